Background: an optimization exercise with open tools, aiming at small area. Do not read the settings as production practice. Only simulation tests tie the RTL to the original design; equivalence was not proved. The runs stand in the order in which they began. Some may have run side by side, so a run need not build on the results above it, and the first need not be the original design. The series may have gaps, and a smaller design here may also do less where the tests do not look.

--- design/flow/design.v ---
module PrimeCounter(Clock, Reset_n, En, Increment, TC, Count);
	parameter width = 32;
	parameter count_limit = 1000000;
	parameter rollover = 0;
	input Clock, En, Reset_n;
	input [9:0] Increment;
	output TC;
	output reg [width - 1 : 0 ] Count;
	reg tc_reg;
	assign TC = tc_reg;		 
	always @(posedge Clock)
	begin
		if (!Reset_n) begin
			Count <= 0;
			tc_reg <= 0;
		end
		else begin
			if(Count >= (count_limit - 1) ) begin		 
				tc_reg <= 1;
				if (rollover) begin
					Count <= 0;
				end
				else begin
					Count <= Count;
				end
			end
			else if(En && (Count < (count_limit - 1) ) ) begin
				Count <= Count + Increment;
				tc_reg <= 0;
			end
			else begin
				Count <= Count;
			end
		end
	end
endmodule
module PrimeStateMachine( clk, SW, KEYS, CountBlockDone, DispSelect, LoadVal, NextState);
	input clk;
	input [9:0] SW;
	input [3:0] KEYS;
	input CountBlockDone;
	output reg [1:0] DispSelect;
	output reg [19:0] LoadVal;
	output [1:0] NextState;
	reg [1:0] state;
	wire Reset;
	wire LSB_Entry;
	wire MSB_Entry;
	reg sync_LSB;
	reg sync_MSB;
	reg sync_Reset;
	assign Reset = KEYS[3];
	assign LSB_Entry = KEYS[0];
	assign MSB_Entry = KEYS[1];
	assign NextState = state;
	always@(posedge clk) begin : StateMachine
		parameter LSB_Load = 0, MSB_Load = 1, Calculate = 3, Display = 2;		 
		sync_LSB <= LSB_Entry;
		sync_MSB <= MSB_Entry;
		sync_Reset <= Reset;
		if(!sync_Reset) begin
			state <= LSB_Load;
			LoadVal <= 0;
			DispSelect <= 0;
		end
		else begin
			case (state)
				LSB_Load : begin
					LoadVal[9:0] <= SW;
					DispSelect <= 0;
					if( !sync_LSB ) begin		 
						state <= MSB_Load;
					end
				end
				MSB_Load : begin
					LoadVal[19:10] <= SW;
					DispSelect <= 0;
					if( !sync_MSB) begin		 
						state <= Calculate;
					end
				end
				Calculate : begin
					DispSelect <= 1;
					if(CountBlockDone) begin
						state <= Display;
					end
					else begin
						state <= Calculate;
					end
				end
				Display : begin
					DispSelect <= 2;
				end
			endcase
		end
	end
endmodule
module SevenSegment(value, disp0, disp1, disp2, disp3, disp4, disp5);
	input [19:0] value;
	output [6:0] disp0;
	output [6:0] disp1;
	output [6:0] disp2;
	output [6:0] disp3;
	output [6:0] disp4;
	output [6:0] disp5;
	wire [ 3:0 ] DispValues [  5 : 0 ];		 
	assign DispValues[0] = value % 10;					
	assign DispValues[1] = (value/10) % 10;
	assign DispValues[2] = (value/100) % 10;
	assign DispValues[3] = (value/1000) % 10;
	assign DispValues[4] = (value/10000) % 10;
	assign DispValues[5] = (value/100000) % 10;
	BCD Disp_0( .value(DispValues[0]) , .disp(disp0) );
	BCD Disp_1( .value(DispValues[1]) , .disp(disp1) );
	BCD Disp_2( .value(DispValues[2]) , .disp(disp2) );
	BCD Disp_3( .value(DispValues[3]) , .disp(disp3) );
	BCD Disp_4( .value(DispValues[4]) , .disp(disp4) );
	BCD Disp_5( .value(DispValues[5]) , .disp(disp5) );	
endmodule
module BCD(value, disp);
	input [3:0] value;
	output reg [6:0] disp;
	always @(*)
	begin
		case(value)
			4'b0000 : disp [6:0] <= 7'b1000000; 
			4'b0001 : disp [6:0] <= 7'b1111001; 
			4'b0010 : disp [6:0] <= 7'b0100100; 
			4'b0011 : disp [6:0] <= 7'b0110000; 
			4'b0100 : disp [6:0] <= 7'b0011001; 
			4'b0101 : disp [6:0] <= 7'b0010010; 
			4'b0110 : disp [6:0] <= 7'b0000010; 
			4'b0111 : disp [6:0] <= 7'b1111000; 
			4'b1000 : disp [6:0] <= 7'b0000000; 
			4'b1001 : disp [6:0] <= 7'b0011000; 
			default:	disp [6:0] <= 7'b0000001; 
		endcase
	end	
endmodule
module primeFinder(clk, SW, KEYS, LEDR, HEX0, HEX1, HEX2, HEX3, HEX4, HEX5);
	parameter DIGITS_OUT = 6;
	parameter WIDTH = 20;		 
	input clk;
	input [9:0] SW;
	input [3:0] KEYS;
	output [9:0] LEDR;
	output [6:0] HEX0;
	output [6:0] HEX1;
	output [6:0] HEX2;
	output [6:0] HEX3;
	output [6:0] HEX4;
	output [6:0] HEX5;
	wire Reset;
	assign Reset = KEYS[3];
	wire [ WIDTH - 1 : 0] InputValue;
	reg [ WIDTH - 1 : 0] TimeTaken;
	wire CounterBlockEnable;
	wire [ WIDTH - 1 : 0] LargestPrime_out;
	wire [ WIDTH - 1 : 0] LargestPrime = 20'd888888;
	reg [ WIDTH - 1 : 0] PrimeLimit;
	wire [1:0] state_out;
	wire [1:0] DisplaySelect;
	reg [WIDTH - 1 : 0 ] DisplayVal;
	wire PrimeDetermined;
	always@(posedge clk) begin
		if(~state_out[1]) begin
			DisplayVal <= InputValue;		 
		end
		else if (state_out[0]) begin
			DisplayVal <= TimeTaken;			 
		end
		else if (~state_out[0]) begin		 
			DisplayVal <= LargestPrime;
		end
		else begin
			DisplayVal <= 0;
		end
	end
	assign LEDR[0] = (~state_out[0] & ~state_out[1] );
	assign LEDR[1] = ( state_out[0] & ~state_out[1] );
	assign LEDR[2] = ( state_out[0] & state_out[1] );
	assign LEDR[3] = ( ~state_out[0] & state_out[1] );
	SevenSegment Display_0 (.value(DisplayVal[19:0]),
									.disp0(HEX0),
									.disp1(HEX1),
									.disp2(HEX2),
									.disp3(HEX3),
									.disp4(HEX4),
									.disp5(HEX5)
									);
	PrimeStateMachine SM_0(.clk(clk) ,
									.SW(SW[9:0]),
									.KEYS(KEYS[3:0]), 
									.CountBlockDone(PrimeDetermined),  
									.DispSelect(DisplaySelect),
									.LoadVal(InputValue[19:0]),
									.NextState(state_out[1:0]) 
									);
	always@(posedge clk) begin
		if(~state_out[1]) begin
			PrimeLimit <= InputValue;		 
		end
		else if (state_out[0]) begin
			PrimeLimit <= InputValue;			 
		end
		else if (~state_out[0]) begin		 
			PrimeLimit <= 0;
		end
		else begin
			PrimeLimit <= 0;
		end
	end
	wire RTC_Reset;
	wire RTC_Enable;
	wire RTC_TC;
	assign RTC_Enable = (state_out[1] & state_out[0] );
	assign RTC_Reset = KEYS[3];
	assign LEDR[9] = RTC_Enable;
	assign LEDR[8] = RTC_TC;
	assign LEDR[7:4] = 4'b0000;
	wire [25:0] RTC_Count;
	PrimeCounter CalculationTime( .Clock(clk),
											.Reset_n(RTC_Reset),
											.En(RTC_Enable),
											.Increment(1'b1),
											.TC(RTC_TC),
											.Count(RTC_Count)
											);
	defparam CalculationTime.width = 26;
	defparam CalculationTime.count_limit = 100;
	defparam CalculationTime.rollover = 1;
	assign PrimeDetermined = (TimeTaken >= 1000);
	wire RTC_TC_Rise = ~RTC_TC & (RTC_Count >= (100 - 1));
	always@(posedge clk) begin
		if(!RTC_Reset) begin
			TimeTaken <= 0;
		end
		else if(RTC_TC_Rise) begin
			TimeTaken <= TimeTaken + 1;
		end
	end
endmodule
--- design/flow/run.sh ---
#!/bin/bash
# synth_recipe.tcl (not shown) runs the flow's synth.tcl, then flattens the netlist and writes it again
# the make line also repeats each setting of config.mk as NAME=value (left out here)
make -C /OpenROAD-flow-scripts/flow DESIGN_CONFIG=/design/flow/config.mk WORK_HOME=/design/flow/orfs CLKGATE_MAP_FILE= SYNTH_SCRIPT=/design/flow/synth_recipe.tcl finish
--- design/flow/config.mk ---
export PLATFORM = sky130hd
export DESIGN_NAME = primeFinder
export DESIGN_NICKNAME = primeFinder
export VERILOG_FILES = /design/flow/design.v
export SDC_FILE = /design/flow/constraint.sdc
export NUM_CORES = 4
export LEC_CHECK = 0
export CAP_MARGIN = 20
export CORE_MARGIN = 2
export CORE_UTILIZATION = 40
export SLEW_MARGIN = 20
--- design/flow/constraint.sdc ---
create_clock -name core_clock -period 25.0 [get_ports {clk}]
set_input_delay 5.0000 -clock core_clock [delete_from_list [all_inputs] [get_ports {clk}]]
set_output_delay 5.0000 -clock core_clock [all_outputs]
set_load 0.01 [all_outputs]
==> results of run 1 <==
==> synthesized netlist by cell type (22+ instances only) <==
cell type  number
a211oi_1       42
a21boi_0       30
a21o_1         24
a21oi_1       145
a31oi_1        53
and2_1         47
and3_1         27
buf_2          42
buf_4          22
clkbuf_1       86
dfxtp_1        92
ha_1           50
inv_1          77
mux2i_1        44
nand2_1       257
nand2b_1       30
nand3_1        89
nand4_1        39
nor2_1        214
nor3_1        103
nor4_1         28
o211ai_1       40
o21a_1         33
o21ai_0       147
o22ai_1        29
o31ai_1        37
or2_2          26
or3_1          33
xnor2_1        96
xor2_1         24
==> metal layers <==
metal	track usage	share of wire
met5	0	0
met4	0.06273	0.020
met3	0.01220	0.049
met2	0.3984	0.48
met1	0.2950	0.45
==> area by class of cell <==
| class | instances | area (um2) | area share |
|---|---|---|---|
| flip-flops and latches | 92 | 1843 | 0.09815 |
| multi-input cells | 2207 | 14770 | 0.7863 |
| well taps | 592 | 740.7 | 0.03945 |
| repair buffers | 87 | 805.8 | 0.04291 |
| clock buffers | 9 | 225.2 | 0.01199 |
| inverters | 88 | 330.3 | 0.01759 |
| clock inverters | 7 | 67.56 | 0.003598 |
==> through the flow <==
step	cell area, um2	hold WS [ps]	util	std cells
floorplan	17780	440.5	-	2556
global placement	18460	458.8	0.4203	3066
detailed placement	18460	460.0	0.4203	3066
CTS	18760	470.0	0.4269	3082
global route	18780	495.5	0.4274	3082
finish	18780	465.6	0.4274	3082
==> worst paths after layout <==
check / depth (start not counted) / from / end
setup reg to reg: 10 / CalculationTime.Count[0] / TimeTaken[19]
hold / removal: 2 / SM_0.LoadVal[2] / SM_0.LoadVal[2]
hold reg to reg: 2 / SM_0.LoadVal[2] / SM_0.LoadVal[2]
setup / recovery: 39 / DisplayVal[17] / HEX2[0]
==> critical path, delay by kind of cell, from the launching register on <==
family / cells / cell delay (ps)
compound gates: 17 / 6300
simple gates: 13 / 4530
buf+inv: 5 / 1290
fa+ha+maj: 2 / 400
xor+xnor: 2 / 380
flops: 1 / 310
==> cell families after synthesis <==
logic type	count (synthesis)	synth area share
AOI/OAI and AO/OA	922	0.3861
xor gates and xnor gates	124	0.06370
adders and majority gates	61	0.04157
buffers and inverters	257	0.06787
DFF	92	0.1041
muxes	72	0.04631
other	1	0.0002119
and+or+nand+nor	1005	0.2902
==> impl_metrics.tcl, run 1 <==
set metrics [dict create \
    route.detailed.drc 0 \
    core_area_um2 43930 \
    die_y_um 214.3 \
    clk_latency_ps 340 \
    drt_iter0_markers 1587 \
    cts_resized 0 \
    routedWlPerCell_um 17.63 \
    synth-edff-count 0 \
    drive_gt1_frac 0.08554 \
    hold_path.class "flop to flop" \
    dp_slack_ps 6992 \
    rsz0062_at_grt "no" \
    drtPass1Iterations 6 \
    synthFlopType "dfxtp_1" \
    cts_root_buf "clkbuf_16" \
    path_max_fanout 59 \
    die_x_um 214.3 \
    path_class "flop to output port" \
    async_flop_share 0 \
    layout_commonest_cell "nand2_1" \
    diodes 0 \
    reg2reg_setup_slack_ps 21680 \
    skew_ps 6.236 \
    cts_buffers 9 \
    drv_slew 0 \
    clock.fmax_mhz 53.80 \
    cts_tree "built" \
    regMostFlops "CalculationTime.Count" \
    worstPathRequired_ps 20000 \
    cp_slowest_cell "nor2_1" \
    portBuffers 61 \
    worst_slack_ps 6412 \
    status "finished clean" \
    largest_reg_flops 26 \
    clk_pin_slew_worst_paths_ps 70 \
    core.rowCount 77 \
    yosys-top-cells-area "dfxtp_1 (10%), nand2_1 (5.5%), xnor2_1 (4.8%)" \
    grt_max_degree 62 \
    post-route-period-util 0.7435 \
    cp_data_arrival_time_ps 13590 \
    synth_area_per_cell_um2 6.984 \
    dp_hpwl_mm 40.22 \
    syn_inst 2534 \
    synth_top_area_cell "dfxtp_1" \
    synth_top_area_frac 0.1041 \
    grt_pass1_vias 18250 \
    final_hold_viol_count 0 \
    mostFrequentLayoutCells "nand2_1 (257), nor2_1 (214), o21ai_0 (147)" \
    ys_seq_elements 92 \
    grt_pass1_wl_mm 90.45 \
    start_util 0.4028 \
    vias 19540 \
    ios 67 \
    critical-path-max-stage-delay_ps 760 \
    ctsHoldBuffers 0 \
    nNetsFinal 2550 \
    htreeDepth 3 \
    relSlewSlack 0.2527 \
    netlist-cell-type-count 141 \
    viasPerCell 6.339 \
    track_usage 0.2248 \
    die_area_um2 45940 \
    finalSetupTns_ps 0 \
    clkSinkCount 92 \
    min_period_ps 18590 \
    cap_violations 0 \
    end_kind "output port" \
    clk_path_buf_depth 2 \
    postCtsSetupRepairBufs 0 \
    fillers 4627 \
    start_kind "flop" \
    detail-route-antenna-nets 0 \
    setup_violations 0 \
    worst_pin_slew_ps 1117 \
    wirelength_mm 54.33 \
    yosysWarningCount 5 \
    antenna_found_initial 0 \
    grt_overflow 0 \
    synth_area_um2 17700 \
    ys_seq_area_frac 0.1041 \
    gp_congestion 0.9029 \
    area_growth_pct 6.109 \
]
Power of run 1 is left out: the tool's default activity adds up to more than one toggle a clock period on the data nets, which glitch-free logic cannot reach.
==> run 2, diff against run 1 <==
==> design/flow/design.v (replaced) <==
module PrimeCounter(clk, Reset_n, En, TC, T);
	input clk, Reset_n, En;
	output reg TC;
	output reg [9:0] T;
	reg [6:0] P;
	wire wrap = P[6] & P[5] & P[1] & P[0];	 
	always @(posedge clk) begin
		if (!Reset_n) begin
			P <= 7'd0;
			TC <= 1'b0;
			T <= 10'd0;
		end else if (wrap) begin
			P <= 7'd0;
			TC <= 1'b1;
			T <= T + 10'd1;		 
		end else if (En) begin
			P <= P + 7'd1;
			TC <= 1'b0;
		end
	end
endmodule
module PrimeStateMachine(clk, SW, KEYS, Done, state, V);
	input clk;
	input [9:0] SW;
	input [3:0] KEYS;
	input Done;
	output reg [1:0] state;
	output reg [19:0] V;
	reg sLO, sHI, sRST;
	always @(posedge clk) begin
		sLO <= KEYS[0];
		sHI <= KEYS[1];
		sRST <= KEYS[3];
		if (!sRST) begin
			state <= 2'b00;
			V <= 20'd0;
		end else begin
			case (state)
				2'b00: begin
					V[9:0] <= SW;
					if (!sLO) state <= 2'b01;
				end
				2'b01: begin
					V[19:10] <= SW;
					if (!sHI) state <= 2'b11;
				end
				2'b11: if (Done) state <= 2'b10;
				default: ;
			endcase
		end
	end
endmodule
module SevenSegment(value, disp0, disp1, disp2, disp3, disp4, disp5);
	input [19:0] value;
	output [6:0] disp0, disp1, disp2, disp3, disp4, disp5;
	function [3:0] add3(input [3:0] d);
		begin
			add3[3] = d[3] | (d[2] & d[1]) | (d[2] & d[0]);
			add3[2] = (d[3] & d[0]) | (d[2] & ~d[1] & ~d[0]);
			add3[1] = (d[3] & ~d[0]) | (~d[2] & d[1]) | (d[1] & d[0]);
			add3[0] = (d[3] & ~d[0]) | (~d[3] & ~d[2] & d[0]) | (d[2] & d[1] & ~d[0]);
		end
	endfunction
	reg [27:0] bcd;
	integer i, j;
	always @(*) begin
		bcd = 28'd0;
		for (i = 19; i >= 0; i = i - 1) begin
			for (j = 0; j < 7; j = j + 1)
				bcd[4*j +: 4] = add3(bcd[4*j +: 4]);
			bcd = {bcd[26:0], value[i]};
		end
	end
	BCD Disp_0(.value(bcd[3:0]),   .disp(disp0));
	BCD Disp_1(.value(bcd[7:4]),   .disp(disp1));
	BCD Disp_2(.value(bcd[11:8]),  .disp(disp2));
	BCD Disp_3(.value(bcd[15:12]), .disp(disp3));
	BCD Disp_4(.value(bcd[19:16]), .disp(disp4));
	BCD Disp_5(.value(bcd[23:20]), .disp(disp5));
endmodule
module BCD(value, disp);
	input [3:0] value;
	output reg [6:0] disp;
	always @(*) begin
		case (value)
			4'd0: disp = 7'b1000000;
			4'd1: disp = 7'b1111001;
			4'd2: disp = 7'b0100100;
			4'd3: disp = 7'b0110000;
			4'd4: disp = 7'b0011001;
			4'd5: disp = 7'b0010010;
			4'd6: disp = 7'b0000010;
			4'd7: disp = 7'b1111000;
			4'd8: disp = 7'b0000000;
			4'd9: disp = 7'b0011000;
			default: disp = 7'bxxxxxxx;
		endcase
	end
endmodule
module primeFinder(clk, SW, KEYS, LEDR, HEX0, HEX1, HEX2, HEX3, HEX4, HEX5);
	input clk;
	input [9:0] SW;
	input [3:0] KEYS;
	output [9:0] LEDR;
	output [6:0] HEX0, HEX1, HEX2, HEX3, HEX4, HEX5;
	wire [1:0] state;
	wire [19:0] V;
	wire TC;
	wire [9:0] T;
	reg [19:0] D;
	wire calc = state[1] & state[0];
	wire done = T[9] & T[8] & T[7] & T[6] & T[5] & T[3];
	PrimeStateMachine SM_0(.clk(clk), .SW(SW), .KEYS(KEYS), .Done(done), .state(state), .V(V));
	PrimeCounter CalculationTime(.clk(clk), .Reset_n(KEYS[3]), .En(calc), .TC(TC), .T(T));
	always @(posedge clk) begin
		if (!state[1]) D <= V;
		else if (state[0]) D <= {10'd0, T};
		else D <= 20'd888888;
	end
	assign LEDR[0] = ~state[1] & ~state[0];
	assign LEDR[1] = ~state[1] & state[0];
	assign LEDR[2] = calc;
	assign LEDR[3] = state[1] & ~state[0];
	assign LEDR[7:4] = 4'b0000;
	assign LEDR[8] = TC;
	assign LEDR[9] = calc;
	SevenSegment Display_0(.value(D), .disp0(HEX0), .disp1(HEX1), .disp2(HEX2),
		.disp3(HEX3), .disp4(HEX4), .disp5(HEX5));
endmodule
--- a/design/flow/config.mk
+++ b/design/flow/config.mk
@@ -5,6 +5,8 @@
 export SDC_FILE = /design/flow/constraint.sdc
 export NUM_CORES = 4
 export LEC_CHECK = 0
+export ABC_AREA = 1
+export ABC_CLOCK_PERIOD_IN_PS = 25000
 export CAP_MARGIN = 20
 export CORE_MARGIN = 2
 export CORE_UTILIZATION = 40
==> run 2 against run 1 <==
  * Worst setup slack improved by 6900 ps
  * Maximum frequency increased by 58%
  * Global-route usage decreased by 6.5 points
  * Cell area decreased by 49%
  * Non-clock buffer count decreased by 26
  * Critical path type unchanged
  * Largest cell class unchanged
  * Highest routed layer unchanged
==> impl_metrics.tcl, run 2 <==
set metrics [dict create \
    netlist_top_cells_count "nand2_1 (560), nor2_1 (170), nand3_1 (165), inv_1 (137), nand2_2 (98)" \
    grt_overflow 0 \
    portBuffers 61 \
    min_period_ps 11730 \
    viasPerCell 4.735 \
    ys_seq_area_frac 0.1485 \
    drtPass1Iterations 4 \
    grt_pass1_wl_mm 31.97 \
    ios 67 \
    reg2reg_setup_slack_ps 22860 \
    finalNonFillerCells 1890 \
    cts_buffers 9 \
    dp_hpwl_mm 14.65 \
    clock.fmax_mhz 85.27 \
    drt_iter0_markers 275 \
    cts_root_buf "clkbuf_16" \
    crit_start "D[18]" \
    setup_violations 0 \
    ctsHoldBuffers 0 \
    gp_congestion 0.8224 \
    postCtsSetupRepairBufs 0 \
    synth_top_area_frac 0.2474 \
    critical-path-max-stage-delay_ps 540 \
    synth-edff-count 0 \
    post-route-period-util 0.4691 \
    start_kind "flop" \
    rsz0062_at_grt "no" \
    skew_ps 7.640 \
    drv_slew 0 \
    syn_inst 1552 \
    start_util 0.4054 \
    synth_area_um2 8496 \
    htreeDepth 3 \
    status "finished clean" \
    synth_area_per_cell_um2 5.474 \
    nNetsFinal 1652 \
    cts_tree "built" \
    drive_gt1_frac 0.1591 \
    die_area_um2 22420 \
    yosys-top-cells-area "nand2_1 (25%), dfxtp_1 (15%), nand3_1 (9.7%)" \
    synthMostInstantiatedCell "nand2_1" \
    path_class "flop to output port" \
    clkSinkCount 63 \
    fillers 2311 \
    end_kind "output port" \
    core.rowCount 53 \
    async_flop_share 0 \
    routedWlPerCell_um 9.410 \
    worstHoldStart "SM_0.V[10]" \
    area_growth_pct 13.64 \
    antenna_found_initial 0 \
    vias 8949 \
    diodes 0 \
    grt_max_degree 22 \
    worstPathRequired_ps 20000 \
    clk_pin_slew_worst_paths_ps 50 \
    r2r_start "SM_0.state[1]" \
    hold_path.class "flop to flop" \
    path_max_fanout 8 \
    clk_latency_ps 320 \
    die_x_um 149.7 \
    grt_pass1_vias 7869 \
    yosysWarningCount 5 \
    cts_resized 0 \
    fin_util 0.4607 \
    track_usage 0.1599 \
    ys_seq_elements 63 \
    netlist-cell-type-count 43 \
    reg_top3 "D x20, SM_0.V x20, CalculationTime.T x10" \
    mostFrequentLayoutCells "nand2_1 (560), nor2_1 (170), nand3_1 (165)" \
    die_y_um 149.7 \
    detail-route-antenna-nets 0 \
    route.detailed.drc 0 \
    relSlewSlack 0.4966 \
    layout_commonest_cell "nand2_1" \
    crit_top_cell "nand2_1" \
    cp_slowest_cell "clkdlybuf4s50_1" \
    clk_path_buf_depth 2 \
    worst_pin_slew_ps 752.4 \
    dp_cells 1875 \
    cap_violations 0 \
    finalSetupTns_ps 0 \
    synthFlopType "dfxtp_1" \
    cp_data_arrival_time_ps 6730 \
    synth_top_area_cell "nand2_1" \
    wirelength_mm 17.79 \
    final_hold_viol_count 0 \
    core_area_um2 20960 \
]
-- run 2: cell types whose count changed after synthesis, sizes merged, moves of 92 or more --
cell / change
xnor2: -100
nand2: +418
nand3: +103
a21oi: -92
o21ai: -103
nor3: -98
inv: +99
-- run 2: worst max-delay path, delay by kind of cell (launching register included) --
family / cells / cell delay (ps)
adders and majority gates: 1 / 320
and+or+nand+nor: 32 / 3550
DFF: 1 / 460
AOI/OAI and AO/OA: 5 / 830
buffers and inverters: 10 / 1250
-- run 2: path summary, 6_finish.rpt --
kind | to | cells past startpoint
hold / removal | D[10] | 2
setup / recovery | HEX5[3] | 48
hold reg to reg | D[10] | 2
setup reg to reg | CalculationTime.P[5] | 7
-- run 2: per-stage QoR --
| step | area, um2 | worst slack (ps) | hold WS, ps |
|---|---|---|---|
| floorplan | 8507 | 14950 | 410.1 |
| global placement | 9370 | 13630 | 421.0 |
| detailed placement | 9370 | 13650 | 423.1 |
| CTS | 9654 | 13280 | 431.5 |
| global route | 9654 | 12380 | 442.8 |
| finish | 9654 | 13270 | 429.7 |
-- run 2: cells by family (layout without fill, tap and decap cells) --
group	count (synthesis)	count (layout)	share of synthesized area
xor gates and xnor gates	5	5	0.005154
buffers and inverters	200	260	0.09205
other	1	4	0.0004414
and+or+nand+nor	1111	1111	0.6187
DFF	63	63	0.1485
adders and majority gates	26	26	0.03829
AOI/OAI and AO/OA	146	146	0.09691
-- run 2: area by class of cell --
type,instances,area [um2],share of cell area
Tap cell,275,344.1,0.03564
Sequential cell,63,1261,0.1306
Multi-Input combinational cell,1292,6464,0.6695
Inverter,184,690.7,0.07154
Clock inverter,3,17.52,0.001814
Timing Repair Buffer,61,610.6,0.06325
Clock buffer,12,266.5,0.02761
-- run 2: layer usage --
metal	wire, um	global-route usage
met1	9246	0.2175
met4	93	0.02123
met3	422	0.01341
met2	8022	0.2823
met5	0	0
Power of run 2 is left out for the same reason.
==> run 3, diff against run 2 <==
==> design/flow/flow/run.sh (new file) <==
#!/bin/bash
# Standard layout, unchanged; logs kept in the work folder.
bash standard.sh > standard.log 2>&1
==> design/flow/standard.sh (new file) <==
#!/bin/bash
# synth_recipe.tcl (not shown) runs the flow's synth.tcl, then flattens the netlist and writes it again
# the make line also repeats each setting of config.mk as NAME=value (left out here)
make -C /OpenROAD-flow-scripts/flow DESIGN_CONFIG=/design/flow/config.mk WORK_HOME=/design/flow/orfs CLKGATE_MAP_FILE= SYNTH_SCRIPT=/design/flow/synth_recipe.tcl "${@:-finish}"
removed: design/flow/run.sh
==> run 3 against run 2 <==
  * Register-to-register slack about the same
  * Critical endpoint unchanged
  * Via count stayed put
  * Cell count is the same
  * Still clean on timing, DRC and antenna
  * Sequential share of layout area unchanged
  * Flip-flop and latch count stayed put
  * Critical path depth unchanged
  * Wire length did not move
  * Largest cell class unchanged
==> impl_metrics.tcl, run 3 <==
set metrics [dict create \
    highest_layer "met4" \
    drtPass1Iterations 4 \
    mostFrequentLayoutCells "nand2_1 (560), nor2_1 (170), nand3_1 (165)" \
    netlist-cell-type-count 43 \
    path_max_fanout 8 \
    cts_tree "built" \
    synth_area_um2 8496 \
    setup_violations 0 \
    htreeDepth 3 \
    start_kind "flop" \
    routedWlPerCell_um 9.410 \
    layout_commonest_cell "nand2_1" \
    ios 67 \
    cp_slowest_cell "clkdlybuf4s50_1" \
    skew_ps 7.640 \
    relSlewSlack 0.4966 \
    die_y_um 149.7 \
    worst_slack_ps 13270 \
    path_class "flop to output port" \
    synth_top_area_frac 0.2474 \
    area_growth_pct 13.64 \
    synth-edff-count 0 \
    die_x_um 149.7 \
    grt_max_degree 22 \
    synthFlopType "dfxtp_1" \
    wl_met2_mm 8.022 \
    viasPerCell 4.735 \
    vias 8949 \
    status "finished clean" \
    crit_top_cell "nand2_1" \
    clkSinkCount 63 \
    track_usage 0.1599 \
    route.detailed.drc 0 \
    finalNonFillerCells 1890 \
    ys_seq_elements 63 \
    cts_root_buf "clkbuf_16" \
    synth_area_per_cell_um2 5.474 \
    cts_buffers 9 \
    async_flop_share 0 \
    rsz0062_at_grt "no" \
    hold_path.class "flop to flop" \
    critical-path-max-stage-delay_ps 540 \
    dp_hpwl_mm 14.65 \
    gp_congestion 0.8224 \
    drive_gt1_frac 0.1591 \
    diodes 0 \
    dp_cells 1875 \
    hold_depth 2 \
    clk_path_buf_depth 2 \
    reg_top3 "D x20, SM_0.V x20, CalculationTime.T x10" \
    grt_overflow 0 \
    yosysWarningCount 5 \
    cp_data_arrival_time_ps 6730 \
    final_hold_viol_count 0 \
    antenna_found_initial 0 \
    synth_top_area_cell "nand2_1" \
    dp_slack_ps 13650 \
    min_period_ps 11730 \
    postCtsSetupRepairBufs 0 \
    core_area_um2 20960 \
    core.rowCount 53 \
    grt_pass1_vias 7869 \
    clk_pin_slew_worst_paths_ps 50 \
    yosys-top-cells-area "nand2_1 (25%), dfxtp_1 (15%), nand3_1 (9.7%)" \
    worstRegToRegCells 7 \
    drv_slew 0 \
    start_util 0.4054 \
    end_kind "output port" \
    clock.fmax_mhz 85.27 \
    detail-route-antenna-nets 0 \
    ctsHoldBuffers 0 \
    wirelength_mm 17.79 \
    grt_pass1_wl_mm 31.97 \
    drt_iter0_markers 275 \
    clk_latency_ps 320 \
    worst_pin_slew_ps 752.4 \
    worstPathRequired_ps 20000 \
    routed-wl-met3_um 422 \
    netlist_top_cells_count "nand2_1 (560), nor2_1 (170), nand3_1 (165), inv_1 (137), nand2_2 (98)" \
    wl_met1_mm 9.246 \
    syn_inst 1552 \
    ys_seq_area_frac 0.1485 \
    synthMostInstantiatedCell "nand2_1" \
    portBuffers 61 \
    post-route-period-util 0.4691 \
    cap_violations 0 \
    finalSetupTns_ps 0 \
    die_area_um2 22420 \
    cts_resized 0 \
    nNetsFinal 1652 \
    whs_ps 429.7 \
]
-- run 3: area by class of cell --
cell class,instances,area [um2]
Fill cell,2311,11300
Multi-Input combinational cell,1292,6464
Sequential cell,63,1261
Inverter,184,690.7
Timing Repair Buffer,61,610.6
Tap cell,275,344.1
Clock buffer,12,266.5
Clock inverter,3,17.52
-- run 3: final timing paths --
kind / from / slack, ps / to
setup / recovery: D[18] / 13270 / HEX5[3]
hold reg to reg: SM_0.V[10] / 430 / D[10]
setup reg to reg: SM_0.state[1] / 22860 / CalculationTime.P[5]
hold / removal: SM_0.V[10] / 430 / D[10]
-- run 3: critical path, delay by kind of cell, from the launching register on --
kind            cells  cell delay [ps]
flops               1              460
compound gates      5              830
fa+ha+maj           1              320
simple gates       32             3550
buf+inv            10             1250
-- run 3: metrics by stage --
step | utilization | instance area [um2]
floorplan | - | 8507
CTS | 0.4607 | 9654
global placement | 0.4472 | 9370
global route | 0.4607 | 9654
detailed placement | 0.4472 | 9370
finish | 0.4607 | 9654
-- run 3: logic make-up (layout without fill, tap and decap cells) --
group                    after synthesis  count (layout)  synth area share
XOR/XNOR                               5               5          0.005154
other                                  1               4         0.0004414
adder cells (fa/ha/maj)               26              26           0.03829
AND/OR/NAND/NOR                     1111            1111            0.6187
flip-flops                            63              63            0.1485
AO/OA/AOI/OAI                        146             146           0.09691
buffers and inverters                200             260           0.09205
-- run 3: metal layers --
metal / vias to the layer above / global-route usage
li1: 5037 / -
met1: 3807 / 0.2175
met2: 97 / 0.2823
met3: 8 / 0.01341
met4: 0 / 0.02123
met5: - / 0
Power of run 3 is left out for the same reason.
==> run 4, diff against run 3 <==
==> design/flow/flow/run.sh (replaced) <==
#!/bin/bash
# Standard synthesis, then the combinational logic is re-mapped for area
# (flip-flops untouched), then the standard layout from floorplan on, with
# the smallest buffer on the ports. Each tool's output goes to its own log here.
set -euo pipefail
HERE=$(pwd)
R=$HERE/orfs/results/$FLOW_PLATFORM/primeFinder/base
bash standard.sh synth > std_synth.log 2>&1
cp $R/1_2_yosys.v $HERE/1_2_yosys.std.v
export RS_LIB=$FLOW_HOME/platforms/sky130hd/lib/sky130_fd_sc_hd__tt_025C_1v80.lib
export RS_SCRIPT=$HERE/flow/area.abc
export RS_IN=$HERE/1_2_yosys.std.v
export RS_OUT=$HERE/1_2_yosys.rs.v
export RS_STAT=$HERE/resynth_stat.txt
export RS_DONT_USE="$(cat $HERE/flow/dont_use.txt)"
yosys -c $HERE/flow/resynth.tcl > resynth.log 2>&1
cp $RS_OUT $R/1_2_yosys.v
rm -f $R/1_synth.odb $R/1_synth.sdc
bash standard.sh BUFFER_PORTS_ARGS="-buffer_cell sky130_fd_sc_hd__buf_1" finish > std_finish.log 2>&1
==> design/flow/flow/area.abc (new file) <==
strash
&get -n
&deepsyn -T 60
&put
dch -f
amap
==> design/flow/flow/dont_use.txt (new file) <==
sky130_fd_sc_hd__lpflow_bleeder_1 sky130_fd_sc_hd__lpflow_clkbufkapwr_1 sky130_fd_sc_hd__lpflow_clkbufkapwr_16 sky130_fd_sc_hd__lpflow_clkbufkapwr_2 sky130_fd_sc_hd__lpflow_clkbufkapwr_4 sky130_fd_sc_hd__lpflow_clkbufkapwr_8 sky130_fd_sc_hd__lpflow_clkinvkapwr_1 sky130_fd_sc_hd__lpflow_clkinvkapwr_16 sky130_fd_sc_hd__lpflow_clkinvkapwr_2 sky130_fd_sc_hd__lpflow_clkinvkapwr_4 sky130_fd_sc_hd__lpflow_clkinvkapwr_8 sky130_fd_sc_hd__lpflow_decapkapwr_12 sky130_fd_sc_hd__lpflow_decapkapwr_3 sky130_fd_sc_hd__lpflow_decapkapwr_4 sky130_fd_sc_hd__lpflow_decapkapwr_6 sky130_fd_sc_hd__lpflow_decapkapwr_8 sky130_fd_sc_hd__lpflow_inputiso0n_1 sky130_fd_sc_hd__lpflow_inputiso0p_1 sky130_fd_sc_hd__lpflow_inputiso1n_1 sky130_fd_sc_hd__lpflow_inputiso1p_1 sky130_fd_sc_hd__lpflow_inputisolatch_1 sky130_fd_sc_hd__lpflow_isobufsrc_1 sky130_fd_sc_hd__lpflow_isobufsrc_16 sky130_fd_sc_hd__lpflow_isobufsrc_2 sky130_fd_sc_hd__lpflow_isobufsrc_4 sky130_fd_sc_hd__lpflow_isobufsrc_8 sky130_fd_sc_hd__lpflow_isobufsrckapwr_16 sky130_fd_sc_hd__lpflow_lsbuf_lh_hl_isowell_tap_1 sky130_fd_sc_hd__lpflow_lsbuf_lh_hl_isowell_tap_2 sky130_fd_sc_hd__lpflow_lsbuf_lh_hl_isowell_tap_4 sky130_fd_sc_hd__lpflow_lsbuf_lh_isowell_4 sky130_fd_sc_hd__lpflow_lsbuf_lh_isowell_tap_1 sky130_fd_sc_hd__lpflow_lsbuf_lh_isowell_tap_2 sky130_fd_sc_hd__lpflow_lsbuf_lh_isowell_tap_4 sky130_fd_sc_hd__probe_p_8 sky130_fd_sc_hd__probec_p_8
==> design/flow/flow/resynth.tcl (new file) <==
# Re-map the combinational logic of a synthesized netlist for area; flip-flops kept as they are.
yosys -import
set lib $::env(RS_LIB)
set script $::env(RS_SCRIPT)
read_liberty -ignore_miss_func $lib
read_verilog $::env(RS_IN)
hierarchy -top primeFinder
# keep every flip-flop cell as it is (same instance, name and cell type)
foreach m [list sky130_fd_sc_hd__dfxtp_1 sky130_fd_sc_hd__dfxtp_2 sky130_fd_sc_hd__dfxtp_4 sky130_fd_sc_hd__edfxtp_1 sky130_fd_sc_hd__dfrtp_1 sky130_fd_sc_hd__dfstp_1] { if {[llength [tee -q -s result.string select -list =$m]]} { blackbox =$m } }
flatten
hierarchy -top primeFinder
opt -purge
set du {}
foreach c $::env(RS_DONT_USE) { lappend du -dont_use $c }
abc -script $script -liberty $lib {*}$du
opt_clean -purge
read_liberty -lib -overwrite $lib
hilomap -singleton -hicell sky130_fd_sc_hd__conb_1 HI -locell sky130_fd_sc_hd__conb_1 LO
splitnets
opt_clean -purge
tee -o $::env(RS_STAT) stat -liberty $lib
check -assert
write_verilog -noattr -nohex -nodec $::env(RS_OUT)
==> run 4 against run 3 <==
  * Largest cell class unchanged
  * Die area decreased by 43%
  * Cell count decreased by 47%
  * Still clean on timing, DRC and antenna
  * Maximum frequency decreased by 43%
  * First-iteration DRC count unchanged
  * Worst setup slack got worse by 8900 ps
  * Cell area decreased by 43%
==> impl_metrics.tcl, run 4 <==
set metrics [dict create \
    min_period_ps 20620 \
    synth_area_per_cell_um2 6.149 \
    setup_violations 0 \
    r2r_start "SM_0.state[1]" \
    route.detailed.drc 0 \
    path_max_fanout 7 \
    grt_overflow 0 \
    end_kind "output port" \
    die_x_um 112.8 \
    path_class "flop to output port" \
    core.rowCount 39 \
    cts_buffers 9 \
    grt_pass1_vias 4880 \
    highest_layer "met4" \
    area_growth_pct 15.72 \
    gp_congestion 0.7966 \
    worst_pin_slew_ps 978.7 \
    crit_top_cell "nor2_1" \
    nNetsFinal 860 \
    wl_met2_mm 5.386 \
    drt_iter0_markers 275 \
    start_kind "flop" \
    cp_data_arrival_time_ps 15620 \
    wirelength_mm 11.20 \
    die_y_um 112.8 \
    crit_start "D[19]" \
    finalSetupTns_ps 0 \
    rsz0062_at_grt "no" \
    mostFrequentLayoutCells "nor2_1 (226), clkinv_1 (107), o21ai_0 (94)" \
    clkSinkCount 63 \
    dp_hpwl_mm 8.973 \
    cp_slowest_cell "o31ai_1" \
    hold_path.class "flop to flop" \
    syn_inst 770 \
    clock.fmax_mhz 48.49 \
    drv_slew 0 \
    critical-path-max-stage-delay_ps 660 \
    portBuffers 61 \
    viasPerCell 5.404 \
    routed-wl-met3_um 365 \
    routedWlPerCell_um 11.28 \
    ios 67 \
    clk_path_buf_depth 2 \
    antenna_found_initial 0 \
    final_hold_viol_count 0 \
    core_area_um2 11470 \
    cts_resized 0 \
    clk_latency_ps 320 \
    vias 5366 \
    synth_area_um2 4735 \
    relSlewSlack 0.3451 \
    drtPass1Iterations 4 \
    worstHoldStart "SM_0.sHI" \
    drive_gt1_frac 0.01647 \
    diodes 0 \
    die_area_um2 12720 \
    grt_pass1_wl_mm 20.09 \
    reg_top3 "D x20, SM_0.V x20, CalculationTime.T x10" \
    skew_ps 5.757 \
    cap_violations 0 \
    cts_root_buf "clkbuf_16" \
    track_usage 0.1807 \
    ctsHoldBuffers 0 \
    layout_commonest_cell "nor2_1" \
    detail-route-antenna-nets 0 \
    post-route-period-util 0.8248 \
    status "finished clean" \
    fillers 1170 \
    htreeDepth 3 \
    postCtsSetupRepairBufs 0 \
    cts_tree "built" \
    worstPathRequired_ps 20000 \
    start_util 0.4129 \
    yosysWarningCount 5 \
    clk_pin_slew_worst_paths_ps 50 \
    grt_max_degree 23 \
    wl_met1_mm 5.342 \
]
run 4: area by class of cell:
cell class              instances  area, um2  area share
inverters                     107      401.6     0.07330
clock inverters                 3      65.06     0.01187
clock buffers                  13      260.3     0.04750
multi-input cells             603       3083      0.5627
repair buffers                 61      229.0     0.04179
flip-flops and latches         63       1261      0.2302
well taps                     143      178.9     0.03266
run 4: final timing paths:
kind / to / slack [ps] / cells after the start
worst max-delay path: HEX4[0] / 4380 / 71
worst min-delay path: SM_0.state[1] / 410 / 1
worst max register to register: CalculationTime.P[1] / 21900 / 6
worst min register to register: SM_0.state[1] / 410 / 1
run 4: critical path: cells and delay by family, from the launching register on:
kind | cells | cell delay, ps
AO/OA/AOI/OAI | 29 | 8890
buffers and inverters | 14 | 2370
flip-flops | 1 | 360
AND/OR/NAND/NOR | 28 | 3650
run 4: through the flow:
stage	setup slack [ps]	cells	hold slack, ps	utilization	cell area, um2
after floorplan	7714	773	387.4	-	4746
after global placement	5793	977	390.2	0.4494	5154
after detailed placement	4955	977	400.9	0.4494	5154
after CTS	4621	993	409.1	0.4778	5479
after global routing	2193	993	416.5	0.4778	5479
final	4379	993	410.0	0.4778	5479
run 4: metal layers:
layer	vias up	track usage
li1	2841	-
met1	2392	0.2271
met2	121	0.3273
met3	12	0.01928
met4	0	0.05041
met5	-	0
Power of run 4 is left out for the same reason.
==> run 5, diff against run 4 <==
--- a/design/flow/flow/run.sh
+++ b/design/flow/flow/run.sh
@@ -16,4 +16,4 @@
 yosys -c $HERE/flow/resynth.tcl > resynth.log 2>&1
 cp $RS_OUT $R/1_2_yosys.v
 rm -f $R/1_synth.odb $R/1_synth.sdc
-bash standard.sh BUFFER_PORTS_ARGS="-buffer_cell sky130_fd_sc_hd__buf_1" finish > std_finish.log 2>&1
+bash standard.sh BUFFER_PORTS_ARGS="-buffer_cell sky130_fd_sc_hd__buf_1" CTS_ARGS="-sink_clustering_enable -sink_clustering_size 64 -sink_clustering_max_diameter 500 -buf_list sky130_fd_sc_hd__clkbuf_4 -root_buf sky130_fd_sc_hd__clkbuf_4 -dont_use_dummy_load -repair_clock_nets" finish > std_finish.log 2>&1
==> run 5 against run 4 <==
  * Clock-buffer cell count down 4
  * Cell area down 4.7%
  * Critical endpoint unchanged
  * Still clean on timing, DRC and antenna
  * Synthesized cell count unchanged
  * Non-clock buffer count unchanged
==> impl_metrics.tcl, run 5 <==
set metrics [dict create \
    ctsHoldBuffers 0 \
    crit_top_cell "nor2_1" \
    status "finished clean" \
    critical-path-max-stage-delay_ps 660 \
    clk_pin_slew_worst_paths_ps 80 \
    grt_pass1_vias 4850 \
    postCtsSetupRepairBufs 0 \
    multi_input_area_um2 3083 \
    min_period_ps 20740 \
    worst_pin_slew_ps 981.9 \
    cts_tree "built" \
    grt_max_degree 23 \
    viasPerCell 5.433 \
    htreeDepth 3 \
    detail-route-antenna-nets 0 \
    area.sequential_um2 1261 \
    synth_area_um2 4735 \
    clk_latency_ps 380 \
    cts_buffers 9 \
    start_util 0.4129 \
    gp_congestion 0.7966 \
    finalSetupTns_ps 0 \
    worstPathRequired_ps 20000 \
    setup_violations 0 \
    track_usage 0.1775 \
    drtPass1Iterations 5 \
    clkSinkCount 63 \
    dp_hpwl_mm 8.973 \
    yosysWarningCount 5 \
    relSlewSlack 0.3430 \
    diodes 0 \
    synth_area_per_cell_um2 6.149 \
    drv_slew 0 \
    cp_slowest_cell "o31ai_1" \
    skew_ps 24.26 \
    clock.fmax_mhz 48.22 \
    hold_path.class "flop to flop" \
    final_hold_viol_count 0 \
    die_y_um 112.8 \
    route.detailed.drc 0 \
    path_class "flop to output port" \
    rsz0062_at_grt "no" \
    placed_cell_area_um2 5154 \
    clk_path_buf_depth 2 \
    whs_ps 422.3 \
    cts_resized 0 \
    grt_overflow 0 \
    path_max_fanout 7 \
    end_kind "output port" \
    area_growth_pct 10.28 \
    syn_inst 770 \
    antenna_found_initial 0 \
    start_kind "flop" \
    cap_violations 0 \
    drive_gt1_frac 0.01068 \
    die_area_um2 12720 \
    die_x_um 112.8 \
    nNetsFinal 860 \
    cp_data_arrival_time_ps 15740 \
    mostFrequentLayoutCells "nor2_1 (226), clkinv_1 (107), o21ai_0 (94)" \
    fillers 1211 \
    vias 5357 \
    fin_util 0.4553 \
    core_area_um2 11470 \
    cts_root_buf "clkbuf_4" \
    core.rowCount 39 \
    grt_pass1_wl_mm 19.78 \
    wirelength_mm 11.05 \
    routedWlPerCell_um 11.20 \
    final_area_um2 5221 \
    layout_commonest_cell "nor2_1" \
    ios 67 \
    reg_top3 "D x20, SM_0.V x20, CalculationTime.T x10" \
    post-route-period-util 0.8295 \
    drt_iter0_markers 255 \
    portBuffers 61 \
]
[run 5: layout make-up]
class | count | area share
Clock buffer | 9 | 0.01294
Inverter | 107 | 0.07692
Sequential cell | 63 | 0.2416
Multi-Input combinational cell | 603 | 0.5905
Tap cell | 143 | 0.03427
Timing Repair Buffer | 61 | 0.04385
[run 5: worst paths after layout]
path,from,endpoint,slack (ps),depth (start not counted)
min reg2reg,SM_0.sHI,SM_0.state[1],420,1
max,D[19],HEX4[0],4260,71
max reg2reg,SM_0.state[1],CalculationTime.P[1],21960,6
min,SM_0.sHI,SM_0.state[1],420,1
[run 5: worst max-delay path, delay by kind of cell (launching register included)]
kind	cells	cell delay, ps
simple gates	28	3650
compound gates	29	8940
flops	1	370
buf+inv	14	2390
[run 5: metrics by stage]
step,setup slack [ps],instances
CTS,4546,986
global route,2106,986
finish,4263,986
global placement,5793,977
detailed placement,4955,977
floorplan,7714,773
[run 5: metal layers]
metal	track usage	vias up	routed length, um
met2	0.3190	123	5292
met3	0.01607	14	363
li1	-	2837	-
met4	0.05691	0	153
met5	0	-	0
met1	0.2241	2383	5237
Power of run 5 is left out for the same reason.
==> run 6, diff against run 5 <==
==> design/flow/design.v (replaced) <==
module PrimeCounter(clk, Reset_n, En, TC);
	input clk, Reset_n, En;
	output reg TC;
	reg [6:0] P;
	wire wrap = P[6] & P[5] & P[1] & P[0];	 
	always @(posedge clk) begin
		if (!Reset_n) begin
			P <= 7'd0;
			TC <= 1'b0;
		end else if (wrap) begin
			P <= 7'd0;
			TC <= 1'b1;
		end else if (En) begin
			P <= P + 7'd1;
			TC <= 1'b0;
		end
	end
endmodule
module PrimeStateMachine(clk, KEYS, Done, sRST, state, F);
	input clk;
	input [3:0] KEYS;
	input Done;
	output reg sRST;
	output reg [1:0] state;
	output reg F;
	reg sKEY;
	reg [1:0] next;
	always @(*) begin
		next = state;
		if (!sRST) next = 2'b00;
		else case (state)
			2'b00: if (!sKEY) next = 2'b01;
			2'b01: if (!sKEY) next = 2'b11;
			2'b11: if (Done) next = 2'b10;
			default: ;
		endcase
	end
	always @(posedge clk) begin
		sRST <= KEYS[3];
		sKEY <= (next == 2'b00) ? KEYS[0] : KEYS[1];
		state <= next;
		F <= (next == state);
	end
endmodule
module SevenSegment(hi, lo, disp0, disp1, disp2, disp3, disp4, disp5);
	input [9:0] hi, lo;
	output [6:0] disp0, disp1, disp2, disp3, disp4, disp5;
	function [3:0] add3(input [3:0] d);
		case (d)
			4'd0: add3 = 4'd0; 4'd1: add3 = 4'd1; 4'd2: add3 = 4'd2; 4'd3: add3 = 4'd3; 4'd4: add3 = 4'd4;
			4'd5: add3 = 4'd8; 4'd6: add3 = 4'd9; 4'd7: add3 = 4'd10; 4'd8: add3 = 4'd11; 4'd9: add3 = 4'd12;
			default: add3 = 4'bxxxx;
		endcase
	endfunction
	wire [9:0] H = hi;
	wire [9:0] L = lo;
	wire [14:0] M = {H, 4'b0} + {H, 3'b0} + L;	 
	wire [4:0] mh = M[14:10];
	wire [10:0] N = {mh, 4'b0} + {mh, 3'b0} + M[9:0];	 
	wire [10:0] Q0 = H + mh;	 
	reg [12:0] dl;
	wire [10:0] Q = Q0 + dl[12];
	reg [11:0] dh;
	integer i, j;
	always @(*) begin
		dl = 13'd0;
		for (i = 10; i >= 0; i = i - 1) begin
			for (j = 0; j < 3; j = j + 1) dl[4*j +: 4] = add3(dl[4*j +: 4]);
			dl = {dl[11:0], N[i]};
		end
		dh = 12'd0;
		for (i = 10; i >= 0; i = i - 1) begin
			for (j = 0; j < 3; j = j + 1) dh[4*j +: 4] = add3(dh[4*j +: 4]);
			dh = {dh[10:0], Q[i]};
		end
	end
	BCD Disp_0(.value(dl[3:0]),   .disp(disp0));
	BCD Disp_1(.value(dl[7:4]),   .disp(disp1));
	BCD Disp_2(.value(dl[11:8]),  .disp(disp2));
	BCD Disp_3(.value(dh[3:0]),   .disp(disp3));
	BCD Disp_4(.value(dh[7:4]),   .disp(disp4));
	BCD Disp_5(.value(dh[11:8]),  .disp(disp5));
endmodule
module BCD(value, disp);
	input [3:0] value;
	output reg [6:0] disp;
	always @(*) begin
		case (value)
			4'd0: disp = 7'b1000000;
			4'd1: disp = 7'b1111001;
			4'd2: disp = 7'b0100100;
			4'd3: disp = 7'b0110000;
			4'd4: disp = 7'b0011001;
			4'd5: disp = 7'b0010010;
			4'd6: disp = 7'b0000010;
			4'd7: disp = 7'b1111000;
			4'd8: disp = 7'b0000000;
			4'd9: disp = 7'b0011000;
			default: disp = 7'bxxxxxxx;
		endcase
	end
endmodule
module primeFinder(clk, SW, KEYS, LEDR, HEX0, HEX1, HEX2, HEX3, HEX4, HEX5);
	input clk;
	input [9:0] SW;
	input [3:0] KEYS;
	output [9:0] LEDR;
	output [6:0] HEX0, HEX1, HEX2, HEX3, HEX4, HEX5;
	wire sRST, F, TC;
	wire [1:0] state;
	reg [9:0] X, Y, Z;
	wire load_lo = ~state[1] & ~state[0];
	wire load_hi = ~state[1] & state[0];
	wire calc = state[1] & state[0];
	wire show = state[1] & ~state[0];
	wire done = TC & Y[9] & Y[8] & Y[7] & Y[6] & Y[5] & Y[2] & Y[1] & Y[0];
	PrimeStateMachine SM_0(.clk(clk), .KEYS(KEYS), .Done(done), .sRST(sRST), .state(state), .F(F));
	PrimeCounter CalculationTime(.clk(clk), .Reset_n(KEYS[3]), .En(calc), .TC(TC));
	always @(posedge clk) begin
		Z <= sRST ? SW : 10'd0;
		X <= (load_hi & F) ? Z : show ? 10'd868 : 10'd0;
		if (load_lo | (load_hi & ~F)) Y <= Z;
		else if (calc) Y <= (F & sRST) ? Y + {9'd0, TC} : 10'd0;
		else if (show) Y <= 10'd56;
	end
	assign LEDR[0] = load_lo;
	assign LEDR[1] = load_hi;
	assign LEDR[2] = calc;
	assign LEDR[3] = show;
	assign LEDR[7:4] = 4'b0000;
	assign LEDR[8] = TC;
	assign LEDR[9] = calc;
	SevenSegment Display_0(.hi(X), .lo(Y), .disp0(HEX0), .disp1(HEX1), .disp2(HEX2),
		.disp3(HEX3), .disp4(HEX4), .disp5(HEX5));
endmodule
==> run 6 against run 5 <==
  * Wire length decreased by 24%
  * Largest cell class unchanged
  * Critical path depth increased by 23
  * Via count decreased by 22%
  * Register-to-register slack improved by 440 ps
  * Maximum frequency decreased by 1.6%
  * Highest routed layer unchanged
  * First-iteration DRC count decreased by 39%
  * Worst setup slack got worse by 340 ps
  * Sequential share of layout area decreased by 1.0 points
  * Cell count decreased by 19%
  * Synthesized area decreased by 21%
  * Critical endpoint is now HEX3[3]
  * Still clean
  * Cell area decreased by 20%
==> impl_metrics.tcl, run 6 <==
set metrics [dict create \
    cts_resized 0 \
    critical-path-max-stage-delay_ps 480 \
    core.rowCount 35 \
    nNetsFinal 708 \
    vias 4162 \
    layout_commonest_cell "nor2_1" \
    routedWlPerCell_um 10.52 \
    final_hold_viol_count 0 \
    worstRegToRegCells 13 \
    diodes 0 \
    cp_slowest_cell "o21ai_0" \
    die_y_um 100.7 \
    worstPathRequired_ps 20000 \
    antenna_found_initial 0 \
    cts_buffers 5 \
    wl_met2_mm 3.995 \
    core_area_um2 9153 \
    path_class "flop to output port" \
    path_max_fanout 5 \
    routed-wl-met3_um 215 \
    status "finished clean" \
    clock.fmax_mhz 47.45 \
    cts_tree "built" \
    synth_area_per_cell_um2 6.015 \
    grt_pass1_vias 3647 \
    die_area_um2 10140 \
    highest_layer "met4" \
    grt_pass1_wl_mm 14.79 \
    post-route-period-util 0.8430 \
    viasPerCell 5.190 \
    track_usage 0.1685 \
    clk_path_buf_depth 2 \
    reg_top3 "X x10, Y x10, Z x10" \
    end_kind "output port" \
    grt_max_degree 22 \
    dp_hpwl_mm 7.044 \
    crit_top_cell "o21ai_0" \
    drtPass1Iterations 4 \
    setup.worst_path.end "HEX3[3]" \
    setup_violations 0 \
    r2r-end "Y[9]" \
    syn_inst 622 \
    finalSetupTns_ps 0 \
    synth_area_um2 3741 \
    portBuffers 61 \
    clkSinkCount 43 \
    yosysWarningCount 5 \
    drt_iter0_markers 155 \
    wirelength_mm 8.439 \
    relSlewSlack 0.5048 \
    drv_slew 0 \
    crit_start "X[3]" \
    drive_gt1_frac 0.007236 \
    hold_path.class "flop to flop" \
    detail-route-antenna-nets 0 \
    clk_pin_slew_worst_paths_ps 110 \
    start_util 0.4087 \
    postCtsSetupRepairBufs 0 \
    gp_congestion 0.8155 \
    mostFrequentLayoutCells "nor2_1 (146), clkinv_1 (90), o21ai_0 (78)" \
    cap_violations 0 \
    min_period_ps 21070 \
    clk_latency_ps 340 \
    area_growth_pct 11.14 \
    start_kind "flop" \
    skew_ps 9.751 \
    route.detailed.drc 0 \
    r2r_start "Y[0]" \
    rsz0062_at_grt "no" \
    cts_root_buf "clkbuf_4" \
    die_x_um 100.7 \
    htreeDepth 2 \
    ctsHoldBuffers 0 \
    grt_overflow 0 \
    reg2reg_setup_slack_ps 22400 \
    wl_met1_mm 4.139 \
    cp_data_arrival_time_ps 16070 \
    ios 67 \
    worst_pin_slew_ps 741.0 \
]
-- run 6: worst min path at each step --
| stage | slack [ps] | cells past startpoint | endpoint | from |
|---|---|---|---|---|
| after floorplan | 400 | 2 | X[0] | Z[0] |
| after global placement | 420 | 2 | X[1] | Z[1] |
| after detailed placement | 420 | 2 | X[1] | Z[1] |
| after CTS | 440 | 2 | X[1] | Z[1] |
| after global routing | 460 | 2 | X[1] | Z[1] |
| final | 440 | 2 | X[7] | Z[7] |
-- run 6: cell type report --
| cell class | instances | area, um2 |
|---|---|---|
| clock buffer | 5 | 37.54 |
| fill | 981 | 4995 |
| inverter | 90 | 337.8 |
| multi-input combinational | 492 | 2454 |
| sequential | 43 | 960.9 |
| tap | 111 | 138.9 |
| timing repair buffer | 61 | 229.0 |
-- run 6: critical path, delay by kind of cell (launching register included) --
kind	cells	cell delay, ps
AOI/OAI and AO/OA	41	8240
buffers and inverters	14	1880
DFF	1	420
and+or+nand+nor	39	5150
-- run 6: per-stage QoR --
step / utilization / hold WS, ps / cell area, um2 / setup WS, ps / cells
after floorplan: - / 403.3 / 3752 / 6760 / 625
after global placement: 0.4502 / 422.3 / 4120 / 4880 / 797
after detailed placement: 0.4502 / 418.3 / 4120 / 4407 / 797
after CTS: 0.4543 / 444.2 / 4158 / 3947 / 802
after global routing: 0.4543 / 461.0 / 4158 / 1311 / 802
final: 0.4543 / 436.8 / 4158 / 3925 / 802
-- run 6: layer usage --
metal,global-route usage,vias up
met5,0,-
met4,0.03688,0
met3,0.01595,7
met2,0.3056,54
met1,0.2156,1828
li1,-,2273
Power of run 6 is left out for the same reason.
==> run 7, diff against run 6 <==
--- a/design/flow/design.v
+++ b/design/flow/design.v
@@ -1,30 +1,35 @@
-module PrimeCounter(clk, Reset_n, En, TC);
+module PrimeCounter(clk, Reset_n, En, Act, Phi, Pnext, TC, P0);
 	input clk, Reset_n, En;
+	input Act;	 
+	input [6:1] Phi;
+	output [6:1] Pnext;	 
 	output reg TC;
-	reg [6:0] P;
-	wire wrap = P[6] & P[5] & P[1] & P[0];	 
+	output reg P0;
+	wire wrap = Act & Phi[6] & Phi[4] & Phi[3] & ~Phi[2] & Phi[1] & P0;	 
+	wire step = Reset_n & ~wrap & En;
+	assign Pnext = step ? {Phi[5:1], P0} : 6'd0;
 	always @(posedge clk) begin
 		if (!Reset_n) begin
-			P <= 7'd0;
+			P0 <= 1'b0;
 			TC <= 1'b0;
 		end else if (wrap) begin
-			P <= 7'd0;
+			P0 <= 1'b0;
 			TC <= 1'b1;
 		end else if (En) begin
-			P <= P + 7'd1;
+			P0 <= ~(Phi[6] ^ Phi[2]);
 			TC <= 1'b0;
 		end
 	end
 endmodule
-module PrimeStateMachine(clk, KEYS, Done, sRST, state, F);
+module PrimeStateMachine(clk, KEYS, Done, sRST, state, next, F);
 	input clk;
 	input [3:0] KEYS;
 	input Done;
 	output reg sRST;
 	output reg [1:0] state;
+	output reg [1:0] next;
 	output reg F;
 	reg sKEY;
-	reg [1:0] next;
 	always @(*) begin
 		next = state;
 		if (!sRST) next = 2'b00;
@@ -39,7 +44,7 @@
 		sRST <= KEYS[3];
 		sKEY <= (next == 2'b00) ? KEYS[0] : KEYS[1];
 		state <= next;
-		F <= (next == state);
+		F <= (next == state) & sRST;
 	end
 endmodule
 module SevenSegment(hi, lo, disp0, disp1, disp2, disp3, disp4, disp5);
@@ -106,20 +111,25 @@
 	input [3:0] KEYS;
 	output [9:0] LEDR;
 	output [6:0] HEX0, HEX1, HEX2, HEX3, HEX4, HEX5;
-	wire sRST, F, TC;
-	wire [1:0] state;
+	wire sRST, F, TC, P0;
+	wire [1:0] state, next;
+	wire [6:1] Pnext;
 	reg [9:0] X, Y, Z;
 	wire load_lo = ~state[1] & ~state[0];
 	wire load_hi = ~state[1] & state[0];
 	wire calc = state[1] & state[0];
 	wire show = state[1] & ~state[0];
 	wire done = TC & Y[9] & Y[8] & Y[7] & Y[6] & Y[5] & Y[2] & Y[1] & Y[0];
-	PrimeStateMachine SM_0(.clk(clk), .KEYS(KEYS), .Done(done), .sRST(sRST), .state(state), .F(F));
-	PrimeCounter CalculationTime(.clk(clk), .Reset_n(KEYS[3]), .En(calc), .TC(TC));
+	PrimeStateMachine SM_0(.clk(clk), .KEYS(KEYS), .Done(done), .sRST(sRST), .state(state),
+		.next(next), .F(F));
+	PrimeCounter CalculationTime(.clk(clk), .Reset_n(KEYS[3]), .En(calc), .Act(state[1]), .Phi(Z[5:0]),
+		.Pnext(Pnext), .TC(TC), .P0(P0));
 	always @(posedge clk) begin
-		Z <= sRST ? SW : 10'd0;
+		Z[9:6] <= SW[9:6];
+		Z[5:0] <= next[1] ? Pnext : SW[5:0];
 		X <= (load_hi & F) ? Z : show ? 10'd868 : 10'd0;
-		if (load_lo | (load_hi & ~F)) Y <= Z;
+		if (load_lo) Y <= F ? Z : 10'd0;
+		else if (load_hi & ~F) Y <= Z;
 		else if (calc) Y <= (F & sRST) ? Y + {9'd0, TC} : 10'd0;
 		else if (show) Y <= 10'd56;
 	end
==> run 7 against run 6 <==
  * Still clean on timing, DRC and antenna
  * Critical path type unchanged
  * Sequential share of layout area down 2.2 points
  * Flip-flop and latch count down 6
  * Cell area down 3.5%
  * Synthesized cell count down 1.6%
  * Critical endpoint is now HEX4[0]
  * Via count down 1.5%
==> impl_metrics.tcl, run 7 <==
set metrics [dict create \
    status "finished clean" \
    cap_violations 0 \
    die_area_um2 9755 \
    drive_gt1_frac 0.008798 \
    finalSetupTns_ps 0 \
    final_hold_viol_count 0 \
    critical-path-max-stage-delay_ps 470 \
    skew_ps 27.46 \
    hold_path.class "flop to flop" \
    gp_congestion 0.7960 \
    rsz0062_at_grt "no" \
    cts_root_buf "clkbuf_4" \
    drv_slew 0 \
    cts_resized 0 \
    end_kind "output port" \
    hold_depth 2 \
    cp_data_arrival_time_ps 15220 \
    layout_commonest_cell "nor2_1" \
    detail-route-antenna-nets 0 \
    r2r-end "Y[8]" \
    min_period_ps 20220 \
    r2r_start "Y[0]" \
    grt_max_degree 22 \
    worstPathRequired_ps 20000 \
    nNetsFinal 699 \
    setup_violations 0 \
    grt_pass1_wl_mm 14.79 \
    track_usage 0.1723 \
    syn_inst 612 \
    cts_tree "built" \
    clk_path_buf_depth 2 \
    placed_cell_area_um2 3975 \
    synth_area_um2 3592 \
    path_class "flop to output port" \
    worstHoldStart "Z[7]" \
    dp_hpwl_mm 7.013 \
    antenna_found_initial 0 \
    vias 4101 \
    reg_top3 "X x10, Y x10, Z x10" \
    postCtsSetupRepairBufs 0 \
    ctsHoldBuffers 0 \
    synth_area_per_cell_um2 5.870 \
    drtPass1Iterations 5 \
    cts_buffers 5 \
    diodes 0 \
    clk_latency_ps 340 \
    clk_pin_slew_worst_paths_ps 110 \
    relSlewSlack 0.4790 \
    drt_iter0_markers 161 \
    post-route-period-util 0.8090 \
    htreeDepth 2 \
    mostFrequentLayoutCells "nor2_1 (156), clkinv_1 (90), o21ai_0 (73)" \
    portBuffers 61 \
    grt_pass1_vias 3590 \
    start_kind "flop" \
    yosysWarningCount 5 \
    core.rowCount 34 \
    wirelength_mm 8.288 \
    routedWlPerCell_um 10.49 \
    start_util 0.4119 \
    core_area_um2 8721 \
    hold-path-endpoint "X[7]" \
    final_area_um2 4013 \
    reg2reg_setup_slack_ps 22470 \
    cp_slowest_cell "o21ai_0" \
    clkSinkCount 37 \
    worstRegToRegCells 11 \
    die_y_um 98.77 \
    ios 67 \
    crit_top_cell "nor2_1" \
    area_growth_pct 11.70 \
    worst_pin_slew_ps 773.3 \
    clock.fmax_mhz 49.45 \
    route.detailed.drc 0 \
    viasPerCell 5.191 \
    die_x_um 98.77 \
    grt_overflow 0 \
    path_max_fanout 6 \
]
[run 7: changes by cell type in the layout (fill, tap and decap cells not counted), moves of 3 or more]
cell / change
o22ai_1: -3
dfxtp_1: -6
and2_0: -4
nor2b_1: -8
a32o_1: +6
a22oi_1: +4
a211oi_1: -5
or2_0: -5
o21ai_0: -5
nor2_1: +10
[run 7: through the flow]
step | setup WS [ps] | util | hold WS (ps) | std cells
global placement | 5634 | 0.4558 | 435.1 | 785
floorplan | 7170 | - | 403.3 | 615
detailed placement | 5241 | 0.4558 | 430.8 | 785
CTS | 4783 | 0.4601 | 413.0 | 790
finish | 4776 | 0.4601 | 400.2 | 790
global route | 2164 | 0.4601 | 428.3 | 790
[run 7: metal layers]
metal	part of all wire	GRT usage	up-vias
met2	0.48	0.3191	68
li1	-	-	2270
met3	0.025	0.01348	5
met4	0.0084	0.03583	0
met5	0	0	-
met1	0.49	0.2180	1758
[run 7: critical path, delay by kind of cell, from the launching register on]
| kind | cells | cell delay [ps] |
|---|---|---|
| buf+inv | 8 | 1030 |
| simple gates | 53 | 7510 |
| compound gates | 34 | 5920 |
| flops | 1 | 410 |
[run 7: layout make-up]
| class | instances | area [um2] |
|---|---|---|
| well taps | 108 | 135.1 |
| repair buffers | 62 | 236.5 |
| inverters | 90 | 337.8 |
| multi-input cells | 488 | 2425 |
| clock buffers | 5 | 37.54 |
| fillers | 957 | 4708 |
| flip-flops and latches | 37 | 840.8 |
[run 7: worst max path at each step]
stage | startpoint | to
global placement | X[3] | HEX4[0]
detailed placement | X[3] | HEX4[0]
global route | X[2] | HEX4[0]
CTS | X[3] | HEX4[0]
finish | X[2] | HEX4[0]
floorplan | X[3] | HEX4[0]
Power of run 7 is left out for the same reason.
==> run 8, diff against run 7 <==
--- a/design/flow/design.v
+++ b/design/flow/design.v
@@ -9,16 +9,9 @@
 	wire step = Reset_n & ~wrap & En;
 	assign Pnext = step ? {Phi[5:1], P0} : 6'd0;
 	always @(posedge clk) begin
-		if (!Reset_n) begin
-			P0 <= 1'b0;
-			TC <= 1'b0;
-		end else if (wrap) begin
-			P0 <= 1'b0;
-			TC <= 1'b1;
-		end else if (En) begin
-			P0 <= ~(Phi[6] ^ Phi[2]);
-			TC <= 1'b0;
-		end
+		TC <= Reset_n & wrap;
+		if (!Reset_n | wrap) P0 <= 1'b0;
+		else if (En) P0 <= ~(Phi[6] ^ Phi[2]);
 	end
 endmodule
 module PrimeStateMachine(clk, KEYS, Done, sRST, state, next, F);
@@ -128,10 +121,10 @@
 		Z[9:6] <= SW[9:6];
 		Z[5:0] <= next[1] ? Pnext : SW[5:0];
 		X <= (load_hi & F) ? Z : show ? 10'd868 : 10'd0;
-		if (load_lo) Y <= F ? Z : 10'd0;
-		else if (load_hi & ~F) Y <= Z;
-		else if (calc) Y <= (F & sRST) ? Y + {9'd0, TC} : 10'd0;
+		if ((load_lo & F) | (load_hi & ~F)) Y <= Z;
+		else if ((load_hi & F) | (calc & F & sRST)) Y <= Y + {9'd0, TC};
 		else if (show) Y <= 10'd56;
+		else Y <= 10'd0;
 	end
 	assign LEDR[0] = load_lo;
 	assign LEDR[1] = load_hi;
==> run 8 against run 7 <==
  * Critical path type unchanged
  * Synthesized cell count shrank 1.3%
  * Still clean
  * Critical endpoint is now HEX5[3]
  * Largest cell class unchanged
  * Cell count shrank 1.4%
  * Global-route usage grew 0.26 points
  * Clock-buffer cell count is the same
  * Flip-flop and latch count is the same
==> impl_metrics.tcl, run 8 <==
set metrics [dict create \
    area_growth_pct 12.16 \
    postCtsSetupRepairBufs 0 \
    detail-route-antenna-nets 0 \
    grt_overflow 0 \
    cts_root_buf "clkbuf_4" \
    start_util 0.4148 \
    cp_data_arrival_time_ps 15280 \
    cts_tree "built" \
    drt_iter0_markers 114 \
    relSlewSlack 0.4030 \
    skew_ps 37.20 \
    clkSinkCount 37 \
    worstHoldStart "Z[7]" \
    final_hold_viol_count 0 \
    cts_resized 0 \
    r2r_start "SM_0.state[1]" \
    end_kind "output port" \
    routedWlPerCell_um 10.34 \
    rsz0062_at_grt "no" \
    reg_top3 "X x10, Y x10, Z x10" \
    viasPerCell 5.172 \
    drv_slew 0 \
    ios 67 \
    worst_pin_slew_ps 886.2 \
    start_kind "flop" \
    critical-path-max-stage-delay_ps 490 \
    cts_buffers 5 \
    vias 4029 \
    clock.fmax_mhz 49.30 \
    diodes 0 \
    drive_gt1_frac 0.008902 \
    wirelength_mm 8.058 \
    cp_slowest_cell "o21ai_0" \
    antenna_found_initial 0 \
    nNetsFinal 691 \
    hold_depth 2 \
    path_class "flop to output port" \
    path_max_fanout 7 \
    track_usage 0.1749 \
    drtPass1Iterations 4 \
    post-route-period-util 0.8113 \
    clk_pin_slew_worst_paths_ps 120 \
    worstRegToRegCells 5 \
    gp_congestion 0.8409 \
    dp_hpwl_mm 6.775 \
    worstPathRequired_ps 20000 \
    synth_area_per_cell_um2 5.672 \
    grt_pass1_vias 3417 \
    clk_path_buf_depth 2 \
    layout_commonest_cell "nor2_1" \
    grt_pass1_wl_mm 13.66 \
    setup_violations 0 \
    syn_inst 604 \
    status "finished clean" \
    ctsHoldBuffers 0 \
    fillers 946 \
    core.rowCount 33 \
    r2r-end "Y[3]" \
    mostFrequentLayoutCells "nor2_1 (135), clkinv_1 (94), o21ai_0 (88)" \
    crit_top_cell "nand2_1" \
    cap_violations 0 \
    yosysWarningCount 5 \
    die_area_um2 9321 \
    route.detailed.drc 0 \
    synth_area_um2 3426 \
    portBuffers 61 \
    die_y_um 96.55 \
    hold-path-endpoint "X[7]" \
    htreeDepth 2 \
    die_x_um 96.55 \
    hold_path.class "flop to flop" \
    core_area_um2 8258 \
    min_period_ps 20280 \
    grt_max_degree 13 \
    finalSetupTns_ps 0 \
    reg2reg_setup_slack_ps 22900 \
    clk_latency_ps 340 \
]
run 8: how the worst max path moves through the flow:
stage	from	endpoint	slack, ps	cells after the start
after floorplan	X[1]	HEX4[0]	7450	93
after global placement	X[1]	HEX5[3]	5490	92
after detailed placement	X[1]	HEX5[3]	5150	92
after CTS	X[1]	HEX5[3]	4730	92
after global routing	X[1]	HEX5[0]	2090	92
final	X[1]	HEX5[3]	4720	92
run 8: critical path, delay by kind of cell, from the launching register on:
kind / cells / cell delay [ps]
compound gates: 36 / 7570
simple gates: 46 / 5600
buf+inv: 10 / 1470
flops: 1 / 410
run 8: through the flow:
| stage | util | instance area (um2) | setup WS [ps] | cells | hold WS (ps) |
|---|---|---|---|---|---|
| 2_1_floorplan | - | 3437 | 7454 | 607 | 403.3 |
| 3_3_place_gp | 0.4608 | 3805 | 5490 | 774 | 427.1 |
| 3_5_place_dp | 0.4608 | 3805 | 5148 | 774 | 420.0 |
| 4_1_cts | 0.4653 | 3842 | 4734 | 779 | 400.5 |
| 5_1_grt | 0.4653 | 3842 | 2088 | 779 | 408.2 |
| 6_report | 0.4653 | 3842 | 4718 | 779 | 393.1 |
run 8: layout make-up:
cell class	instances	area [um2]	area share
Tap cell	105	131.4	0.03419
Timing Repair Buffer	62	236.5	0.06154
Clock buffer	5	37.54	0.009769
Sequential cell	37	740.7	0.1928
Inverter	94	352.8	0.09183
Multi-Input combinational cell	476	2344	0.6099
run 8: per-layer routing:
metal  share of wire  track usage  vias to the layer above
li1                -            -                     2239
met1            0.49       0.2185                     1727
met4          0.0082      0.03052                        0
met2            0.47       0.3264                       56
met3           0.029      0.01862                        7
met5               0            0                        -
Power of run 8 is left out for the same reason.
==> run 9, diff against run 8 <==
--- a/design/flow/flow/run.sh
+++ b/design/flow/flow/run.sh
@@ -16,4 +16,4 @@
 yosys -c $HERE/flow/resynth.tcl > resynth.log 2>&1
 cp $RS_OUT $R/1_2_yosys.v
 rm -f $R/1_synth.odb $R/1_synth.sdc
-bash standard.sh BUFFER_PORTS_ARGS="-buffer_cell sky130_fd_sc_hd__buf_1" CTS_ARGS="-sink_clustering_enable -sink_clustering_size 64 -sink_clustering_max_diameter 500 -buf_list sky130_fd_sc_hd__clkbuf_4 -root_buf sky130_fd_sc_hd__clkbuf_4 -dont_use_dummy_load -repair_clock_nets" finish > std_finish.log 2>&1
+bash standard.sh BUFFER_PORTS_ARGS="-buffer_cell sky130_fd_sc_hd__buf_1" CTS_ARGS="-sink_clustering_enable -sink_clustering_size 64 -sink_clustering_max_diameter 500 -buf_list sky130_fd_sc_hd__clkbuf_8 -root_buf sky130_fd_sc_hd__clkbuf_8 -dont_use_dummy_load -repair_clock_nets" finish > std_finish.log 2>&1
==> run 9 against run 8 <==
  * Wire length about the same
  * Via count about the same
  * First-iteration DRC count down 3.5%
  * Non-clock buffer count unchanged
  * Synthesized cell count unchanged
==> impl_metrics.tcl, run 9 <==
set metrics [dict create \
    status "finished clean" \
    clk_path_buf_depth 2 \
    worstHoldStart "Z[7]" \
    worstPathRequired_ps 20000 \
    finalNonFillerCells 779 \
    skew_ps 26.17 \
    worst_pin_slew_ps 889.2 \
    critical-path-max-stage-delay_ps 490 \
    min_period_ps 20240 \
    grt_max_degree 13 \
    whs_ps 402.6 \
    clkSinkCount 37 \
    wirelength_mm 8.064 \
    synth_area_per_cell_um2 5.672 \
    core_area_um2 8258 \
    layout_commonest_cell "nor2_1" \
    cp_slowest_cell "o21ai_0" \
    cts_buffers 5 \
    clock.fmax_mhz 49.42 \
    detail-route-antenna-nets 0 \
    portBuffers 61 \
    route.detailed.drc 0 \
    drv_slew 0 \
    die_area_um2 9321 \
    nNetsFinal 691 \
    path_class "flop to output port" \
    synth_area_um2 3426 \
    yosysWarningCount 5 \
    grt_pass1_wl_mm 13.68 \
    dp_hpwl_mm 6.775 \
    track_usage 0.1765 \
    relSlewSlack 0.4009 \
    postCtsSetupRepairBufs 0 \
    path_max_fanout 7 \
    start_util 0.4148 \
    diodes 0 \
    mostFrequentLayoutCells "nor2_1 (135), clkinv_1 (94), o21ai_0 (88)" \
    drive_gt1_frac 0.008902 \
    fillers 942 \
    dp_cells 774 \
    hold_path.class "flop to flop" \
    grt_pass1_vias 3432 \
    r2r-end "Y[3]" \
    r2r_start "SM_0.state[1]" \
    reg_top3 "X x10, Y x10, Z x10" \
    crit_top_cell "nand2_1" \
    finalSetupTns_ps 0 \
    end_kind "output port" \
    core.rowCount 33 \
    htreeDepth 2 \
    cts_tree "built" \
    die_x_um 96.55 \
    start_kind "flop" \
    area_growth_pct 13.08 \
    hold-path-endpoint "X[7]" \
    setup_violations 0 \
    hold_depth 2 \
    cp_data_arrival_time_ps 15240 \
    rsz0062_at_grt "no" \
    cts_root_buf "clkbuf_8" \
    syn_inst 604 \
    post-route-period-util 0.8094 \
    drt_iter0_markers 110 \
    ctsHoldBuffers 0 \
    vias 4027 \
    grt_overflow 0 \
    die_y_um 96.55 \
    clk_latency_ps 290 \
    ios 67 \
    worstRegToRegCells 5 \
    reg2reg_setup_slack_ps 22900 \
    gp_congestion 0.8409 \
    clk_pin_slew_worst_paths_ps 80 \
    routedWlPerCell_um 10.35 \
    cap_violations 0 \
    cts_resized 0 \
    viasPerCell 5.169 \
    final_hold_viol_count 0 \
    drtPass1Iterations 4 \
    antenna_found_initial 0 \
]
==> run 9: final cells by class <==
| cell class | instances | area (um2) | area share |
|---|---|---|---|
| Multi-Input combinational cell | 476 | 2344 | 0.6050 |
| Sequential cell | 37 | 740.7 | 0.1912 |
| Inverter | 94 | 352.8 | 0.09109 |
| Timing Repair Buffer | 62 | 236.5 | 0.06105 |
| Tap cell | 105 | 131.4 | 0.03391 |
| Clock buffer | 5 | 68.82 | 0.01776 |
==> run 9: worst max-delay path by stage <==
stage	from	to	slack, ps	cells past startpoint
3_5_place_dp	X[1]	HEX5[3]	5150	92
3_3_place_gp	X[1]	HEX5[3]	5490	92
5_1_grt	X[1]	HEX5[0]	2140	92
6_report	X[1]	HEX5[3]	4760	92
2_1_floorplan	X[1]	HEX4[0]	7450	93
4_1_cts	X[1]	HEX5[3]	4780	92
==> run 9: per-stage QoR <==
step,utilization,cell area (um2),worst slack [ps]
floorplan,-,3437,7454
global placement,0.4608,3805,5490
detailed placement,0.4608,3805,5148
CTS,0.4691,3874,4782
global route,0.4691,3874,2141
finish,0.4691,3874,4764
==> run 9: worst max-delay path: cells and delay by family (launching register included) <==
| kind | cells | cell delay, ps |
|---|---|---|
| AO/OA/AOI/OAI | 36 | 7570 |
| AND/OR/NAND/NOR | 46 | 5600 |
| buffers and inverters | 10 | 1470 |
| flip-flops | 1 | 400 |
==> run 9: layer usage <==
layer | share of wire | track usage | up-vias
met5 | 0 | 0 | -
met4 | 0.0088 | 0.03756 | 0
met3 | 0.033 | 0.02095 | 8
met2 | 0.47 | 0.3281 | 56
met1 | 0.48 | 0.2176 | 1726
li1 | - | - | 2237
Power of run 9 is left out for the same reason.
==> run 10, diff against run 9 <==
--- a/design/flow/flow/run.sh
+++ b/design/flow/flow/run.sh
@@ -16,4 +16,4 @@
 yosys -c $HERE/flow/resynth.tcl > resynth.log 2>&1
 cp $RS_OUT $R/1_2_yosys.v
 rm -f $R/1_synth.odb $R/1_synth.sdc
-bash standard.sh BUFFER_PORTS_ARGS="-buffer_cell sky130_fd_sc_hd__buf_1" CTS_ARGS="-sink_clustering_enable -sink_clustering_size 64 -sink_clustering_max_diameter 500 -buf_list sky130_fd_sc_hd__clkbuf_8 -root_buf sky130_fd_sc_hd__clkbuf_8 -dont_use_dummy_load -repair_clock_nets" finish > std_finish.log 2>&1
+bash standard.sh BUFFER_PORTS_ARGS="-buffer_cell sky130_fd_sc_hd__buf_1" CTS_ARGS="-sink_clustering_enable -sink_clustering_size 64 -sink_clustering_max_diameter 500 -buf_list sky130_fd_sc_hd__clkbuf_4 -root_buf sky130_fd_sc_hd__clkbuf_8 -dont_use_dummy_load -repair_clock_nets" finish > std_finish.log 2>&1
==> run 10 against run 9 <==
  * Highest routed layer unchanged
  * Largest cell class unchanged
  * Worst setup slack did not move
  * Still clean on timing, DRC and antenna
  * Worst hold slack did not move
  * Non-clock buffer count did not move
  * Synthesized cell count did not move
==> impl_metrics.tcl, run 10 <==
set metrics [dict create \
    clkSinkCount 37 \
    worstPathRequired_ps 20000 \
    min_period_ps 20240 \
    setup_violations 0 \
    detail-route-antenna-nets 0 \
    cp_data_arrival_time_ps 15240 \
    mostFrequentLayoutCells "nor2_1 (135), clkinv_1 (94), o21ai_0 (88)" \
    crit_top_cell "nand2_1" \
    core_area_um2 8258 \
    multi_input_area_um2 2344 \
    cts_resized 0 \
    postCtsSetupRepairBufs 0 \
    start_kind "flop" \
    worst_pin_slew_ps 889.2 \
    die_area_um2 9321 \
    r2r-end "Y[3]" \
    drv_slew 0 \
    reg_top3 "X x10, Y x10, Z x10" \
    nNetsFinal 691 \
    dp_slack_ps 5148 \
    drt_iter0_markers 110 \
    cts_root_buf "clkbuf_8" \
    relSlewSlack 0.4009 \
    path_max_fanout 7 \
    ctsHoldBuffers 0 \
    clk_pin_slew_worst_paths_ps 80 \
    status "finished clean" \
    final_hold_viol_count 0 \
    syn_inst 604 \
    hold_path.class "flop to flop" \
    grt_overflow 0 \
    drive_gt1_frac 0.008902 \
    portBuffers 61 \
    area.sequential_um2 740.7 \
    grt_pass1_vias 3432 \
    layout_commonest_cell "nor2_1" \
    reg2reg_setup_slack_ps 22900 \
    vias 4027 \
    worst_slack_ps 4764 \
    cts_tree "built" \
    rsz0062_at_grt "no" \
    skew_ps 26.17 \
    clk_latency_ps 290 \
    cts_buffers 5 \
    route.detailed.drc 0 \
    die_x_um 96.55 \
    finalSetupTns_ps 0 \
    hold-path-endpoint "X[7]" \
    worstRegToRegCells 5 \
    viasPerCell 5.169 \
    path_class "flop to output port" \
    cp_slowest_cell "o21ai_0" \
    wirelength_mm 8.064 \
    synth_area_um2 3426 \
    worstHoldStart "Z[7]" \
    post-route-period-util 0.8094 \
    r2r_start "SM_0.state[1]" \
    clock.fmax_mhz 49.42 \
    area_growth_pct 13.08 \
    ios 67 \
    gp_congestion 0.8409 \
    end_kind "output port" \
    start_util 0.4148 \
    synth_area_per_cell_um2 5.672 \
    hold_depth 2 \
    grt_pass1_wl_mm 13.68 \
    diodes 0 \
    grt_max_degree 13 \
    core.rowCount 33 \
    dp_hpwl_mm 6.775 \
    cap_violations 0 \
    routedWlPerCell_um 10.35 \
    die_y_um 96.55 \
    htreeDepth 2 \
    yosysWarningCount 5 \
    critical-path-max-stage-delay_ps 490 \
    clk_path_buf_depth 2 \
    antenna_found_initial 0 \
    fillers 942 \
    track_usage 0.1765 \
    drtPass1Iterations 4 \
]
==> run 10: worst max-delay path by stage <==
stage	start	end	slack [ps]
finish	X[1]	HEX5[3]	4760
global route	X[1]	HEX5[0]	2140
CTS	X[1]	HEX5[3]	4780
detailed placement	X[1]	HEX5[3]	5150
global placement	X[1]	HEX5[3]	5490
floorplan	X[1]	HEX4[0]	7450
==> run 10: cell type report <==
cell class              count  share of cell area
clock buffers               5             0.01776
inverters                  94             0.09109
multi-input cells         476              0.6050
flip-flops and latches     37              0.1912
well taps                 105             0.03391
repair buffers             62             0.06105
==> run 10: metal layers <==
| layer | track usage | routed length (um) | up-vias |
|---|---|---|---|
| met5 | 0 | 0 | - |
| met4 | 0.03756 | 71 | 0 |
| met3 | 0.02095 | 265 | 8 |
| met2 | 0.3281 | 3815 | 56 |
| met1 | 0.2176 | 3911 | 1726 |
| li1 | - | - | 2237 |
==> run 10: critical path: cells and delay by family, from the launching register on <==
| kind | cells | cell delay, ps |
|---|---|---|
| compound gates | 36 | 7570 |
| buf+inv | 10 | 1470 |
| simple gates | 46 | 5600 |
| flops | 1 | 400 |
==> run 10: stage by stage <==
step                      utilization  std cells  instance area [um2]  hold WS (ps)
after detailed placement       0.4608        774                 3805         420.0
after global placement         0.4608        774                 3805         427.1
final                          0.4691        779                 3874         402.6
after CTS                      0.4691        779                 3874         411.0
after floorplan                     -        607                 3437         403.3
after global routing           0.4691        779                 3874         427.0
Power of run 10 is left out for the same reason.
==> run 11, diff against run 10 <==
--- a/design/flow/flow/run.sh
+++ b/design/flow/flow/run.sh
@@ -16,4 +16,4 @@
 yosys -c $HERE/flow/resynth.tcl > resynth.log 2>&1
 cp $RS_OUT $R/1_2_yosys.v
 rm -f $R/1_synth.odb $R/1_synth.sdc
-bash standard.sh BUFFER_PORTS_ARGS="-buffer_cell sky130_fd_sc_hd__buf_1" CTS_ARGS="-sink_clustering_enable -sink_clustering_size 64 -sink_clustering_max_diameter 500 -buf_list sky130_fd_sc_hd__clkbuf_4 -root_buf sky130_fd_sc_hd__clkbuf_8 -dont_use_dummy_load -repair_clock_nets" finish > std_finish.log 2>&1
+bash standard.sh BUFFER_PORTS_ARGS="-buffer_cell sky130_fd_sc_hd__buf_1" CTS_ARGS="-sink_clustering_enable -sink_clustering_size 64 -sink_clustering_max_diameter 500 -buf_list sky130_fd_sc_hd__clkbuf_4 -root_buf sky130_fd_sc_hd__clkbuf_4 -dont_use_dummy_load -repair_clock_nets" finish > std_finish.log 2>&1
--- a/design/flow/config.mk
+++ b/design/flow/config.mk
@@ -9,5 +9,6 @@
 export ABC_CLOCK_PERIOD_IN_PS = 25000
 export CAP_MARGIN = 20
 export CORE_MARGIN = 2
-export CORE_UTILIZATION = 40
+export CORE_UTILIZATION = 65
+export PLACE_DENSITY = 0.75
 export SLEW_MARGIN = 20
==> run 11 against run 10 <==
  * Largest cell class unchanged
  * Worst setup slack worse by 170 ps
  * Synthesized area did not move
  * Still clean on timing, DRC and antenna
  * Die area fell by 37%
  * Worst hold slack gained 24 ps
==> impl_metrics.tcl, run 11 <==
set metrics [dict create \
    status "finished clean" \
    reg_top3 "X x10, Y x10, Z x10" \
    postCtsSetupRepairBufs 0 \
    cts_root_buf "clkbuf_4" \
    clk_path_buf_depth 2 \
    r2r_start "SM_0.state[1]" \
    r2r-end "Y[3]" \
    hold_depth 2 \
    hold-path-endpoint "X[7]" \
    drive_gt1_frac 0.008902 \
    path_class "flop to output port" \
    path_max_fanout 7 \
    fillers 445 \
    yosysWarningCount 5 \
    rsz0062_at_grt "no" \
    nNetsFinal 691 \
    die_area_um2 5867 \
    worst_pin_slew_ps 918.0 \
    die_x_um 76.60 \
    grt_overflow 0 \
    grt_max_degree 11 \
    crit_start "X[1]" \
    cts_resized 0 \
    grt_pass1_vias 3527 \
    crit_top_cell "nand2_1" \
    htreeDepth 2 \
    clock.fmax_mhz 49.02 \
    worstPathRequired_ps 20000 \
    setup_violations 0 \
    drt_iter0_markers 205 \
    die_y_um 76.60 \
    diodes 0 \
    synth_area_um2 3426 \
    synth_area_per_cell_um2 5.672 \
    end_kind "output port" \
    dp_hpwl_mm 6.569 \
    clkSinkCount 37 \
    final_hold_viol_count 0 \
    hold_path.class "flop to flop" \
    clk_pin_slew_worst_paths_ps 90 \
    crit_family "compound AO/OA/AOI/OAI gates" \
    routedWlPerCell_um 10.58 \
    vias 4160 \
    mostFrequentLayoutCells "nor2_1 (135), clkinv_1 (94), o21ai_0 (88)" \
    ios 67 \
    min_period_ps 20400 \
    relSlewSlack 0.3815 \
    track_usage 0.2687 \
    skew_ps 7.642 \
    core_area_um2 5107 \
    antenna_found_initial 0 \
    cts_tree "built" \
    wirelength_mm 7.872 \
    clk_latency_ps 340 \
    grt_pass1_wl_mm 13.58 \
    drv_slew 0 \
    cts_buffers 5 \
    layout_commonest_cell "nor2_1" \
    viasPerCell 5.591 \
    critical-path-max-stage-delay_ps 470 \
    detail-route-antenna-nets 0 \
    gp_congestion 0.8332 \
    area_growth_pct 10.88 \
    core.rowCount 26 \
    drtPass1Iterations 6 \
    worstHoldStart "Z[7]" \
    crit_buf_inv 10 \
    start_util 0.6707 \
    syn_inst 604 \
    post-route-period-util 0.8160 \
    start_kind "flop" \
    reg2reg_setup_slack_ps 22840 \
    cp_slowest_cell "o21ai_0" \
    finalSetupTns_ps 0 \
    route.detailed.drc 0 \
    cap_violations 0 \
    ctsHoldBuffers 0 \
    portBuffers 61 \
    cp_data_arrival_time_ps 15400 \
    worstRegToRegCells 5 \
]
run 11: how the worst max path moves through the flow:
stage / slack, ps / depth (start not counted) / to
finish: 4600 / 92 / HEX5[3]
global route: 2150 / 92 / HEX5[3]
CTS: 4750 / 92 / HEX5[3]
detailed placement: 5180 / 92 / HEX5[3]
global placement: 5830 / 92 / HEX5[3]
floorplan: 7450 / 93 / HEX4[0]
run 11: per-stage QoR:
stage                     utilization  hold WS (ps)  cells  cell area [um2]  setup WS [ps]
after floorplan                     -         403.3    607             3437           7454
after global placement         0.7364         422.9    739             3761           5828
after detailed placement       0.7364         422.4    739             3761           5182
after CTS                      0.7438         439.0    744             3799           4747
after global routing           0.7438         450.4    744             3799           2152
final                          0.7438         426.2    744             3799           4599
run 11: worst reg2reg max path, stage by stage (launching register included):
cell      delay, ps
dfxtp_1         400
clkinv_1        220
o21ai_0         780
clkinv_1        360
o211ai_1        190
o211ai_1        100
run 11: routing by layer:
metal	track usage	vias up	part of all wire
li1	-	2242	-
met1	0.3021	1815	0.44
met2	0.5265	94	0.51
met3	0.02962	9	0.035
met4	0.07636	0	0.012
met5	0	-	0
run 11: final cells by class:
class	instances	area [um2]	share of cell area
multi-input cells	476	2344	0.6169
flip-flops and latches	37	740.7	0.1950
inverters	94	352.8	0.09289
repair buffers	62	236.5	0.06225
well taps	70	87.58	0.02306
clock buffers	5	37.54	0.009881
Power of run 11 is left out for the same reason.
==> run 12, diff against run 11 <==
==> design/flow/flow/run.sh (replaced) <==
#!/bin/bash
# Standard synthesis; then the combinational logic is re-mapped for area with a
# few ABC scripts (flip-flops untouched) and the smallest result is kept; then the
# standard layout from floorplan on, with the smallest buffer on the ports and a
# small clock tree. Each tool's output goes to its own log in this folder.
set -euo pipefail
HERE=$(pwd)
R=$HERE/orfs/results/$FLOW_PLATFORM/primeFinder/base
bash standard.sh synth > std_synth.log 2>&1
cp $R/1_2_yosys.v $HERE/1_2_yosys.std.v
export RS_LIB=$FLOW_HOME/platforms/sky130hd/lib/sky130_fd_sc_hd__tt_025C_1v80.lib
export RS_IN=$HERE/1_2_yosys.std.v
export RS_DONT_USE="$(cat $HERE/flow/dont_use.txt)"
for s in $HERE/flow/abc*.abc; do
  n=$(basename $s .abc)
  RS_SCRIPT=$s RS_OUT=$HERE/rs_$n.v RS_STAT=$HERE/rs_$n.stat \
    yosys -c $HERE/flow/resynth.tcl > resynth_$n.log 2>&1 &
done
wait
best=""; bestarea=""
for s in $HERE/flow/abc*.abc; do
  n=$(basename $s .abc)
  [ -f $HERE/rs_$n.v ] || continue
  a=$(awk '/Chip area/ {print $NF}' $HERE/rs_$n.stat)
  echo "$n $a" >> resynth_areas.txt
  if [ -z "$best" ] || awk -v a=$a -v b=$bestarea 'BEGIN{exit !(a<b)}'; then best=$n; bestarea=$a; fi
done
echo "chosen $best $bestarea" >> resynth_areas.txt
cp $HERE/rs_$best.v $R/1_2_yosys.v
rm -f $R/1_synth.odb $R/1_synth.sdc
bash standard.sh BUFFER_PORTS_ARGS="-buffer_cell sky130_fd_sc_hd__buf_1" CTS_ARGS="-sink_clustering_enable -sink_clustering_size 64 -sink_clustering_max_diameter 500 -buf_list sky130_fd_sc_hd__clkbuf_4 -root_buf sky130_fd_sc_hd__clkbuf_4 -dont_use_dummy_load -repair_clock_nets" finish > std_finish.log 2>&1
==> design/flow/flow/abc1.abc (new file) <==
strash
&get -n
&deepsyn -T 60
&put
dch -f
amap
==> design/flow/flow/abc2.abc (new file) <==
strash
&get -n
&deepsyn -T 30
&deepsyn -T 30 -S 3
&put
dch -f
amap
==> design/flow/flow/abc3.abc (new file) <==
strash
&get -n
&deepsyn -T 30
&deepsyn -T 30 -S 3
&put
dch -f
amap -m -F 2
==> design/flow/flow/abc4.abc (new file) <==
strash
dc2
&get -n
&deepsyn -T 30
&deepsyn -T 30 -S 3
&put
dch -f
amap
--- a/design/flow/config.mk
+++ b/design/flow/config.mk
@@ -9,6 +9,5 @@
 export ABC_CLOCK_PERIOD_IN_PS = 25000
 export CAP_MARGIN = 20
 export CORE_MARGIN = 2
-export CORE_UTILIZATION = 65
-export PLACE_DENSITY = 0.75
+export CORE_UTILIZATION = 40
 export SLEW_MARGIN = 20
removed: design/flow/flow/area.abc
==> run 12 against run 11 <==
  * Register-to-register slack improved by 130 ps
  * Flip-flop and latch count did not move
  * Critical path depth stayed put
  * Synthesized area fell by 1.0%
  * Die area grew 57%
  * Non-clock buffer count fell by 1
  * Global-route usage down 9.2 points
==> impl_metrics.tcl, run 12 <==
set metrics [dict create \
    path_max_fanout 8 \
    postCtsSetupRepairBufs 0 \
    layout_commonest_cell "nor2_1" \
    mostFrequentLayoutCells "nor2_1 (140), clkinv_1 (92), o21ai_0 (83)" \
    grt_pass1_wl_mm 13.68 \
    detail-route-antenna-nets 0 \
    die_y_um 96.07 \
    synth_area_um2 3391 \
    synth_area_per_cell_um2 5.642 \
    multi_input_area_um2 2321 \
    portBuffers 61 \
    start_util 0.4127 \
    cp_slowest_cell "o21ai_0" \
    relSlewSlack 0.4804 \
    finalSetupTns_ps 0 \
    drt_iter0_markers 120 \
    cts_tree "built" \
    clk_latency_ps 340 \
    ios 67 \
    grt_overflow 0 \
    vias 3986 \
    cts_resized 0 \
    worst_pin_slew_ps 771.3 \
    cap_violations 0 \
    cts_root_buf "clkbuf_4" \
    antenna_found_initial 0 \
    clk_pin_slew_worst_paths_ps 110 \
    drive_gt1_frac 0.008955 \
    crit_top_cell "o21ai_0" \
    skew_ps 26.74 \
    syn_inst 601 \
    viasPerCell 5.143 \
    critical-path-max-stage-delay_ps 610 \
    clk_path_buf_depth 2 \
    grt_pass1_vias 3421 \
    path_class "flop to output port" \
    post-route-period-util 0.8210 \
    status "finished clean" \
    area_growth_pct 12.21 \
    cp_data_arrival_time_ps 15530 \
    ctsHoldBuffers 0 \
    drv_slew 0 \
    rsz0062_at_grt "no" \
    final_hold_viol_count 0 \
    setup_violations 0 \
    cts_buffers 5 \
    whs_ps 433.6 \
    drtPass1Iterations 4 \
    route.detailed.drc 0 \
    hold_path.class "flop to flop" \
    die_area_um2 9229 \
    die_x_um 96.07 \
    htreeDepth 2 \
    clock.fmax_mhz 48.72 \
    core.rowCount 33 \
    gp_congestion 0.7694 \
    wirelength_mm 7.861 \
    nNetsFinal 687 \
    grt_max_degree 12 \
    reg_top3 "X x10, Y x10, Z x10" \
    track_usage 0.1770 \
    yosysWarningCount 5 \
    end_kind "output port" \
    diodes 0 \
    dp_hpwl_mm 6.622 \
    routedWlPerCell_um 10.14 \
    start_kind "flop" \
    area.sequential_um2 740.7 \
    min_period_ps 20530 \
    fillers 932 \
    core_area_um2 8217 \
    clkSinkCount 37 \
    worstPathRequired_ps 20000 \
]
-- run 12: cell type report --
cell class,instances,share of cell area
Clock buffer,5,0.009865
Inverter,92,0.09076
Multi-Input combinational cell,475,0.6100
Sequential cell,37,0.1947
Tap cell,105,0.03453
Timing Repair Buffer,61,0.06018
-- run 12: path summary, 6_finish.rpt --
path / startpoint / end / slack (ps) / cells after the start
worst max-delay path: X[1] / HEX5[4] / 4470 / 92
worst min-delay path: Z[7] / X[7] / 430 / 2
worst max register to register: Y[1] / Y[9] / 22970 / 12
worst min register to register: Z[7] / X[7] / 430 / 2
-- run 12: metrics by stage --
step | cells | worst slack, ps | utilization | area (um2)
2_1_floorplan | 604 | 7097 | - | 3402
3_3_place_gp | 770 | 5251 | 0.4579 | 3762
3_5_place_dp | 770 | 4983 | 0.4579 | 3762
4_1_cts | 775 | 4550 | 0.4625 | 3800
5_1_grt | 775 | 1874 | 0.4631 | 3805
6_report | 775 | 4474 | 0.4631 | 3805
-- run 12: metal layers --
layer  global-route usage  share of wire  vias to the layer above
met5                    0              0                        -
met1               0.2166           0.49                     1709
met4              0.04286         0.0078                        0
met2               0.3299           0.47                       53
met3              0.01644          0.028                        6
li1                     -              -                     2218
-- run 12: worst max-delay path: cells and delay by family (launching register included) --
kind	cells	cell delay, ps
buffers and inverters	10	1300
DFF	1	470
and+or+nand+nor	44	5300
AOI/OAI and AO/OA	38	8120
Power of run 12 is left out for the same reason.
==> run 13, diff against run 12 <==
==> design/flow/flow/run.sh (replaced) <==
#!/bin/bash
# Standard synthesis; then the combinational logic is re-mapped for area with a
# few ABC scripts (flip-flops untouched) and the smallest result is kept; then the
# standard layout from floorplan on, with the smallest buffer on the ports, a
# small clock tree and one tie cell for the constant outputs. Each tool's output goes to its own log in this folder.
set -euo pipefail
HERE=$(pwd)
R=$HERE/orfs/results/$FLOW_PLATFORM/primeFinder/base
bash standard.sh synth > std_synth.log 2>&1
cp $R/1_2_yosys.v $HERE/1_2_yosys.std.v
export RS_LIB=$FLOW_HOME/platforms/sky130hd/lib/sky130_fd_sc_hd__tt_025C_1v80.lib
export RS_IN=$HERE/1_2_yosys.std.v
export RS_DONT_USE="$(cat $HERE/flow/dont_use.txt)"
i=0
for s in $HERE/flow/abc*.abc; do
  n=$(basename $s .abc)
  RS_SCRIPT=$s RS_OUT=$HERE/rs_$n.v RS_STAT=$HERE/rs_$n.stat \
    yosys -c $HERE/flow/resynth.tcl > resynth_$n.log 2>&1 &
  i=$((i+1))
  if [ $((i % 4)) -eq 0 ]; then wait; fi
done
wait
best=""; bestarea=""
for s in $HERE/flow/abc*.abc; do
  n=$(basename $s .abc)
  [ -f $HERE/rs_$n.v ] || continue
  a=$(awk '/Chip area/ {print $NF}' $HERE/rs_$n.stat)
  echo "$n $a" >> resynth_areas.txt
  if [ -z "$best" ] || awk -v a=$a -v b=$bestarea 'BEGIN{exit !(a<b)}'; then best=$n; bestarea=$a; fi
done
echo "chosen $best $bestarea" >> resynth_areas.txt
cp $HERE/rs_$best.v $R/1_2_yosys.v
rm -f $R/1_synth.odb $R/1_synth.sdc
bash standard.sh SKIP_REPAIR_TIE_FANOUT=1 BUFFER_PORTS_ARGS="-buffer_cell sky130_fd_sc_hd__buf_1" CTS_ARGS="-sink_clustering_enable -sink_clustering_size 64 -sink_clustering_max_diameter 500 -buf_list sky130_fd_sc_hd__clkbuf_4 -root_buf sky130_fd_sc_hd__clkbuf_4 -dont_use_dummy_load -repair_clock_nets" finish > std_finish.log 2>&1
==> design/flow/flow/abc1.abc (replaced) <==
strash
&get -n
&deepsyn -T 10
&put
dch -f
amap
==> design/flow/flow/abc10.abc (new file) <==
strash
&get -n
&deepsyn -T 10 -S 7
&deepsyn -T 10 -S 11
&put
dch -f
amap -m -F 2
==> design/flow/flow/abc2.abc (replaced) <==
strash
&get -n
&deepsyn -T 10
&put
dch -f
amap -m -F 2
==> design/flow/flow/abc3.abc (replaced) <==
strash
&get -n
&deepsyn -T 10
&deepsyn -T 10 -S 3
&put
dch -f
amap
==> design/flow/flow/abc4.abc (replaced) <==
strash
&get -n
&deepsyn -T 10
&deepsyn -T 10 -S 3
&put
dch -f
amap -m -F 2
==> design/flow/flow/abc5.abc (new file) <==
strash
&get -n
&deepsyn -T 10 -S 3
&deepsyn -T 10 -S 5
&put
dch -f
amap
==> design/flow/flow/abc6.abc (new file) <==
strash
&get -n
&deepsyn -T 10 -S 3
&deepsyn -T 10 -S 5
&put
dch -f
amap -m -F 2
==> design/flow/flow/abc7.abc (new file) <==
strash
&get -n
&deepsyn -T 10 -S 1
&put
dch -f
amap
==> design/flow/flow/abc8.abc (new file) <==
strash
&get -n
&deepsyn -T 10 -S 1
&put
dch -f
amap -m -F 2
==> design/flow/flow/abc9.abc (new file) <==
strash
&get -n
&deepsyn -T 10 -S 7
&deepsyn -T 10 -S 11
&put
dch -f
amap
--- a/design/flow/config.mk
+++ b/design/flow/config.mk
@@ -9,5 +9,6 @@
 export ABC_CLOCK_PERIOD_IN_PS = 25000
 export CAP_MARGIN = 20
 export CORE_MARGIN = 2
-export CORE_UTILIZATION = 40
+export CORE_UTILIZATION = 65
+export PLACE_DENSITY = 0.75
 export SLEW_MARGIN = 20
==> run 13 against run 12 <==
  * Still clean on timing, DRC and antenna
  * Worst hold slack lost 33 ps
  * Register-to-register slack lost 180 ps
  * Cell area shrank 1.6%
  * Die area shrank 37%
  * Synthesized area is essentially flat
  * Non-clock buffer count is the same
  * Clock-buffer cell count is the same
  * Clock skew shrank 4.9 ps
  * Critical endpoint is now HEX4[0]
  * Largest cell class unchanged
  * Highest routed layer unchanged
==> impl_metrics.tcl, run 13 <==
set metrics [dict create \
    cp_data_arrival_time_ps 15730 \
    crit_start "X[3]" \
    r2r_start "SM_0.state[0]" \
    route.detailed.drc 0 \
    ctsHoldBuffers 0 \
    detail-route-antenna-nets 0 \
    worstPathRequired_ps 20000 \
    cts_root_buf "clkbuf_4" \
    grt_overflow 0 \
    grt_pass1_vias 3670 \
    synth_area_um2 3388 \
    path_max_fanout 8 \
    crit_top_cell "o21ai_0" \
    end_kind "output port" \
    postCtsSetupRepairBufs 0 \
    crit_buf_inv 12 \
    start_util 0.6677 \
    setup_violations 0 \
    die_area_um2 5806 \
    clk_path_buf_depth 2 \
    worstHoldStart "Z[7]" \
    start_kind "flop" \
    routedWlPerCell_um 10.99 \
    status "finished clean" \
    clk_latency_ps 350 \
    relSlewSlack 0.3095 \
    yosysWarningCount 5 \
    drt_iter0_markers 175 \
    cap_violations 0 \
    diodes 0 \
    clkSinkCount 37 \
    cts_buffers 5 \
    area_growth_pct 10.45 \
    crit_family "compound AO/OA/AOI/OAI gates" \
    hold_path.class "flop to flop" \
    track_usage 0.2795 \
    wirelength_mm 8.068 \
    clk_pin_slew_worst_paths_ps 100 \
    syn_inst 598 \
    grt_pass1_wl_mm 14.16 \
    dp_hpwl_mm 6.626 \
    ios 67 \
    viasPerCell 5.698 \
    drv_slew 0 \
    worst_pin_slew_ps 1030 \
    mostFrequentLayoutCells "nor2_1 (133), clkinv_1 (95), o21ai_0 (86)" \
    portBuffers 61 \
    cp_slowest_cell "o21ai_0" \
    layout_commonest_cell "nor2_1" \
    antenna_found_initial 0 \
    cts_resized 0 \
    core_area_um2 5075 \
    die_x_um 76.20 \
    die_y_um 76.20 \
    vias 4182 \
    gp_congestion 0.9092 \
    synth_area_per_cell_um2 5.666 \
    rsz0062_at_grt "no" \
    reg_top3 "X x10, Y x10, Z x10" \
    nNetsFinal 681 \
    drive_gt1_frac 0.007530 \
    skew_ps 21.83 \
    htreeDepth 2 \
    post-route-period-util 0.8293 \
    path_class "flop to output port" \
    cts_tree "built" \
    drtPass1Iterations 5 \
    critical-path-max-stage-delay_ps 570 \
    grt_max_degree 12 \
    core.rowCount 26 \
    final_hold_viol_count 0 \
    clock.fmax_mhz 48.23 \
    finalSetupTns_ps 0 \
    min_period_ps 20730 \
]
run 13: cell type report:
| cell class | instances | area [um2] |
|---|---|---|
| well taps | 70 | 87.58 |
| multi-input cells | 466 | 2291 |
| repair buffers | 61 | 229.0 |
| inverters | 95 | 356.6 |
| flip-flops and latches | 37 | 740.7 |
| clock buffers | 5 | 37.54 |
| fillers | 451 | 1333 |
run 13: path summary, 6_finish.rpt:
check / endpoint / slack (ps) / depth (start not counted)
setup / recovery: HEX4[0] / 4270 / 92
setup reg to reg: Y[8] / 22790 / 6
hold / removal: X[7] / 400 / 2
hold reg to reg: X[7] / 400 / 2
run 13: routing by layer:
layer,track usage,share of wire
met1,0.3114,0.43
met2,0.5345,0.50
met3,0.02725,0.045
met4,0.1200,0.019
met5,0,0
run 13: through the flow:
stage                       util  worst slack, ps  hold slack [ps]  cells  instance area (um2)
after global placement    0.7300             5535            420.6    729                 3705
after global routing      0.7374             1812            430.4    734                 3742
after floorplan                -             7063            403.3    598                 3388
final                     0.7374             4267            400.7    734                 3742
after CTS                 0.7374             4486            415.9    734                 3742
after detailed placement  0.7300             4956            422.0    729                 3705
run 13: worst reg2reg max path: cells and delay by family (launching register included):
family | cells | cell delay (ps)
simple gates | 2 | 470
buf+inv | 2 | 530
compound gates | 2 | 730
flops | 1 | 410
Power of run 13 is left out for the same reason.
==> run 14, diff against run 13 <==
--- a/design/flow/flow/run.sh
+++ b/design/flow/flow/run.sh
@@ -31,4 +31,4 @@
 echo "chosen $best $bestarea" >> resynth_areas.txt
 cp $HERE/rs_$best.v $R/1_2_yosys.v
 rm -f $R/1_synth.odb $R/1_synth.sdc
-bash standard.sh SKIP_REPAIR_TIE_FANOUT=1 BUFFER_PORTS_ARGS="-buffer_cell sky130_fd_sc_hd__buf_1" CTS_ARGS="-sink_clustering_enable -sink_clustering_size 64 -sink_clustering_max_diameter 500 -buf_list sky130_fd_sc_hd__clkbuf_4 -root_buf sky130_fd_sc_hd__clkbuf_4 -dont_use_dummy_load -repair_clock_nets" finish > std_finish.log 2>&1
+bash standard.sh SKIP_REPAIR_TIE_FANOUT=1 BUFFER_PORTS_ARGS="-buffer_cell sky130_fd_sc_hd__buf_1" CTS_ARGS="-sink_clustering_enable -sink_clustering_size 64 -sink_clustering_max_diameter 500 -buf_list {sky130_fd_sc_hd__clkbuf_2 sky130_fd_sc_hd__clkbuf_4} -root_buf sky130_fd_sc_hd__clkbuf_4 -dont_use_dummy_load -repair_clock_nets" finish > std_finish.log 2>&1
==> run 14 against run 13 <==
  * Worst hold slack is the same
  * Cell count stayed put
  * Maximum frequency unchanged
  * Worst setup slack unchanged
  * Clock skew stayed put
  * Synthesized area stayed put
  * Critical path type unchanged
  * Critical endpoint unchanged
==> impl_metrics.tcl, run 14 <==
set metrics [dict create \
    status "finished clean" \
    worstHoldStart "Z[7]" \
    synth_area_per_cell_um2 5.666 \
    core_area_um2 5075 \
    clock.fmax_mhz 48.23 \
    crit_start "X[3]" \
    worstPathRequired_ps 20000 \
    cap_violations 0 \
    yosysWarningCount 5 \
    layout_commonest_cell "nor2_1" \
    clkSinkCount 37 \
    grt_pass1_vias 3670 \
    area_growth_pct 10.45 \
    cp_data_arrival_time_ps 15730 \
    crit_top_cell "o21ai_0" \
    min_period_ps 20730 \
    cts_root_buf "clkbuf_4" \
    synth_area_um2 3388 \
    drtPass1Iterations 5 \
    grt_pass1_wl_mm 14.16 \
    diodes 0 \
    viasPerCell 5.698 \
    cts_tree "built" \
    reg_top3 "X x10, Y x10, Z x10" \
    crit_buf_inv 12 \
    start_kind "flop" \
    detail-route-antenna-nets 0 \
    drv_slew 0 \
    vias 4182 \
    post-route-period-util 0.8293 \
    core.rowCount 26 \
    die_y_um 76.20 \
    htreeDepth 2 \
    dp_hpwl_mm 6.626 \
    die_x_um 76.20 \
    cp_slowest_cell "o21ai_0" \
    skew_ps 21.83 \
    drt_iter0_markers 175 \
    path_max_fanout 8 \
    portBuffers 61 \
    hold_path.class "flop to flop" \
    grt_overflow 0 \
    final_hold_viol_count 0 \
    track_usage 0.2795 \
    ctsHoldBuffers 0 \
    setup_violations 0 \
    grt_max_degree 12 \
    ios 67 \
    die_area_um2 5806 \
    route.detailed.drc 0 \
    cts_resized 0 \
    r2r_start "SM_0.state[0]" \
    multi_input_area_um2 2291 \
    gp_congestion 0.9092 \
    antenna_found_initial 0 \
    reg2reg_setup_slack_ps 22790 \
    finalNonFillerCells 734 \
    clk_path_buf_depth 2 \
    postCtsSetupRepairBufs 0 \
    area.sequential_um2 740.7 \
    clk_pin_slew_worst_paths_ps 100 \
    start_util 0.6677 \
    crit_family "compound AO/OA/AOI/OAI gates" \
    dp_cells 729 \
    relSlewSlack 0.3095 \
    critical-path-max-stage-delay_ps 570 \
    cts_buffers 5 \
    clk_latency_ps 350 \
    routedWlPerCell_um 10.99 \
    wirelength_mm 8.068 \
    nNetsFinal 681 \
    syn_inst 598 \
    path_class "flop to output port" \
    worst_pin_slew_ps 1030 \
    drive_gt1_frac 0.007530 \
    end_kind "output port" \
    mostFrequentLayoutCells "nor2_1 (133), clkinv_1 (95), o21ai_0 (86)" \
    fillers 451 \
    finalSetupTns_ps 0 \
    rsz0062_at_grt "no" \
]
run 14: cell type report:
| cell class | instances | area share |
|---|---|---|
| timing repair buffer | 61 | 0.06118 |
| inverter | 95 | 0.09529 |
| sequential | 37 | 0.1979 |
| clock buffer | 5 | 0.01003 |
| tap | 70 | 0.02340 |
| multi-input combinational | 466 | 0.6122 |
run 14: routing by layer:
metal / GRT usage / up-vias / part of all wire
li1: - / 2220 / -
met5: 0 / - / 0
met3: 0.02725 / 14 / 0.045
met4: 0.1200 / 0 / 0.019
met2: 0.5345 / 116 / 0.50
met1: 0.3114 / 1832 / 0.43
run 14: per-stage QoR:
step | hold WS, ps | instance area [um2] | setup WS, ps | util
after detailed placement | 422.0 | 3705 | 4956 | 0.7300
final | 400.7 | 3742 | 4267 | 0.7374
after global routing | 430.4 | 3742 | 1812 | 0.7374
after CTS | 415.9 | 3742 | 4486 | 0.7374
after floorplan | 403.3 | 3388 | 7063 | -
after global placement | 420.6 | 3705 | 5535 | 0.7300
run 14: worst reg2reg max path, stage by stage (launching register included):
cell and delay [ps]:
dfxtp_1 410, clkinv_1 120, nor2_1 200, nand2_1 270, o21ai_0 370, clkinv_1 410
o32ai_1 360
run 14: worst paths after layout:
check,depth (start not counted),end
max,92,HEX4[0]
min,2,X[7]
max reg2reg,6,Y[8]
min reg2reg,2,X[7]
Power of run 14 is left out for the same reason.
==> run 15, diff against run 14 <==
--- a/design/flow/flow/run.sh
+++ b/design/flow/flow/run.sh
@@ -31,4 +31,4 @@
 echo "chosen $best $bestarea" >> resynth_areas.txt
 cp $HERE/rs_$best.v $R/1_2_yosys.v
 rm -f $R/1_synth.odb $R/1_synth.sdc
-bash standard.sh SKIP_REPAIR_TIE_FANOUT=1 BUFFER_PORTS_ARGS="-buffer_cell sky130_fd_sc_hd__buf_1" CTS_ARGS="-sink_clustering_enable -sink_clustering_size 64 -sink_clustering_max_diameter 500 -buf_list {sky130_fd_sc_hd__clkbuf_2 sky130_fd_sc_hd__clkbuf_4} -root_buf sky130_fd_sc_hd__clkbuf_4 -dont_use_dummy_load -repair_clock_nets" finish > std_finish.log 2>&1
+bash standard.sh SKIP_REPAIR_TIE_FANOUT=1 BUFFER_PORTS_ARGS="-buffer_cell sky130_fd_sc_hd__buf_1" CTS_ARGS="-sink_clustering_enable -sink_clustering_size 64 -sink_clustering_max_diameter 500 -buf_list sky130_fd_sc_hd__clkbuf_4 -root_buf sky130_fd_sc_hd__clkbuf_4 -dont_use_dummy_load -repair_clock_nets" finish > std_finish.log 2>&1
==> design/flow/flow/abc11.abc (new file) <==
strash
&get -n
&dc2
&deepsyn -T 10 -S 0
&put
dch -f
amap
==> design/flow/flow/abc12.abc (new file) <==
strash
&get -n
&dc2
&deepsyn -T 10 -S 9
&put
dch -f
amap
==> design/flow/flow/abc13.abc (new file) <==
strash
&get -n
&dc2
&deepsyn -T 10 -S 10
&put
dch -f
amap
==> design/flow/flow/abc14.abc (new file) <==
strash
&get -n
&dc2
&deepsyn -T 10 -S 15
&put
dch -f
amap
==> run 15 against run 14 <==
  * Still clean
  * Non-clock buffer count unchanged
  * Sequential share of layout area unchanged
  * Critical path type unchanged
  * Synthesized area is the same
  * Synthesized cell count is the same
  * Core utilization unchanged
  * Cell count unchanged
  * Register-to-register slack about the same
  * Critical path depth is the same
  * Via count unchanged
  * Clock-buffer cell count unchanged
==> impl_metrics.tcl, run 15 <==
set metrics [dict create \
    cts_root_buf "clkbuf_4" \
    cts_buffers 5 \
    crit_buf_inv 12 \
    cp_data_arrival_time_ps 15730 \
    clk_latency_ps 350 \
    clk_pin_slew_worst_paths_ps 100 \
    detail-route-antenna-nets 0 \
    die_y_um 76.20 \
    core_area_um2 5075 \
    grt_overflow 0 \
    ios 67 \
    drive_gt1_frac 0.007530 \
    area_growth_pct 10.45 \
    reg_top3 "X x10, Y x10, Z x10" \
    die_area_um2 5806 \
    cts_tree "built" \
    wirelength_mm 8.068 \
    end_kind "output port" \
    postCtsSetupRepairBufs 0 \
    final_hold_viol_count 0 \
    grt_pass1_wl_mm 14.16 \
    dp_hpwl_mm 6.626 \
    cp_slowest_cell "o21ai_0" \
    cts_resized 0 \
    grt_pass1_vias 3670 \
    mostFrequentLayoutCells "nor2_1 (133), clkinv_1 (95), o21ai_0 (86)" \
    gp_congestion 0.9092 \
    route.detailed.drc 0 \
    portBuffers 61 \
    cap_violations 0 \
    ctsHoldBuffers 0 \
    setup_violations 0 \
    layout_commonest_cell "nor2_1" \
    core.rowCount 26 \
    synth_area_per_cell_um2 5.666 \
    syn_inst 598 \
    yosysWarningCount 5 \
    nNetsFinal 681 \
    hold_path.class "flop to flop" \
    clock.fmax_mhz 48.23 \
    area.sequential_um2 740.7 \
    skew_ps 21.83 \
    crit_top_cell "o21ai_0" \
    start_util 0.6677 \
    crit_family "compound AO/OA/AOI/OAI gates" \
    diodes 0 \
    clk_path_buf_depth 2 \
    drtPass1Iterations 5 \
    drt_iter0_markers 175 \
    multi_input_area_um2 2291 \
    clkSinkCount 37 \
    finalSetupTns_ps 0 \
    relSlewSlack 0.3095 \
    htreeDepth 2 \
    grt_max_degree 12 \
    drv_slew 0 \
    critical-path-max-stage-delay_ps 570 \
    status "finished clean" \
    worstPathRequired_ps 20000 \
    routedWlPerCell_um 10.99 \
    viasPerCell 5.698 \
    synth_area_um2 3388 \
    path_max_fanout 8 \
    min_period_ps 20730 \
    die_x_um 76.20 \
    track_usage 0.2795 \
    vias 4182 \
    antenna_found_initial 0 \
    path_class "flop to output port" \
    fillers 451 \
    post-route-period-util 0.8293 \
    rsz0062_at_grt "no" \
    worst_pin_slew_ps 1030 \
    start_kind "flop" \
]
run 15: final cells by class:
type	count	area share
Inverter	95	0.09529
Tap cell	70	0.02340
Multi-Input combinational cell	466	0.6122
Clock buffer	5	0.01003
Timing Repair Buffer	61	0.06118
Sequential cell	37	0.1979
run 15: stage by stage:
step | setup WS, ps | instance area, um2 | hold slack, ps | std cells | utilization
6_report | 4267 | 3742 | 400.7 | 734 | 0.7374
5_1_grt | 1812 | 3742 | 430.4 | 734 | 0.7374
4_1_cts | 4486 | 3742 | 415.9 | 734 | 0.7374
3_5_place_dp | 4956 | 3705 | 422.0 | 729 | 0.7300
3_3_place_gp | 5535 | 3705 | 420.6 | 729 | 0.7300
2_1_floorplan | 7063 | 3388 | 403.3 | 598 | -
run 15: path summary, 6_finish.rpt:
path	from	end	slack, ps	cells past startpoint
worst min-delay path	Z[7]	X[7]	400	2
worst max register to register	SM_0.state[0]	Y[8]	22790	6
worst min register to register	Z[7]	X[7]	400	2
worst max-delay path	X[3]	HEX4[0]	4270	92
run 15: worst register-to-register path, stage by stage (launching register included):
cell	delay, ps
dfxtp_1	410
clkinv_1	120
nor2_1	200
nand2_1	270
o21ai_0	370
clkinv_1	410
o32ai_1	360
run 15: per-layer routing:
layer | part of all wire | GRT usage | vias up
met5 | 0 | 0 | -
met3 | 0.045 | 0.02725 | 14
met1 | 0.43 | 0.3114 | 1832
met4 | 0.019 | 0.1200 | 0
met2 | 0.50 | 0.5345 | 116
li1 | - | - | 2220
Power of run 15 is left out for the same reason.

[what the ideal ports hide]
Ports are ideal in the flow. The routed layouts listed here were re-timed in OpenROAD. Step 1 assumes that a clkbuf_16 drives the clock port and a buf_2 every other input. Step 2 times the ports against the registers' clock, not the clock port: input delays grow and output delays shrink by t, the midpoint of the rising clock arrivals with the driver on. Three values: ideal, step 1, step 2; two values: the first two.
| run | shift t [ns] | setup WS [ns] | hold WS [ns] | worst setup path after step 2 | slew at the worst register clock pin (ns) |
|---|---|---|---|---|---|
| run 1 | 0.372 | 6.412 / 6.380 / 6.753 | 0.466 / 0.466 / 0.466 | register to output | 0.07 / 0.07 |
| run 2 | 0.348 | 13.272 / 13.239 / 13.587 | 0.430 / 0.430 / 0.430 | register to output | 0.05 / 0.05 |
| run 3 | 0.348 | 13.272 / 13.239 / 13.587 | 0.430 / 0.430 / 0.430 | register to output | 0.05 / 0.05 |
| run 4 | 0.350 | 4.379 / 4.348 / 4.698 | 0.410 / 0.410 / 0.410 | register to output | 0.05 / 0.05 |
| run 5 | 0.394 | 4.263 / 4.239 / 4.633 | 0.422 / 0.422 / 0.422 | register to output | 0.09 / 0.09 |
| run 6 | 0.361 | 3.925 / 3.902 / 4.263 | 0.437 / 0.437 / 0.437 | register to output | 0.11 / 0.11 |
| run 7 | 0.354 | 4.776 / 4.753 / 5.107 | 0.400 / 0.400 / 0.400 | register to output | 0.11 / 0.11 |
| run 8 | 0.346 | 4.718 / 4.696 / 5.042 | 0.393 / 0.393 / 0.393 | register to output | 0.12 / 0.12 |
| run 9 | 0.303 | 4.764 / 4.738 / 5.041 | 0.403 / 0.403 / 0.403 | register to output | 0.08 / 0.08 |
| run 10 | 0.303 | 4.764 / 4.738 / 5.041 | 0.403 / 0.403 / 0.403 | register to output | 0.08 / 0.08 |
| run 11 | 0.358 | 4.599 / 4.578 / 4.936 | 0.426 / 0.426 / 0.426 | register to output | 0.09 / 0.09 |
| run 12 | 0.347 | 4.474 / 4.452 / 4.799 | 0.434 / 0.434 / 0.434 | register to output | 0.11 / 0.11 |
| run 13 | 0.358 | 4.267 / 4.244 / 4.602 | 0.401 / 0.401 / 0.401 | register to output | 0.10 / 0.10 |
| run 14 | 0.358 | 4.267 / 4.244 / 4.602 | 0.401 / 0.401 / 0.401 | register to output | 0.10 / 0.10 |
| run 15 | 0.358 | 4.267 / 4.244 / 4.602 | 0.401 / 0.401 / 0.401 | register to output | 0.10 / 0.10 |
After both steps setup and hold are still met in every run listed.
